Source: an optimization exercise on an open RTL-to-GDS flow (aim: small area, a short achievable clock period and few clock cycles per item). Production flows keep margins and buffers that such runs may drop.
Function was checked by simulation only, so behaviour that the tests miss may differ from the original.
Runs are listed by start time; runs that overlapped did not see each other's results, and the first one shown may already differ from the original design.
Not every run is shown, and edits may drop behaviour that the tests do not exercise.
Power is estimated from default activity; no workload was simulated.

$ cat design.v
module mant_mul8 (input wire [7:0] x, input wire [7:0] y, output wire [15:0] r0, output wire [15:0] r1);
    wire pp0_0 = x[0] & y[0];
    wire pp0_1 = x[0] & y[1];
    wire pp0_2 = x[0] & y[2];
    wire pp0_3 = x[0] & y[3];
    wire pp0_4 = x[0] & y[4];
    wire pp0_5 = x[0] & y[5];
    wire pp0_6 = x[0] & y[6];
    wire pp0_7 = x[0] & y[7];
    wire pp1_0 = x[1] & y[0];
    wire pp1_1 = x[1] & y[1];
    wire pp1_2 = x[1] & y[2];
    wire pp1_3 = x[1] & y[3];
    wire pp1_4 = x[1] & y[4];
    wire pp1_5 = x[1] & y[5];
    wire pp1_6 = x[1] & y[6];
    wire pp1_7 = x[1] & y[7];
    wire pp2_0 = x[2] & y[0];
    wire pp2_1 = x[2] & y[1];
    wire pp2_2 = x[2] & y[2];
    wire pp2_3 = x[2] & y[3];
    wire pp2_4 = x[2] & y[4];
    wire pp2_5 = x[2] & y[5];
    wire pp2_6 = x[2] & y[6];
    wire pp2_7 = x[2] & y[7];
    wire pp3_0 = x[3] & y[0];
    wire pp3_1 = x[3] & y[1];
    wire pp3_2 = x[3] & y[2];
    wire pp3_3 = x[3] & y[3];
    wire pp3_4 = x[3] & y[4];
    wire pp3_5 = x[3] & y[5];
    wire pp3_6 = x[3] & y[6];
    wire pp3_7 = x[3] & y[7];
    wire pp4_0 = x[4] & y[0];
    wire pp4_1 = x[4] & y[1];
    wire pp4_2 = x[4] & y[2];
    wire pp4_3 = x[4] & y[3];
    wire pp4_4 = x[4] & y[4];
    wire pp4_5 = x[4] & y[5];
    wire pp4_6 = x[4] & y[6];
    wire pp4_7 = x[4] & y[7];
    wire pp5_0 = x[5] & y[0];
    wire pp5_1 = x[5] & y[1];
    wire pp5_2 = x[5] & y[2];
    wire pp5_3 = x[5] & y[3];
    wire pp5_4 = x[5] & y[4];
    wire pp5_5 = x[5] & y[5];
    wire pp5_6 = x[5] & y[6];
    wire pp5_7 = x[5] & y[7];
    wire pp6_0 = x[6] & y[0];
    wire pp6_1 = x[6] & y[1];
    wire pp6_2 = x[6] & y[2];
    wire pp6_3 = x[6] & y[3];
    wire pp6_4 = x[6] & y[4];
    wire pp6_5 = x[6] & y[5];
    wire pp6_6 = x[6] & y[6];
    wire pp6_7 = x[6] & y[7];
    wire pp7_0 = x[7] & y[0];
    wire pp7_1 = x[7] & y[1];
    wire pp7_2 = x[7] & y[2];
    wire pp7_3 = x[7] & y[3];
    wire pp7_4 = x[7] & y[4];
    wire pp7_5 = x[7] & y[5];
    wire pp7_6 = x[7] & y[6];
    wire pp7_7 = x[7] & y[7];
    wire hs0 = pp0_6 ^ pp1_5;
    wire hc0 = pp0_6 & pp1_5;
    wire fs1 = pp0_7 ^ pp1_6 ^ pp2_5;
    wire fc1 = (pp0_7 & pp1_6) | (pp2_5 & (pp0_7 ^ pp1_6));
    wire hs2 = pp3_4 ^ pp4_3;
    wire hc2 = pp3_4 & pp4_3;
    wire fs3 = pp1_7 ^ pp2_6 ^ pp3_5;
    wire fc3 = (pp1_7 & pp2_6) | (pp3_5 & (pp1_7 ^ pp2_6));
    wire hs4 = pp4_4 ^ pp5_3;
    wire hc4 = pp4_4 & pp5_3;
    wire fs5 = pp2_7 ^ pp3_6 ^ pp4_5;
    wire fc5 = (pp2_7 & pp3_6) | (pp4_5 & (pp2_7 ^ pp3_6));
    wire hs6 = pp0_4 ^ pp1_3;
    wire hc6 = pp0_4 & pp1_3;
    wire fs7 = pp0_5 ^ pp1_4 ^ pp2_3;
    wire fc7 = (pp0_5 & pp1_4) | (pp2_3 & (pp0_5 ^ pp1_4));
    wire hs8 = pp3_2 ^ pp4_1;
    wire hc8 = pp3_2 & pp4_1;
    wire fs9 = pp2_4 ^ pp3_3 ^ pp4_2;
    wire fc9 = (pp2_4 & pp3_3) | (pp4_2 & (pp2_4 ^ pp3_3));
    wire fs10 = pp5_1 ^ pp6_0 ^ hs0;
    wire fc10 = (pp5_1 & pp6_0) | (hs0 & (pp5_1 ^ pp6_0));
    wire fs11 = pp5_2 ^ pp6_1 ^ pp7_0;
    wire fc11 = (pp5_2 & pp6_1) | (pp7_0 & (pp5_2 ^ pp6_1));
    wire fs12 = hc0 ^ fs1 ^ hs2;
    wire fc12 = (hc0 & fs1) | (hs2 & (hc0 ^ fs1));
    wire fs13 = pp6_2 ^ pp7_1 ^ fc1;
    wire fc13 = (pp6_2 & pp7_1) | (fc1 & (pp6_2 ^ pp7_1));
    wire fs14 = hc2 ^ fs3 ^ hs4;
    wire fc14 = (hc2 & fs3) | (hs4 & (hc2 ^ fs3));
    wire fs15 = pp5_4 ^ pp6_3 ^ pp7_2;
    wire fc15 = (pp5_4 & pp6_3) | (pp7_2 & (pp5_4 ^ pp6_3));
    wire fs16 = fc3 ^ hc4 ^ fs5;
    wire fc16 = (fc3 & hc4) | (fs5 & (fc3 ^ hc4));
    wire fs17 = pp3_7 ^ pp4_6 ^ pp5_5;
    wire fc17 = (pp3_7 & pp4_6) | (pp5_5 & (pp3_7 ^ pp4_6));
    wire fs18 = pp6_4 ^ pp7_3 ^ fc5;
    wire fc18 = (pp6_4 & pp7_3) | (fc5 & (pp6_4 ^ pp7_3));
    wire fs19 = pp4_7 ^ pp5_6 ^ pp6_5;
    wire fc19 = (pp4_7 & pp5_6) | (pp6_5 & (pp4_7 ^ pp5_6));
    wire hs20 = pp0_3 ^ pp1_2;
    wire hc20 = pp0_3 & pp1_2;
    wire fs21 = pp2_2 ^ pp3_1 ^ pp4_0;
    wire fc21 = (pp2_2 & pp3_1) | (pp4_0 & (pp2_2 ^ pp3_1));
    wire fs22 = pp5_0 ^ hc6 ^ fs7;
    wire fc22 = (pp5_0 & hc6) | (fs7 & (pp5_0 ^ hc6));
    wire fs23 = fc7 ^ hc8 ^ fs9;
    wire fc23 = (fc7 & hc8) | (fs9 & (fc7 ^ hc8));
    wire fs24 = fc9 ^ fc10 ^ fs11;
    wire fc24 = (fc9 & fc10) | (fs11 & (fc9 ^ fc10));
    wire fs25 = fc11 ^ fc12 ^ fs13;
    wire fc25 = (fc11 & fc12) | (fs13 & (fc11 ^ fc12));
    wire fs26 = fc13 ^ fc14 ^ fs15;
    wire fc26 = (fc13 & fc14) | (fs15 & (fc13 ^ fc14));
    wire fs27 = fc15 ^ fc16 ^ fs17;
    wire fc27 = (fc15 & fc16) | (fs17 & (fc15 ^ fc16));
    wire fs28 = pp7_4 ^ fc17 ^ fc18;
    wire fc28 = (pp7_4 & fc17) | (fc18 & (pp7_4 ^ fc17));
    wire fs29 = pp5_7 ^ pp6_6 ^ pp7_5;
    wire fc29 = (pp5_7 & pp6_6) | (pp7_5 & (pp5_7 ^ pp6_6));
    wire hs30 = pp0_2 ^ pp1_1;
    wire hc30 = pp0_2 & pp1_1;
    wire fs31 = pp2_1 ^ pp3_0 ^ hs20;
    wire fc31 = (pp2_1 & pp3_0) | (hs20 & (pp2_1 ^ pp3_0));
    wire fs32 = hs6 ^ hc20 ^ fs21;
    wire fc32 = (hs6 & hc20) | (fs21 & (hs6 ^ hc20));
    wire fs33 = hs8 ^ fc21 ^ fs22;
    wire fc33 = (hs8 & fc21) | (fs22 & (hs8 ^ fc21));
    wire fs34 = fs10 ^ fc22 ^ fs23;
    wire fc34 = (fs10 & fc22) | (fs23 & (fs10 ^ fc22));
    wire fs35 = fs12 ^ fc23 ^ fs24;
    wire fc35 = (fs12 & fc23) | (fs24 & (fs12 ^ fc23));
    wire fs36 = fs14 ^ fc24 ^ fs25;
    wire fc36 = (fs14 & fc24) | (fs25 & (fs14 ^ fc24));
    wire fs37 = fs16 ^ fc25 ^ fs26;
    wire fc37 = (fs16 & fc25) | (fs26 & (fs16 ^ fc25));
    wire fs38 = fs18 ^ fc26 ^ fs27;
    wire fc38 = (fs18 & fc26) | (fs27 & (fs18 ^ fc26));
    wire fs39 = fs19 ^ fc27 ^ fs28;
    wire fc39 = (fs19 & fc27) | (fs28 & (fs19 ^ fc27));
    wire fs40 = fc19 ^ fc28 ^ fs29;
    wire fc40 = (fc19 & fc28) | (fs29 & (fc19 ^ fc28));
    wire fs41 = pp6_7 ^ pp7_6 ^ fc29;
    wire fc41 = (pp6_7 & pp7_6) | (fc29 & (pp6_7 ^ pp7_6));
    assign r0[0] = pp0_0;
    assign r1[0] = 1'b0;
    assign r0[1] = pp0_1;
    assign r1[1] = pp1_0;
    assign r0[2] = pp2_0;
    assign r1[2] = hs30;
    assign r0[3] = hc30;
    assign r1[3] = fs31;
    assign r0[4] = fc31;
    assign r1[4] = fs32;
    assign r0[5] = fc32;
    assign r1[5] = fs33;
    assign r0[6] = fc33;
    assign r1[6] = fs34;
    assign r0[7] = fc34;
    assign r1[7] = fs35;
    assign r0[8] = fc35;
    assign r1[8] = fs36;
    assign r0[9] = fc36;
    assign r1[9] = fs37;
    assign r0[10] = fc37;
    assign r1[10] = fs38;
    assign r0[11] = fc38;
    assign r1[11] = fs39;
    assign r0[12] = fc39;
    assign r1[12] = fs40;
    assign r0[13] = fc40;
    assign r1[13] = fs41;
    assign r0[14] = pp7_7;
    assign r1[14] = fc41;
    assign r0[15] = 1'b0;
    assign r1[15] = 1'b0;
endmodule
module bf16mul_s1 (
    input  wire [15:0] operand_a,
    input  wire [15:0] operand_b,
    output wire [24:0] mid
);
    function [15:0] ks16(input [15:0] p0, input [15:0] q0);
        reg [15:0] g, p, gg, pp, g2, p2;
        integer i, d;
        begin
            g = p0 & q0; p = p0 ^ q0;
            gg = g; pp = p;
            for (d = 1; d < 16; d = d * 2) begin
                g2 = gg; p2 = pp;
                for (i = d; i < 16; i = i + 1) begin
                    g2[i] = gg[i] | (pp[i] & gg[i-d]);
                    p2[i] = pp[i] & pp[i-d];
                end
                gg = g2; pp = p2;
            end
            ks16[0] = p[0];
            for (i = 1; i < 16; i = i + 1) ks16[i] = p[i] ^ gg[i-1];
        end
    endfunction
    wire sign_a = operand_a[15];
    wire sign_b = operand_b[15];
    wire [7:0] exp_a = operand_a[14:7];
    wire [7:0] exp_b = operand_b[14:7];
    wire [6:0] frac_a = operand_a[6:0];
    wire [6:0] frac_b = operand_b[6:0];
    wire sign_r = sign_a ^ sign_b;
    wire ez_a = ~|exp_a;
    wire ez_b = ~|exp_b;
    wire ef_a = &exp_a;
    wire ef_b = &exp_b;
    wire fz_a = ~|frac_a;
    wire fz_b = ~|frac_b;
    wire nan = (ef_a & ~fz_a) | (ef_b & ~fz_b) | (ef_a & ez_b) | (ef_b & ez_a);
    wire inf = ef_a | ef_b;
    wire zero = ez_a | ez_b;
    wire [1:0] spec = nan ? 2'd3 : inf ? 2'd2 : zero ? 2'd1 : 2'd0;
    wire [15:0] r0, r1;
    mant_mul8 u_mm (.x({1'b1, frac_a}), .y({1'b1, frac_b}), .r0(r0), .r1(r1));
    wire [15:0] mp = ks16(r0, r1);
    wire [9:0] exp_sum = {2'b0, exp_a} + {2'b0, exp_b} - 10'd127;
    assign mid = {spec, sign_r, exp_sum, mp[15:5], |mp[4:0]};
endmodule
module bf16mul_s2 (
    input  wire [24:0] mid,
    output reg  [15:0] result
);
    function [7:0] inc7(input [6:0] v);
        reg [6:0] pa, p2; integer i, d;
        begin
            pa = v;
            for (d = 1; d < 7; d = d * 2) begin
                p2 = pa;
                for (i = d; i < 7; i = i + 1) p2[i] = pa[i] & pa[i-d];
                pa = p2;
            end
            inc7[0] = ~v[0];
            for (i = 1; i < 7; i = i + 1) inc7[i] = v[i] ^ pa[i-1];
            inc7[7] = pa[6];
        end
    endfunction
    wire [1:0] spec = mid[24:23];
    wire sign_r = mid[22];
    wire [9:0] es0 = mid[21:12];
    wire [15:5] mp = mid[11:1];
    wire st5 = mid[0];
    wire [9:0] es1 = es0 + 10'd1;
    wire [9:0] es2 = es0 + 10'd2;
    wire ns = mp[15];
    wire [6:0] fw1 = mp[14:8];
    wire [6:0] fw0 = mp[13:7];
    wire ru1 = mp[7] & (mp[6] | mp[5] | st5 | fw1[0]);
    wire ru0 = mp[6] & (mp[5] | st5 | fw0[0]);
    wire [7:0] fi1 = inc7(fw1);
    wire [7:0] fi0 = inc7(fw0);
    wire ovf1 = ru1 & fi1[7];
    wire ovf0 = ru0 & fi0[7];
    wire [6:0] ff1 = ovf1 ? 7'h40 : ru1 ? fi1[6:0] : fw1;
    wire [6:0] ff0 = ovf0 ? 7'h40 : ru0 ? fi0[6:0] : fw0;
    wire inf0 = es0[9] | es0[8] | (&es0[7:0]);
    wire inf1 = es1[9] | es1[8] | (&es1[7:0]);
    wire inf2 = es2[9] | es2[8] | (&es2[7:0]);
    wire zer0 = (es0 == 10'd0);
    wire zer1 = (es1 == 10'd0);
    wire zer2 = (es2 == 10'd0);
    wire [15:0] n1 = ovf1 ? (inf2 ? {sign_r, 15'h7F80} : zer2 ? {sign_r, 15'b0} : {sign_r, es2[7:0], ff1})
                          : (inf1 ? {sign_r, 15'h7F80} : zer1 ? {sign_r, 15'b0} : {sign_r, es1[7:0], ff1});
    wire [15:0] n0 = ovf0 ? (inf1 ? {sign_r, 15'h7F80} : zer1 ? {sign_r, 15'b0} : {sign_r, es1[7:0], ff0})
                          : (inf0 ? {sign_r, 15'h7F80} : zer0 ? {sign_r, 15'b0} : {sign_r, es0[7:0], ff0});
    always @(*) begin
        case (spec)
            2'd3:    result = 16'h7FC0;
            2'd2:    result = {sign_r, 8'hFF, 7'h00};
            2'd1:    result = {sign_r, 15'b0};
            default: result = ns ? n1 : n0;
        endcase
    end
endmodule
module bf16add_s1 (
    input  wire [15:0] operand_a,
    input  wire [15:0] operand_b,
    output wire [38:0] mid
);
    function [9:0] ks9(input [8:0] x, input [8:0] y, input ci);
        reg [8:0] g, p, gg, pp, g2, p2;
        integer i, d;
        begin
            g = x & y; p = x ^ y;
            gg = g; pp = p;
            gg[0] = g[0] | (p[0] & ci);
            for (d = 1; d < 9; d = d * 2) begin
                g2 = gg; p2 = pp;
                for (i = d; i < 9; i = i + 1) begin
                    g2[i] = gg[i] | (pp[i] & gg[i-d]);
                    p2[i] = pp[i] & pp[i-d];
                end
                gg = g2; pp = p2;
            end
            ks9[0] = p[0] ^ ci;
            for (i = 1; i < 9; i = i + 1) ks9[i] = p[i] ^ gg[i-1];
            ks9[9] = gg[8];
        end
    endfunction
    wire sa = operand_a[15];
    wire sb = operand_b[15];
    wire [7:0] ea = operand_a[14:7];
    wire [7:0] eb = operand_b[14:7];
    wire [6:0] fa = operand_a[6:0];
    wire [6:0] fb = operand_b[6:0];
    wire ha = |ea;
    wire hb = |eb;
    wire [7:0] ma = {ha, fa};
    wire [7:0] mb = {hb, fb};
    wire fza = ~|fa;
    wire fzb = ~|fb;
    wire efa = &ea;
    wire efb = &eb;
    wire za = ~ha & fza;
    wire zb = ~hb & fzb;
    wire eff_sub = sa ^ sb;
    reg special;
    reg [15:0] special_result;
    always @(*) begin
        special = 1'b1;
        if ((efa & ~fza) | (efb & ~fzb))
            special_result = 16'h7FC0;
        else if (efa & efb)
            special_result = eff_sub ? 16'h7FC0 : {sa, 8'hFF, 7'h00};
        else if (efa)
            special_result = {sa, 8'hFF, 7'h00};
        else if (efb)
            special_result = {sb, 8'hFF, 7'h00};
        else if (za & zb)
            special_result = {sa & sb, 15'b0};
        else if (za)
            special_result = operand_b;
        else if (zb)
            special_result = operand_a;
        else begin
            special = 1'b0;
            special_result = 16'h0000;
        end
    end
    wire e_lt = ea < eb;
    wire e_eq = ea == eb;
    wire m_lt = ma < mb;
    wire a_lt_b = e_lt | (e_eq & m_lt);
    wire [7:0] dab = ea - eb;
    wire [7:0] dba = eb - ea;
    wire [7:0] elg = e_lt ? eb : ea;
    wire slg = a_lt_b ? sb : sa;
    wire [7:0] mlg = a_lt_b ? mb : ma;
    wire big_ab = |dab[7:4];
    wire big_ba = |dba[7:4];
    wire [17:0] sx_b = {mb, 10'b0} >> (big_ab ? 4'd15 : dab[3:0]);
    wire [17:0] sx_a = {ma, 10'b0} >> (big_ba ? 4'd15 : dba[3:0]);
    wire [17:0] smx = a_lt_b ? sx_a : sx_b;
    wire big = a_lt_b ? big_ba : big_ab;
    wire [7:0] msa = smx[17:10];
    wire gd = smx[9];
    wire rd = smx[8];
    wire st = (|smx[7:0]) | big;
    wire [9:0] s_w = ks9({1'b0, mlg}, {1'b0, msa} ^ {9{eff_sub}}, eff_sub);
    wire [8:0] sum = s_w[8:0];
    assign mid = {special, special_result, slg, elg, 1'b0, sum, gd, rd, st};
endmodule
module bf16add_s2 (
    input  wire [38:0] mid,
    output reg  [15:0] result
);
    function [8:0] inc8(input [7:0] v);
        reg [7:0] pa, p2; integer i, d;
        begin
            pa = v;
            for (d = 1; d < 8; d = d * 2) begin
                p2 = pa;
                for (i = d; i < 8; i = i + 1) p2[i] = pa[i] & pa[i-d];
                pa = p2;
            end
            inc8[0] = ~v[0];
            for (i = 1; i < 8; i = i + 1) inc8[i] = v[i] ^ pa[i-1];
            inc8[8] = pa[7];
        end
    endfunction
    wire special = mid[38];
    wire [15:0] special_result = mid[37:22];
    wire sgn = mid[21];
    wire [7:0] elg = mid[20:13];
    wire [8:0] sum = mid[11:3];    
    wire g = mid[2];
    wire r = mid[1];
    wire s = mid[0];
    wire elg_zero = ~|elg;
    wire elg_254 = (elg == 8'd254);
    wire elg_253 = (elg == 8'd253);
    wire [8:0] elg_i = inc8(elg);
    wire [7:0] elg_p1 = elg_i[7:0];
    wire [8:0] elg_i2 = inc8(elg_p1);
    wire [7:0] elg_p2 = elg_i2[7:0];
    wire [7:0] m_r = sum[8:1];
    wire ru_r = sum[0] & (g | r | s | sum[1]);
    wire [8:0] i_r = inc8(m_r);
    wire ov_r = ru_r & i_r[8];
    wire [6:0] f_r = ru_r ? i_r[6:0] : m_r[6:0];
    wire inf_r = elg_254 | (elg_253 & ov_r);
    wire [7:0] e_r = ov_r ? elg_p2 : elg_p1;
    wire [7:0] m_n = sum[7:0];
    wire ru_n = g & (r | s | sum[0]);
    wire [8:0] i_n = inc8(m_n);
    wire ov_n = ru_n & i_n[8];
    wire [6:0] f_n = ru_n ? i_n[6:0] : m_n[6:0];
    wire inf_n = elg_254 & ov_n;
    wire zero_n = elg_zero & ~ov_n;
    wire [7:0] e_n = ov_n ? elg_p1 : elg;
    wire [7:0] lim = (elg > 8'd1) ? elg - 8'd1 : 8'd0;
    wire [7:0] mask = (lim >= 8'd7) ? 8'd0 : (8'h80 >> lim);
    wire [7:0] nz = sum[7:0] | mask;
    reg [2:0] lz;
    always @(*) begin
        casez (nz)
            8'b1???????: lz = 3'd0;
            8'b01??????: lz = 3'd1;
            8'b001?????: lz = 3'd2;
            8'b0001????: lz = 3'd3;
            8'b00001???: lz = 3'd4;
            8'b000001??: lz = 3'd5;
            8'b0000001?: lz = 3'd6;
            default:     lz = 3'd7;
        endcase
    end
    wire [7:0] m_l = sum[7:0] << lz;
    wire [6:0] f_l = {m_l[6:1], g & (r | s)};
    wire [7:0] e_l = elg - {5'b0, lz};
    wire l_none = (lz == 3'd0);    
    wire c_r = sum[8];
    wire c_n = ~sum[8] & (sum[7] | l_none);
    wire sum_zero = ~|sum;
    always @(*) begin
        if (special)
            result = special_result;
        else if (sum_zero)
            result = 16'h0000;
        else if (c_r)
            result = inf_r ? {sgn, 8'hFF, 7'h00} : {sgn, e_r, f_r};
        else if (c_n)
            result = inf_n ? {sgn, 8'hFF, 7'h00} : zero_n ? {sgn, 15'b0} : {sgn, e_n, f_n};
        else
            result = {sgn, e_l, f_l};
    end
endmodule
module bf16pe (
    input  wire        clk,
    input  wire        load,       
    input  wire        zero_prod,  
    input  wire [15:0] a_in,
    input  wire [15:0] b_in,
    input  wire [15:0] cx_in,
    input  wire [15:0] cy_in,
    output reg  [15:0] dx,         
    output reg  [15:0] acc
);
    wire [24:0] mm_w;
    reg  [24:0] mm;
    wire [15:0] prod_w;
    reg  [15:0] prod;
    wire [38:0] mid_w;
    reg  [38:0] mid;
    wire [15:0] sum_w;
    bf16mul_s1 u_m1 (.operand_a(a_in), .operand_b(b_in), .mid(mm_w));
    bf16mul_s2 u_m2 (.mid(mm), .result(prod_w));
    bf16add_s1 u_a1 (.operand_a(acc), .operand_b(prod), .mid(mid_w));
    bf16add_s2 u_a2 (.mid(mid), .result(sum_w));
    always @(posedge clk) begin
        mm   <= mm_w;
        prod <= zero_prod ? 16'h8000 : prod_w;
        mid  <= load ? {1'b1, cy_in, 22'd0} : mid_w;
        acc  <= load ? cx_in : sum_w;
        dx   <= acc;
    end
endmodule
module bf16sa (
    input  wire          clk,
    input  wire          load,
    input  wire          zero_prod,
    input  wire [4*16-1:0] a_row,    
    input  wire [2*16-1:0] b_col,    
    input  wire [255:0]  c_in,
    output wire [255:0]  d_out
);
    genvar i, m;
    generate
        for (i = 0; i < 4; i = i + 1) begin : ROW
            for (m = 0; m < 2; m = m + 1) begin : COL
                bf16pe u_pe (
                    .clk(clk),
                    .load(load),
                    .zero_prod(zero_prod),
                    .a_in(a_row[i*16 +: 16]),
                    .b_in(b_col[m*16 +: 16]),
                    .cx_in(c_in[(i*4+2*m)*16 +: 16]),
                    .cy_in(c_in[(i*4+2*m+1)*16 +: 16]),
                    .dx(d_out[(i*4+2*m)*16 +: 16]),
                    .acc(d_out[(i*4+2*m+1)*16 +: 16])
                );
            end
        end
    endgenerate
endmodule
module tensor_core (
    input  wire clk,
    input  wire rst_n,
    input  wire [4*4*16-1:0] matrix_a,
    input  wire [4*4*16-1:0] matrix_b,
    input  wire [4*4*16-1:0] matrix_c,
    input  wire valid_in,
    output wire [4*4*16-1:0] matrix_d,
    output reg  valid_out
);
    reg [63:0] a_s0, a_s1, a_s2, a_s3;
    reg [31:0] b_s0, b_s1, b_s2, b_s3, b_s4, b_s5, b_s6, b_s7;
    reg [10:0] busy;      
    reg        run;       
    wire [63:0] a_k [0:3];
    wire [31:0] b_q [0:7];
    genvar n, k;
    generate
        for (k = 0; k < 4; k = k + 1) begin : KS
            for (n = 0; n < 4; n = n + 1) begin : RS
                assign a_k[k][n*16 +: 16] = matrix_a[(n*4+k)*16 +: 16];
            end
            for (n = 0; n < 2; n = n + 1) begin : CS
                assign b_q[2*k][n*16 +: 16]   = matrix_b[(k*4+2*n)*16 +: 16];
                assign b_q[2*k+1][n*16 +: 16] = matrix_b[(k*4+2*n+1)*16 +: 16];
            end
        end
    endgenerate
    wire a_shift = busy[1] | busy[3] | busy[5];
    always @(posedge clk) begin
        if (!run) begin
            a_s0 <= a_k[0]; a_s1 <= a_k[1]; a_s2 <= a_k[2];
        end else if (a_shift) begin
            a_s0 <= a_s1; a_s1 <= a_s2; a_s2 <= a_s3;
        end
        if (!run || a_shift)
            a_s3 <= a_k[3];
        b_s0 <= run ? b_s1 : b_q[0];
        b_s1 <= run ? b_s2 : b_q[1];
        b_s2 <= run ? b_s3 : b_q[2];
        b_s3 <= run ? b_s4 : b_q[3];
        b_s4 <= run ? b_s5 : b_q[4];
        b_s5 <= run ? b_s6 : b_q[5];
        b_s6 <= run ? b_s7 : b_q[6];
        b_s7 <= b_q[7];
    end
    always @(posedge clk or negedge rst_n) begin
        if (!rst_n) begin
            busy <= 11'd0;
            run <= 1'b0;
            valid_out <= 1'b0;
        end else begin
            busy <= {busy[9:0], valid_in};
            run <= valid_in | (|busy[9:0]);
            valid_out <= busy[10];
        end
    end
    bf16sa u_sa (
        .clk(clk),
        .load(~run),
        .zero_prod(~run | busy[0]),
        .a_row(a_s0),
        .b_col(b_s0),
        .c_in(matrix_c),
        .d_out(matrix_d)
    );
endmodule
$ cat run.sh
#!/bin/bash
# synth_recipe.tcl (not shown) runs the flow's synth.tcl, then flattens the netlist and writes it again
# the make line also repeats each setting of config.mk as NAME=value (left out here)
make -C /OpenROAD-flow-scripts/flow DESIGN_CONFIG=/design/flow/config.mk WORK_HOME=/design/flow/orfs CLKGATE_MAP_FILE= SYNTH_SCRIPT=/design/flow/synth_recipe.tcl finish
$ cat config.mk
export PLATFORM = sky130hd
export DESIGN_NAME = tensor_core
export DESIGN_NICKNAME = tensor_core
export VERILOG_FILES = /design/flow/design.v
export SDC_FILE = /design/flow/constraint.sdc
export NUM_CORES = 4
export LEC_CHECK = 0
export CAP_MARGIN = 20
export CORE_MARGIN = 2
export CORE_UTILIZATION = 40
export SLEW_MARGIN = 20
$ cat constraint.sdc
create_clock -name core_clock -period 7.0 [get_ports {clk}]
set_input_delay 1.4000 -clock core_clock [delete_from_list [all_inputs] [get_ports {clk}]]
set_output_delay 1.4000 -clock core_clock [all_outputs]
set_load 0.01 [all_outputs]
==> run summary, run 1 <==
- Setup ws final: slightly below 1 ns
- Buffers and inverters on the worst path: 1
- CTS H-tree depth: 4
- WHS Path Cells: 0
- Crit share post-route: 0.8590
- Critical Path Start Type: flop
- Final WL: approximately 370,000 um
- Register area share after synthesis: 0.2990
- Stages on worst setup path: 25
- Row cnt: ~190
- #FFs+latches synth: 1,413
- Global-route wire length before repair: around 570,000 um
- Synth unique cells: between 100 and 150
- Pwr Density: 494.4 nW/um^2
- Initial Util: 0.4024
- VDD IR max: between 0.3 and 0.4 mV
- Post-Syn Nets: 13.84k
- CP dominant cell by count: a21oi_1
- Clock Tree Buf Depth: 3
- Top cells by count, synth: nor2_1, dfxtp_1, nand2_1
- Max Clk Rate: between 0.15 and 0.2 GHz
- Max-slew headroom: 0.2564
- Hold bufs inserted after CTS: 0
- Final min period: 6.013 ns
- Post-CTS Resized: 0
- Critical Path AT: 6.67 ns
- IO Count: 1,028
- Maxcap violations: 0
- Initial antenna violation count: 56
- DRT Pass-1 Iters: 8
- GRT overflow: 0
- Initial drt markers: 8,189
- Final setup violation count: 0
- Area Growth Syn to Fin: 18.29%
- CTS tree: yes
- Top Family by Delay on Critical Path: compound AO/OA/AOI/OAI gates
- Final hold slack: between 0.3 and 0.4 ns
- Worst hold-check path type: flop to flop
- PortBufs: 1,027
- Clock Latency Late Sink: 0.88 ns
- Setup Fix Bufs, Post-CTS: 0
- Reg2Reg Capture Point: u_sa.ROW[3].COL[1].u_pe.mid[11]
- Synthesized area: 103,400 sq um
- Clock sink count: approximately 1.4k
- Hold Fails Final Rpt: 0
- Tightest Pin Transition: 1.101 ns
- Full die area: between 200,000 and 300,000 sq um
- Pin count of the biggest net entering global routing: approximately 150
- Global Route Usage Sum: 0.2744
- RSZ-0062 raised after global routing: no
- Root Driver: clkbuf_16
- Antenna-violating nets left: 0
- YS warnings: 6
- Area of the core: approximately 260,000 sq um
- Cell count of the worst reg-to-reg path: 25
- Final nets: approximately 14k
- Crit-path slowest cell: or4b_1
- DRC Markers: 0
- Crit path max fanout: 10
- Per-cell routed wire length: 22.98 um
- Synth top area cells: dfxtp_1, ha_1, edfxtp_1
- Number of synthesized flops with an enable pin: 256
- Last element of the critical path: u_sa.ROW[3].COL[1].u_pe.mid[11]
- Yosys top cell area share: 0.2215
- DP HPWL: between 200,000 and 300,000 um
- Routability Congestion: approximately 0.94
- DR vias: ~93k
- Post-Place Setup Slack: about 1.1 ns
- Crit-path max cell delay: around 0.77 ns
- Count of pins over their slew limit: 0
- Vias in the first global route: slightly above 90k
- Clock-pin slew on the worst setup and hold paths: ~0.06 ns
- Syn avg cell area: approximately 8.5 sq um
- CTS buffer count: about 170
- Ys flop type: dfxtp_1
- P_leak: around 50 nW
- CP endpoint kind: flop
- Worst r2r src: u_sa.ROW[3].COL[1].u_pe.acc[7]
- Crit path from: u_sa.ROW[3].COL[1].u_pe.acc[7]
- Share of cells above drive strength 1: 0.07895
- Mapped Cells: between 10k and 15k
- Clock Skew: around 0.083 ns
- Die H: between 500 and 600 um
- Setup Crit Path Kind: flop to flop
- CP required: ~7.7 ns
- Status: finished clean
- R2R Setup Slk: 0.99 ns
- Dominant cell type by area after synthesis: dfxtp_1
- Count leader, synth: nor2_1
- DIE WIDTH: between 500 and 600 um
- Sum Neg Setup Slack: 0 ns
- Async S/R FF share, synth: 0.009200
- Vias per cell: roughly 5.7
-- power breakdown --
group,switching (mW),internal (mW)
sequential,4.71,10.8
combinational,20.8,14.9
clock,3.88,5.37
-- cell families after synthesis --
family / synth area share
DFF: 0.2990
and+or+nand+nor: 0.1770
muxes: 0.08264
adders and majority gates: 0.1412
buffers and inverters: 0.05552
AOI/OAI and AO/OA: 0.1817
xor gates and xnor gates: 0.06295
-- metal layers --
layer  up-vias  GRT usage  routed length, um
met5         -          0                 84
met4        14    0.08557              12350
met3       531    0.04732              26590
met2      3544     0.4334             166800
met1     44998     0.3796             168400
li1      44171          -                  -
-- registers in the layout (all words and copies together) (netlist names), 64 cells and up --
signal                  count
u_sa.ROW.COL.u_pe.mid     304
u_sa.ROW.COL.u_pe.mm      200
u_sa.ROW.COL.u_pe.acc     128
u_sa.ROW.COL.u_pe.dx      128
u_sa.ROW.COL.u_pe.prod    128
a_s0                       64
a_s1                       64
a_s2                       64
a_s3                       64
-- worst min-delay path by stage --
stage	startpoint	endpoint	slack, ns
detailed placement	busy[10]	valid_out	0.35
finish	busy[10]	valid_out	0.35
CTS	busy[10]	valid_out	0.37
global route	busy[10]	valid_out	0.37
global placement	busy[10]	valid_out	0.35
floorplan	busy[10]	valid_out	0.33
-- metrics by stage --
step           instance area, sq um  cells  power [mW]    util
2_1_floorplan                103400  12097       38.85       -
3_3_place_gp                 116300  15958       50.28  0.4526
3_5_place_dp                 116300  15958       50.51  0.4526
4_1_cts                      122200  16265       60.06  0.4757
5_1_grt                      122300  16272       64.92  0.4759
6_report                     122300  16280       60.46  0.4760
-- cells in the final DEF, fill, tap and decap left out, types with 341 or more instances in the layout --
master,n
inv_1,839
o21ai_0,490
nor2_1,1183
ha_1,642
a21oi_1,885
dfxtp_1,1143
mux2_2,488
clkdlybuf4s50_1,1027
and2_1,341
xnor2_1,473
nand2_1,901
-- layout make-up --
type	count	area (sq um)
timing repair buffer	1140	11150
clock inverter	77	1210
inverter	847	3187
multi-input combinational	9174	66830
fill	24564	134600
clock buffer	230	4718
antenna	15	37.54
tap	3384	4234
sequential	1413	30920
Testbench counts, summed over its fixed seeds: cycles 4,616, items 384.
==> run 2: changes to the inputs <==
--- a/design.v
+++ b/design.v
@@ -285,5 +285,5 @@
     input  wire [15:0] operand_a,
     input  wire [15:0] operand_b,
-    output wire [38:0] mid
+    output wire [53:0] mid
 );
     function [9:0] ks9(input [8:0] x, input [8:0] y, input ci);
@@ -358,20 +358,40 @@
     wire big_ab = |dab[7:4];
     wire big_ba = |dba[7:4];
-    wire [17:0] sx_b = {mb, 10'b0} >> (big_ab ? 4'd15 : dab[3:0]);
-    wire [17:0] sx_a = {ma, 10'b0} >> (big_ba ? 4'd15 : dba[3:0]);
+    wire [17:0] sx_b = {mb, 10'b0} >> dab[3:0];
+    wire [17:0] sx_a = {ma, 10'b0} >> dba[3:0];
     wire [17:0] smx = a_lt_b ? sx_a : sx_b;
     wire big = a_lt_b ? big_ba : big_ab;
-    wire [7:0] msa = smx[17:10];
-    wire gd = smx[9];
-    wire rd = smx[8];
+    wire [7:0] msa = big ? 8'd0 : smx[17:10];
+    wire gd = ~big & smx[9];
+    wire rd = ~big & smx[8];
     wire st = (|smx[7:0]) | big;
-    wire [9:0] s_w = ks9({1'b0, mlg}, {1'b0, msa} ^ {9{eff_sub}}, eff_sub);
-    wire [8:0] sum = s_w[8:0];
-    assign mid = {special, special_result, slg, elg, 1'b0, sum, gd, rd, st};
+    wire [7:0] lim = (elg > 8'd1) ? elg - 8'd1 : 8'd0;
+    wire [7:0] mask = (lim >= 8'd7) ? 8'd0 : (8'h80 >> lim);
+    assign mid = {mask, special, special_result, slg, elg, eff_sub, mlg, msa, gd, rd, st};
 endmodule
 module bf16add_s2 (
-    input  wire [38:0] mid,
+    input  wire [53:0] mid,
     output reg  [15:0] result
 );
+    function [9:0] ks9(input [8:0] x, input [8:0] y, input ci);
+        reg [8:0] g, p, gg, pp, g2, p2;
+        integer i, d;
+        begin
+            g = x & y; p = x ^ y;
+            gg = g; pp = p;
+            gg[0] = g[0] | (p[0] & ci);
+            for (d = 1; d < 9; d = d * 2) begin
+                g2 = gg; p2 = pp;
+                for (i = d; i < 9; i = i + 1) begin
+                    g2[i] = gg[i] | (pp[i] & gg[i-d]);
+                    p2[i] = pp[i] & pp[i-d];
+                end
+                gg = g2; pp = p2;
+            end
+            ks9[0] = p[0] ^ ci;
+            for (i = 1; i < 9; i = i + 1) ks9[i] = p[i] ^ gg[i-1];
+            ks9[9] = gg[8];
+        end
+    endfunction
     function [8:0] inc8(input [7:0] v);
         reg [7:0] pa, p2; integer i, d;
@@ -388,12 +408,16 @@
         end
     endfunction
-    wire special = mid[38];
-    wire [15:0] special_result = mid[37:22];
-    wire sgn = mid[21];
-    wire [7:0] elg = mid[20:13];
-    wire [8:0] sum = mid[11:3];    
+    wire special = mid[45];
+    wire [15:0] special_result = mid[44:29];
+    wire sgn = mid[28];
+    wire [7:0] elg = mid[27:20];
+    wire eff_sub = mid[19];
+    wire [7:0] mlg = mid[18:11];
+    wire [7:0] msa = mid[10:3];
     wire g = mid[2];
     wire r = mid[1];
     wire s = mid[0];
+    wire [9:0] s_w = ks9({1'b0, mlg}, {1'b0, msa} ^ {9{eff_sub}}, eff_sub);
+    wire [8:0] sum = s_w[8:0];
     wire elg_zero = ~|elg;
     wire elg_254 = (elg == 8'd254);
@@ -418,6 +442,5 @@
     wire zero_n = elg_zero & ~ov_n;
     wire [7:0] e_n = ov_n ? elg_p1 : elg;
-    wire [7:0] lim = (elg > 8'd1) ? elg - 8'd1 : 8'd0;
-    wire [7:0] mask = (lim >= 8'd7) ? 8'd0 : (8'h80 >> lim);
+    wire [7:0] mask = mid[53:46];
     wire [7:0] nz = sum[7:0] | mask;
     reg [2:0] lz;
@@ -469,6 +492,6 @@
     wire [15:0] prod_w;
     reg  [15:0] prod;
-    wire [38:0] mid_w;
-    reg  [38:0] mid;
+    wire [53:0] mid_w;
+    reg  [53:0] mid;
     wire [15:0] sum_w;
     bf16mul_s1 u_m1 (.operand_a(a_in), .operand_b(b_in), .mid(mm_w));
@@ -479,5 +502,5 @@
         mm   <= mm_w;
         prod <= zero_prod ? 16'h8000 : prod_w;
-        mid  <= load ? {1'b1, cy_in, 22'd0} : mid_w;
+        mid  <= load ? {8'd0, 1'b1, cy_in, 29'd0} : mid_w;
         acc  <= load ? cx_in : sum_w;
         dx   <= acc;
==> run summary, run 2 <==
- Status: finished clean
- Per-cell routed wire length: 23.68 um
- Sum Neg Setup Slack: 0 ns
- Global Route Usage Sum: 0.2781
- Crit path max fanout: 13
- CP endpoint kind: flop
- Synth unique cells: 120
- Row cnt: about 190
- Register area share after synthesis: 0.3135
- Clock Skew: around 0.12 ns
- Critical Path AT: slightly above 6 ns
- Yosys top cell area share: 0.2381
- Async S/R FF share, synth: 0.008480
- Synthesized area: 106,300 sq um
- Dominant cell type by area after synthesis: dfxtp_1
- Vias in the first global route: 93.42k
- DRT Pass-1 Iters: 6
- IO Count: 1,028
- Critical Path Start Type: flop
- GRT overflow: 0
- Max FFs per register: approximately 420
- Final setup violation count: 0
- CP required: approximately 7.7 ns
- Largest regs: u_sa.ROW.COL.u_pe.mid (424), u_sa.ROW.COL.u_pe.mm (200)
- #FFs+latches synth: ~1.5k
- DR vias: 95.65k
- Mapped Cells: ~12k
- DP HPWL: about 310,000 um
- Root Driver: clkbuf_16
- Final nets: 14.59k
- Setup Fix Bufs, Post-CTS: 0
- YS warnings: 6
- Initial drt markers: 8,874
- Area Growth Syn to Fin: 18.47%
- Clock-pin slew on the worst setup and hold paths: 0.06 ns
- Post-Syn Nets: around 14k
- Tightest Pin Transition: 1.092 ns
- Full die area: 269,800 sq um
- Most flops, register: u_sa.ROW.COL.u_pe.mid
- Setup Crit Path Kind: flop to flop
- Ys flop type: dfxtp_1
- Most frequent cells in the layout: dfxtp_1, nor2_1, clkdlybuf4s50_1
- Number of synthesized flops with an enable pin: about 260
- PortBufs: 1,027
- DRC Markers: 0
- Fillers: 24.99k
- Syn avg cell area: approximately 9 sq um
- CTS H-tree depth: 4
- Crit share post-route: 0.7713
- Final min period: 5.399 ns
- Most common cell after layout, fill and taps aside: dfxtp_1
- Share of cells above drive strength 1: 0.08297
- Clock Tree Buf Depth: 4
- Die H: a little over 500 um
- Initial antenna violation count: 49
- Max Clk Rate: ~0.19 GHz
- Met1 Track Usage GR: 0.3792
- Final WL: 391,100 um
- M2 GR Usage: 0.4347
- GR Util met3: 0.05458
- Post-CTS Resized: 0
- GR peak layer: met2
- Vias per cell: roughly 5.8
- Antenna-violating nets left: 0
- Initial Util: 0.4016
- Count leader, synth: dfxtp_1
- Synth top area cells: dfxtp_1, ha_1, edfxtp_1
- Clock Latency Late Sink: around 0.9 ns
- Hold Fails Final Rpt: 0
- Worst hold-check path type: flop to flop
- Area of the core: about 260,000 sq um
- Routability Congestion: between 0.9 and 1
- Top cells by count, synth: dfxtp_1, nor2_1, nand2_1
- DIE WIDTH: around 520 um
- Count of pins over their slew limit: 0
- Max-slew headroom: 0.2670
- CTS buffer count: approximately 180
- Global-route wire length before repair: 587,500 um
- Hold bufs inserted after CTS: 0
- Pin count of the biggest net entering global routing: about 180
- Maxcap violations: 0
- Clock sink count: 1,533
- RSZ-0062 raised after global routing: no
- CTS tree: yes
run 2: changes by cell type in the layout (fill, tap and decap cells not counted), moves of 45 or more:
cell / previous run / this run
dfxtp_1: 1143 / 1264
nor3_1: 202 / 297
o21ai_0: 490 / 435
xor2_1: 270 / 317
xnor2_1: 473 / 428
a21oi_1: 885 / 793
nand2_1: 901 / 845
a21o_1: 98 / 154
inv_1: 839 / 793
nor2_1: 1183 / 1063
run 2: final timing paths:
kind | startpoint | to | slack, ns | depth (start not counted)
max in group asynchronous | rst_n | run | 5.49 | 1
hold reg to reg | busy[10] | valid_out | 0.35 | 0
hold / removal | busy[10] | valid_out | 0.35 | 0
min in group asynchronous | rst_n | busy[9] | 1.00 | 1
setup reg to reg | u_sa.ROW[3].COL[0].u_pe.mid[19] | u_sa.ROW[3].COL[0].u_pe.acc[12] | 1.60 | 17
setup / recovery | u_sa.ROW[3].COL[0].u_pe.mid[19] | u_sa.ROW[3].COL[0].u_pe.acc[12] | 1.60 | 17
run 2: worst max-delay path: stages (launching register included):
cell and delay, ns:
dfxtp_1 0.65, xor2_1 0.15, ha_1 0.40, a21oi_1 0.21, o22ai_1 0.13, o31a_1 0.38
xor2_1 0.24, nor2_1 0.72, nand2_1 0.28, inv_1 0.26, ha_1 0.19, nor2b_1 0.04
o21ai_0 0.15, nor4b_1 0.79, nand2_1 0.15, a32o_1 0.29, o21ai_0 0.16, o21ai_0 0.09
run 2: through the flow:
| stage | utilization | cell area [sq um] | setup slack (ns) | std cells | hold WS, ns |
|---|---|---|---|---|---|
| global route | 0.4757 | 125900 | 0.9620 | 16508 | 0.3677 |
| detailed placement | 0.4522 | 119700 | 1.514 | 16181 | 0.3402 |
| floorplan | - | 106300 | 1.810 | 12097 | 0.3312 |
| finish | 0.4757 | 125900 | 1.601 | 16517 | 0.3500 |
| global placement | 0.4521 | 119600 | 1.571 | 16180 | 0.3413 |
| CTS | 0.4755 | 125800 | 1.536 | 16501 | 0.3536 |
run 2: layout make-up:
type                       instances  area, sq um  area share
timing repair buffer            1146        11230     0.08918
tap                             3533         4420     0.03511
inverter                         809         3044     0.02418
clock inverter                    80         1086    0.008627
sequential                      1533        33320      0.2647
antenna                           15        37.54   0.0002982
multi-input combinational       9161        67680      0.5376
clock buffer                     240         5077     0.04033
run 2: layer usage:
layer / wire length, um / vias to the layer above
li1: - / 44779
met1: 172400 / 46156
met2: 171900 / 3987
met3: 31050 / 702
met4: 15550 / 22
met5: 163 / -
run 2: cells by family after synthesis:
kind of cell               synth area share
xor gates and xnor gates            0.06219
buffers and inverters               0.05049
DFF                                  0.3135
AOI/OAI and AO/OA                    0.1816
muxes                               0.07520
adders and majority gates            0.1390
and+or+nand+nor                      0.1780
Testbench counts for the RTL of run 2, summed over its fixed seeds: cycles 4,616, items 384.
Power of run 2 is not shown: the default activity estimate is doubtful for this run.
==> run 3: changes to the inputs <==
--- a/design.v
+++ b/design.v
@@ -184,24 +184,6 @@
     input  wire [15:0] operand_a,
     input  wire [15:0] operand_b,
-    output wire [24:0] mid
+    output wire [34:0] mid
 );
-    function [15:0] ks16(input [15:0] p0, input [15:0] q0);
-        reg [15:0] g, p, gg, pp, g2, p2;
-        integer i, d;
-        begin
-            g = p0 & q0; p = p0 ^ q0;
-            gg = g; pp = p;
-            for (d = 1; d < 16; d = d * 2) begin
-                g2 = gg; p2 = pp;
-                for (i = d; i < 16; i = i + 1) begin
-                    g2[i] = gg[i] | (pp[i] & gg[i-d]);
-                    p2[i] = pp[i] & pp[i-d];
-                end
-                gg = g2; pp = p2;
-            end
-            ks16[0] = p[0];
-            for (i = 1; i < 16; i = i + 1) ks16[i] = p[i] ^ gg[i-1];
-        end
-    endfunction
     wire sign_a = operand_a[15];
     wire sign_b = operand_b[15];
@@ -223,12 +205,31 @@
     wire [15:0] r0, r1;
     mant_mul8 u_mm (.x({1'b1, frac_a}), .y({1'b1, frac_b}), .r0(r0), .r1(r1));
-    wire [15:0] mp = ks16(r0, r1);
+    wire [5:0] lo = {1'b0, r0[4:0]} + {1'b0, r1[4:0]};
     wire [9:0] exp_sum = {2'b0, exp_a} + {2'b0, exp_b} - 10'd127;
-    assign mid = {spec, sign_r, exp_sum, mp[15:5], |mp[4:0]};
+    assign mid = {spec, sign_r, exp_sum, r0[14:5], r1[14:5], lo[5], |lo[4:0]};
 endmodule
 module bf16mul_s2 (
-    input  wire [24:0] mid,
+    input  wire [34:0] mid,
     output reg  [15:0] result
 );
+    function [10:0] ks11(input [10:0] x, input [10:0] y, input ci);
+        reg [10:0] g, p, gg, pp, g2, p2;
+        integer i, d;
+        begin
+            g = x & y; p = x ^ y;
+            gg = g; pp = p;
+            gg[0] = g[0] | (p[0] & ci);
+            for (d = 1; d < 11; d = d * 2) begin
+                g2 = gg; p2 = pp;
+                for (i = d; i < 11; i = i + 1) begin
+                    g2[i] = gg[i] | (pp[i] & gg[i-d]);
+                    p2[i] = pp[i] & pp[i-d];
+                end
+                gg = g2; pp = p2;
+            end
+            ks11[0] = p[0] ^ ci;
+            for (i = 1; i < 11; i = i + 1) ks11[i] = p[i] ^ gg[i-1];
+        end
+    endfunction
     function [7:0] inc7(input [6:0] v);
         reg [6:0] pa, p2; integer i, d;
@@ -245,8 +246,9 @@
         end
     endfunction
-    wire [1:0] spec = mid[24:23];
-    wire sign_r = mid[22];
-    wire [9:0] es0 = mid[21:12];
-    wire [15:5] mp = mid[11:1];
+    wire [1:0] spec = mid[34:33];
+    wire sign_r = mid[32];
+    wire [9:0] es0 = mid[31:22];
+    wire [10:0] hi = ks11({1'b0, mid[21:12]}, {1'b0, mid[11:2]}, mid[1]);
+    wire [15:5] mp = hi;
     wire st5 = mid[0];
     wire [9:0] es1 = es0 + 10'd1;
@@ -285,5 +287,5 @@
     input  wire [15:0] operand_a,
     input  wire [15:0] operand_b,
-    output wire [53:0] mid
+    output wire [38:0] mid
 );
     function [9:0] ks9(input [8:0] x, input [8:0] y, input ci);
@@ -324,27 +326,8 @@
     wire zb = ~hb & fzb;
     wire eff_sub = sa ^ sb;
-    reg special;
-    reg [15:0] special_result;
-    always @(*) begin
-        special = 1'b1;
-        if ((efa & ~fza) | (efb & ~fzb))
-            special_result = 16'h7FC0;
-        else if (efa & efb)
-            special_result = eff_sub ? 16'h7FC0 : {sa, 8'hFF, 7'h00};
-        else if (efa)
-            special_result = {sa, 8'hFF, 7'h00};
-        else if (efb)
-            special_result = {sb, 8'hFF, 7'h00};
-        else if (za & zb)
-            special_result = {sa & sb, 15'b0};
-        else if (za)
-            special_result = operand_b;
-        else if (zb)
-            special_result = operand_a;
-        else begin
-            special = 1'b0;
-            special_result = 16'h0000;
-        end
-    end
+    wire nan = (efa & ~fza) | (efb & ~fzb) | (efa & efb & eff_sub);
+    wire inf = efa | efb;
+    wire pass = za | zb;
+    wire [1:0] kind = nan ? 2'd3 : inf ? 2'd2 : pass ? 2'd1 : 2'd0;
     wire e_lt = ea < eb;
     wire e_eq = ea == eb;
@@ -354,5 +337,5 @@
     wire [7:0] dba = eb - ea;
     wire [7:0] elg = e_lt ? eb : ea;
-    wire slg = a_lt_b ? sb : sa;
+    wire slg = (za & zb) ? (sa & sb) : a_lt_b ? sb : sa;
     wire [7:0] mlg = a_lt_b ? mb : ma;
     wire big_ab = |dab[7:4];
@@ -368,8 +351,8 @@
     wire [7:0] lim = (elg > 8'd1) ? elg - 8'd1 : 8'd0;
     wire [7:0] mask = (lim >= 8'd7) ? 8'd0 : (8'h80 >> lim);
-    assign mid = {mask, special, special_result, slg, elg, eff_sub, mlg, msa, gd, rd, st};
+    assign mid = {mask, kind, slg, elg, eff_sub, mlg, msa ^ {8{eff_sub}}, gd, rd, st};
 endmodule
 module bf16add_s2 (
-    input  wire [53:0] mid,
+    input  wire [38:0] mid,
     output reg  [15:0] result
 );
@@ -408,15 +391,14 @@
         end
     endfunction
-    wire special = mid[45];
-    wire [15:0] special_result = mid[44:29];
+    wire [1:0] kind = mid[30:29];
     wire sgn = mid[28];
     wire [7:0] elg = mid[27:20];
     wire eff_sub = mid[19];
     wire [7:0] mlg = mid[18:11];
-    wire [7:0] msa = mid[10:3];
+    wire [7:0] msa = mid[10:3];        
     wire g = mid[2];
     wire r = mid[1];
     wire s = mid[0];
-    wire [9:0] s_w = ks9({1'b0, mlg}, {1'b0, msa} ^ {9{eff_sub}}, eff_sub);
+    wire [9:0] s_w = ks9({1'b0, mlg}, {eff_sub, msa}, eff_sub);
     wire [8:0] sum = s_w[8:0];
     wire elg_zero = ~|elg;
@@ -442,5 +424,5 @@
     wire zero_n = elg_zero & ~ov_n;
     wire [7:0] e_n = ov_n ? elg_p1 : elg;
-    wire [7:0] mask = mid[53:46];
+    wire [7:0] mask = mid[38:31];
     wire [7:0] nz = sum[7:0] | mask;
     reg [2:0] lz;
@@ -459,5 +441,7 @@
     wire [7:0] m_l = sum[7:0] << lz;
     wire [6:0] f_l = {m_l[6:1], g & (r | s)};
-    wire [7:0] e_l = elg - {5'b0, lz};
+    wire [3:0] e_lo = {1'b0, elg[2:0]} - {1'b0, lz};
+    wire [4:0] e_hi_m1 = elg[7:3] - 5'd1;
+    wire [7:0] e_l = {e_lo[3] ? e_hi_m1 : elg[7:3], e_lo[2:0]};
     wire l_none = (lz == 3'd0);    
     wire c_r = sum[8];
@@ -465,6 +449,10 @@
     wire sum_zero = ~|sum;
     always @(*) begin
-        if (special)
-            result = special_result;
+        if (kind == 2'd3)
+            result = 16'h7FC0;
+        else if (kind == 2'd2)
+            result = {sgn, 8'hFF, 7'h00};
+        else if (kind == 2'd1)
+            result = {sgn, elg, mlg[6:0]};
         else if (sum_zero)
             result = 16'h0000;
@@ -488,10 +476,10 @@
     output reg  [15:0] acc
 );
-    wire [24:0] mm_w;
-    reg  [24:0] mm;
+    wire [34:0] mm_w;
+    reg  [34:0] mm;
     wire [15:0] prod_w;
     reg  [15:0] prod;
-    wire [53:0] mid_w;
-    reg  [53:0] mid;
+    wire [38:0] mid_w;
+    reg  [38:0] mid;
     wire [15:0] sum_w;
     bf16mul_s1 u_m1 (.operand_a(a_in), .operand_b(b_in), .mid(mm_w));
@@ -502,6 +490,6 @@
         mm   <= mm_w;
         prod <= zero_prod ? 16'h8000 : prod_w;
-        mid  <= load ? {8'd0, 1'b1, cy_in, 29'd0} : mid_w;
-        acc  <= load ? cx_in : sum_w;
+        mid  <= load ? {8'd0, 2'd1, cx_in[15:7], 2'b0, cx_in[6:0], 11'd0} : mid_w;
+        acc  <= load ? cy_in : sum_w;
         dx   <= acc;
     end
@@ -546,6 +534,6 @@
 );
     reg [63:0] a_s0, a_s1, a_s2, a_s3;
-    reg [31:0] b_s0, b_s1, b_s2, b_s3, b_s4, b_s5, b_s6, b_s7;
-    reg [10:0] busy;      
+    reg [31:0] b_s0, b_s1, b_s2, b_s3, b_s4, b_s5, b_s6;
+    reg [9:0]  busy;      
     reg        run;       
     wire [63:0] a_k [0:3];
@@ -563,5 +551,5 @@
         end
     endgenerate
-    wire a_shift = busy[1] | busy[3] | busy[5];
+    wire a_shift = busy[0] | busy[2] | busy[4];
     always @(posedge clk) begin
         if (!run) begin
@@ -572,22 +560,21 @@
         if (!run || a_shift)
             a_s3 <= a_k[3];
-        b_s0 <= run ? b_s1 : b_q[0];
-        b_s1 <= run ? b_s2 : b_q[1];
-        b_s2 <= run ? b_s3 : b_q[2];
-        b_s3 <= run ? b_s4 : b_q[3];
-        b_s4 <= run ? b_s5 : b_q[4];
-        b_s5 <= run ? b_s6 : b_q[5];
-        b_s6 <= run ? b_s7 : b_q[6];
-        b_s7 <= b_q[7];
+        b_s0 <= run ? b_s1 : b_q[1];
+        b_s1 <= run ? b_s2 : b_q[2];
+        b_s2 <= run ? b_s3 : b_q[3];
+        b_s3 <= run ? b_s4 : b_q[4];
+        b_s4 <= run ? b_s5 : b_q[5];
+        b_s5 <= run ? b_s6 : b_q[6];
+        b_s6 <= b_q[7];
     end
     always @(posedge clk or negedge rst_n) begin
         if (!rst_n) begin
-            busy <= 11'd0;
+            busy <= 10'd0;
             run <= 1'b0;
             valid_out <= 1'b0;
         end else begin
-            busy <= {busy[9:0], valid_in};
-            run <= valid_in | (|busy[9:0]);
-            valid_out <= busy[10];
+            busy <= {busy[8:0], valid_in};
+            run <= valid_in | (|busy[8:0]);
+            valid_out <= busy[9];
         end
     end
@@ -595,7 +582,7 @@
         .clk(clk),
         .load(~run),
-        .zero_prod(~run | busy[0]),
-        .a_row(a_s0),
-        .b_col(b_s0),
+        .zero_prod(~run),
+        .a_row(run ? a_s0 : a_k[0]),
+        .b_col(run ? b_s0 : b_q[0]),
         .c_in(matrix_c),
         .d_out(matrix_d)
--- a/config.mk
+++ b/config.mk
@@ -6,4 +6,5 @@
 export NUM_CORES = 4
 export LEC_CHECK = 0
+export ABC_AREA = 1
 export CAP_MARGIN = 20
 export CORE_MARGIN = 2
==> run summary, run 3 <==
- Most frequent cells in the layout: nand2_1, inv_1, dfxtp_1
- Pin count of the biggest net entering global routing: ~180
- Final nets: ~18k
- Initial Util: 0.4013
- Worst r2r src: u_sa.ROW[3].COL[0].u_pe.mm[1]
- CP endpoint kind: flop
- Setup Fix Bufs, Post-CTS: 0
- Mapped Cells: around 16k
- Vias per cell: ~5
- Crit share post-route: 0.6759
- Worst hold-check path type: flop to flop
- Full die area: 272,500 sq um
- Most flops, register: u_sa.ROW.COL.u_pe.mid
- Final min period: approximately 4.7 ns
- Clock Skew: ~0.1 ns
- DRC Markers: 0
- Syn avg cell area: approximately 6.9 sq um
- Max Used Layer: met5
- Worst Hold Launch: busy[9]
- DRT Pass-1 Iters: 7
- Status: finished clean
- Final instance area: 127,200 sq um
- Area of the core: 267,400 sq um
- Post-CTS Resized: 0
- Met2 wire len: 167,900 um
- Clock Latency Late Sink: between 0.9 and 1 ns
- Area Growth Syn to Fin: 18.50%
- Antenna-violating nets left: 0
- CTS H-tree depth: 4
- Routability Congestion: 0.9727
- Fillers: 27.34k
- Sum Neg Setup Slack: 0 ns
- Setup ws final: 2.269 ns
- Max FFs per register: between 300 and 400
- Clock sink count: about 1.5k
- IO Count: 1,028
- Initial antenna violation count: 56
- Yosys top cell area share: 0.2209
- Synth top area cells: dfxtp_1, nand2_1, ha_1
- Largest regs: u_sa.ROW.COL.u_pe.mid (304), u_sa.ROW.COL.u_pe.mm (272)
- GRT overflow: 0
- Final Non-Filler Cells: 20.21k
- WL met1: ~170,000 um
- Final setup violation count: 0
- Async S/R FF share, synth: 0.008264
- Initial drt markers: 8,601
- YS warnings: 4
- Placed insts: a little under 20k
- Clock-pin slew on the worst setup and hold paths: 0.06 ns
- Die H: 522.0 um
- #FFs+latches synth: 1,452
- Critical Path AT: 5.36 ns
- Critical Path Start Type: flop
- CTS tree: yes
- Placed Area: 120,900 sq um
- Per-cell routed wire length: roughly 19 um
- DR vias: 103.0k
- Synth unique cells: 85
- Top cells by count, synth: nand2_1, inv_1, dfxtp_1
- Maxcap violations: 0
- Max Clk Rate: between 0.2 and 0.25 GHz
- Share of cells above drive strength 1: 0.04676
- Setup Crit Path Kind: flop to flop
- Row cnt: 190
- Crit path from: u_sa.ROW[3].COL[0].u_pe.mm[1]
- Count of pins over their slew limit: 0
- Most common cell after layout, fill and taps aside: nand2_1
- PortBufs: just over 1k
- Crit path max fanout: 10
- Vias in the first global route: about 96k
- CP required: 7.63 ns
- Post-Syn Nets: between 15k and 20k
- Ys flop type: dfxtp_1
- DP HPWL: just over 300,000 um
- Final WL: 382,200 um
- Dominant cell type by area after synthesis: dfxtp_1
- CTS buffer count: around 180
- Global-route wire length before repair: 577,400 um
- Tightest Pin Transition: between 1 and 1.5 ns
- Post-Place Setup Slack: about 1.9 ns
- Register area share after synthesis: 0.2953
- Met3 Routed Length: slightly below 30,000 um
- Global Route Usage Sum: 0.2712
- Root Driver: clkbuf_16
- RSZ-0062 raised after global routing: no
- Synthesized area: about 110,000 sq um
- Count leader, synth: nand2_1
- Max-slew headroom: 0.1798
- Hold Fails Final Rpt: 0
- Number of synthesized flops with an enable pin: 256
- DIE WIDTH: ~520 um
- Hold bufs inserted after CTS: 0
- Clock Tree Buf Depth: 4
==> run 3: cell count changes after synthesis, moves of 346 or more <==
cell / change
o21ai_0: +706
xnor2_1: -353
and2_1: -346
nand3_1: +541
nand2_1: +3788
mux2_2: -480
inv_1: +1401
==> run 3: per-stage QoR <==
step	utilization	hold slack, ns
2_1_floorplan	-	0.3312
3_3_place_gp	0.4522	0.3464
3_5_place_dp	0.4522	0.3457
4_1_cts	0.4751	0.3525
5_1_grt	0.4754	0.3728
6_report	0.4755	0.3521
==> run 3: logic make-up (layout without fill, tap and decap cells) <==
group | count (synthesis) | count (layout) | share of synthesized area
compound gates | 2410 | 2410 | 0.1244
xor+xnor | 481 | 481 | 0.04076
fa+ha+maj | 1040 | 1040 | 0.1453
buf+inv | 2776 | 3748 | 0.09911
flops | 1452 | 1452 | 0.2953
mux | 30 | 30 | 0.002798
other cells | 0 | 42 | 0
simple gates | 7454 | 7454 | 0.2923
==> run 3: area by class of cell <==
cell class | instances | area (sq um) | area share
Multi-Input combinational cell | 11415 | 65040 | 0.5114
Sequential cell | 1452 | 31690 | 0.2492
Timing Repair Buffer | 1131 | 11140 | 0.08757
Inverter | 2294 | 8623 | 0.06781
Clock buffer | 225 | 4930 | 0.03877
Tap cell | 3552 | 4444 | 0.03495
Clock inverter | 98 | 1201 | 0.009445
Antenna cell | 42 | 105.1 | 0.0008265
==> run 3: final timing paths <==
kind                       slack, ns                               to  depth (start not counted)
max reg2reg                     2.27  u_sa.ROW[3].COL[0].u_pe.prod[6]                         17
max                             2.27  u_sa.ROW[3].COL[0].u_pe.prod[6]                         17
min in group asynchronous       0.88                          busy[6]                          1
min reg2reg                     0.35                        valid_out                          0
min                             0.35                        valid_out                          0
max in group asynchronous       5.63                              run                          1
==> run 3: routing by layer <==
layer | vias up | GRT usage
li1 | 51811 | -
met1 | 47047 | 0.3741
met2 | 3548 | 0.4296
met3 | 519 | 0.04853
met4 | 54 | 0.08222
met5 | - | 0
==> run 3: worst max-delay path, cell delays in order, from the launching register on <==
cell,delay [ns]
dfxtp_1,0.32
inv_1,0.05
fa_1,0.41
inv_1,0.16
fa_1,0.28
nand3_1,0.10
nand2_1,0.13
xor2_1,0.42
ha_1,0.26
inv_1,0.04
nor2_1,0.17
nand3_1,0.13
or2_1,0.25
nor2_2,0.33
inv_2,0.17
o21ai_0,0.18
o21ai_0,0.09
o21ai_0,0.95
Testbench counts for the RTL of run 3, summed over its fixed seeds: cycles 4,232, items 384.
Power of run 3 is not shown: the default activity estimate is doubtful for this run.
==> run 4: changes to the inputs <==
--- a/config.mk
+++ b/config.mk
@@ -6,7 +6,7 @@
 export NUM_CORES = 4
 export LEC_CHECK = 0
-export ABC_AREA = 1
 export CAP_MARGIN = 20
 export CORE_MARGIN = 2
 export CORE_UTILIZATION = 40
+export SETUP_SLACK_MARGIN = 2.5
 export SLEW_MARGIN = 20
==> run summary, run 4 <==
- Mapped Cells: approximately 12k
- GRT overflow: 0
- Crit path from: u_sa.ROW[2].COL[0].u_pe.mm[1]
- Setup Crit Path Kind: flop to flop
- Number of synthesized flops with an enable pin: 256
- Worst Hold Launch: busy[9]
- DR vias: roughly 96k
- Initial drt markers: 9,149
- Worst r2r src: u_sa.ROW[2].COL[0].u_pe.mm[1]
- CTS buffer count: approximately 180
- Register area share after synthesis: 0.2986
- Max-slew headroom: 0.2104
- DRT Pass-1 Iters: 7
- CTS tree: yes
- Initial Util: 0.4011
- DRC Markers: 0
- PortBufs: between 1k and 1.5k
- Row cnt: between 150 and 200
- DIE WIDTH: approximately 520 um
- Final WL: around 380,000 um
- IO Count: approximately 1.0k
- R2R Setup Slk: roughly 2.6 ns
- Per-cell routed wire length: 22.25 um
- Global-route wire length before repair: roughly 570,000 um
- Synthesized area: between 100,000 and 150,000 sq um
- Sum Neg Setup Slack: 0 ns
- Core Util, Final: 0.4789
- Root Driver: clkbuf_16
- Hold Fails Final Rpt: 0
- Antenna-violating nets left: 0
- CP Cell Sequence: inv_1 -> fa_1 -> inv_1 -> fa_1 -> a211oi_2 -> nor2_1 -> o31ai_2 -> xor2_1 -> or4_1 -> o21ba_2 -> a21oi_1 -> a311oi_1 -> o31ai_1
- Maxcap violations: 0
- Dominant cell type by area after synthesis: dfxtp_1
- DP HPWL: between 200,000 and 300,000 um
- Final nets: about 15k
- Clock Tree Buf Depth: 4
- Pin count of the biggest net entering global routing: approximately 160
- Post-Syn Nets: 14.26k
- Share of cells above drive strength 1: 0.08939
- Status: finished clean
- Clock Skew: 0.1260 ns
- Ys flop type: dfxtp_1
- Area Growth Syn to Fin: 19.41%
- Top cells by count, synth: nor2_1, dfxtp_1, inv_1
- Crit-path max cell delay: a little under 0.7 ns
- Tightest Pin Transition: around 1.2 ns
- Crit-path slowest cell: or4_1
- Max Clk Rate: between 0.2 and 0.25 GHz
- Max FFs per register: a little over 300
- Count of pins over their slew limit: 0
- Worst hold-check path type: flop to flop
- Routability Congestion: 0.9717
- Global Route Usage Sum: 0.2686
- Vias in the first global route: around 91k
- Full die area: between 200,000 and 300,000 sq um
- Crit path max fanout: 6
- Critical Path Start Type: flop
- YS warnings: 4
- #FFs+latches synth: 1,452
- Fillers: between 20k and 30k
- CP endpoint kind: flop
- Final setup violation count: 0
- Clock-pin slew on the worst setup and hold paths: 0.06 ns
- Initial antenna violation count: between 60 and 70
- Async S/R FF share, synth: 0.008264
- Top Family by Delay on Critical Path: compound AO/OA/AOI/OAI gates
- Area of the core: about 260,000 sq um
- Final min period: 4.435 ns
- Largest regs: u_sa.ROW.COL.u_pe.mid (304), u_sa.ROW.COL.u_pe.mm (272)
- Clock Latency Late Sink: 0.92 ns
- Buffers and inverters on the worst path: 2
- Die H: ~520 um
- Most common cell after layout, fill and taps aside: nor2_1
- Most frequent cells in the layout: nor2_1, dfxtp_1, clkdlybuf4s50_1
- Syn avg cell area: about 8.5 sq um
- RSZ-0062 raised after global routing: yes
- Most flops, register: u_sa.ROW.COL.u_pe.mid
- CTS H-tree depth: 4
- Clock sink count: around 1.5k
- Crit share post-route: 0.6335
- Critical Path AT: ~5 ns
- Synth unique cells: 125
- CP required: about 7.7 ns
- Count leader, synth: nor2_1
- Synth top area cells: dfxtp_1, ha_1, edfxtp_1
- Yosys top cell area share: 0.2233
- Vias per cell: 5.648
run 4: kinds of logic after synthesis:
logic type,count (synthesis),share of synthesized area
adders and majority gates,1042,0.1471
muxes,855,0.08619
DFF,1452,0.2986
xor gates and xnor gates,604,0.04984
buffers and inverters,1586,0.05689
AOI/OAI and AO/OA,2881,0.1794
and+or+nand+nor,4027,0.1820
run 4: worst register-to-register path: cells and delay by family, from the launching register on:
family          cells  cell delay, ns
fa+ha+maj           2            0.70
compound gates      6            1.99
simple gates        2            0.80
xor+xnor            1            0.26
flops               1            0.30
buf+inv             2            0.16
run 4: final timing paths:
path | to | cells after the start
worst min-delay path | valid_out | 0
min in group asynchronous | busy[4] | 1
worst min register to register | valid_out | 0
worst max-delay path | u_sa.ROW[2].COL[0].u_pe.prod[7] | 13
max in group asynchronous | run | 1
worst max register to register | u_sa.ROW[2].COL[0].u_pe.prod[7] | 13
run 4: routing by layer:
metal | up-vias | wire length [um] | GRT usage
li1 | 45848 | - | -
met1 | 45488 | 169400 | 0.3746
met2 | 3662 | 167100 | 0.4210
met3 | 567 | 28780 | 0.04876
met4 | 50 | 11060 | 0.07914
met5 | - | 326 | 0
run 4: layout make-up:
| type | count | area, sq um | area share |
|---|---|---|---|
| Inverter | 994 | 3740 | 0.02951 |
| Sequential cell | 1452 | 31700 | 0.2501 |
| Multi-Input combinational cell | 9412 | 69290 | 0.5467 |
| Antenna cell | 18 | 45.04 | 0.0003554 |
| Clock inverter | 93 | 974.7 | 0.007691 |
| Tap cell | 3533 | 4420 | 0.03488 |
| Clock buffer | 231 | 4906 | 0.03871 |
| Timing Repair Buffer | 1197 | 11660 | 0.09200 |
run 4: what timing repair did:
| item | in CTS | in global routing |
|---|---|---|
| gates resized for setup | 28 | 96 |
| setup buffers | 10 | 29 |
| pin swaps | 1 | 13 |
| cloned | 3 | 0 |
| hold buffers | 0 | 0 |
| endpoints found under the setup margin | 143 | 121 |
run 4: per-stage QoR:
stage	std cells	hold WS [ns]	cell area (sq um)	worst slack, ns
2_1_floorplan	12447	0.3312	106200	2.518
3_3_place_gp	16545	0.3360	119900	1.881
3_5_place_dp	16546	0.3396	119900	1.870
4_1_cts	16883	0.3514	126000	2.508
5_1_grt	16923	0.3621	126700	2.432
6_report	16930	0.3467	126700	2.565
Power of run 4 is not shown: the default activity estimate is doubtful for this run.
==> run 5: changes to the inputs <==
--- a/config.mk
+++ b/config.mk
@@ -9,4 +9,4 @@
 export CORE_MARGIN = 2
 export CORE_UTILIZATION = 40
-export SETUP_SLACK_MARGIN = 2.5
+export SETUP_SLACK_MARGIN = 3.2
 export SLEW_MARGIN = 20
==> run summary, run 5 <==
- Max FFs per register: a little over 300
- Most flops, register: u_sa.ROW.COL.u_pe.mid
- DP HPWL: slightly below 300,000 um
- Crit-path slowest cell: fa_2
- Global-route wire length before repair: roughly 570,000 um
- Most common cell after layout, fill and taps aside: nor2_1
- Critical Path Start Type: flop
- DRC Markers: 0
- Clock Skew: approximately 0.11 ns
- Initial drt markers: 8,813
- Vias in the first global route: about 93k
- Number of synthesized flops with an enable pin: 256
- Full die area: roughly 270,000 sq um
- Buffers and inverters on the worst path: 16
- Largest regs: u_sa.ROW.COL.u_pe.mid (304), u_sa.ROW.COL.u_pe.mm (272)
- CTS H-tree depth: 4
- Setup ws final: ~2.9 ns
- Top cells by count, synth: nor2_1, dfxtp_1, inv_1
- Dominant cell type by area after synthesis: dfxtp_1
- Final min period: 4.051 ns
- Top Family by Delay on Critical Path: buffers and inverters
- Root Driver: clkbuf_16
- Post-Place Setup Slack: 1.821 ns
- Area Growth Syn to Fin: 26.22%
- Clock Latency Late Sink: around 0.91 ns
- CP required: approximately 7.7 ns
- Critical Path AT: approximately 4.8 ns
- Max Clk Rate: roughly 0.25 GHz
- Clock Tree Buf Depth: 4
- Crit share post-route: 0.5787
- GRT overflow: 0
- Die H: between 500 and 600 um
- CTS tree: yes
- Vias per cell: between 5 and 6
- Per-cell routed wire length: ~22 um
- Maxcap violations: 0
- DRT Pass-1 Iters: 8
- DR vias: 97.25k
- CTS buffer count: about 170
- Synth unique cells: roughly 130
- Clock sink count: around 1.5k
- Hold bufs inserted after CTS: 0
- Most frequent cells in the layout: nor2_1, dfxtp_1, clkdlybuf4s50_1
- Core Util, Final: 0.5062
- Worst hold-check path type: flop to flop
- Pin count of the biggest net entering global routing: between 150 and 200
- Synthesized area: roughly 110,000 sq um
- CP endpoint kind: flop
- Fillers: 24.99k
- Crit-path max cell delay: around 0.43 ns
- Syn avg cell area: around 8.5 sq um
- #FFs+latches synth: ~1.5k
- Routability Congestion: between 0.9 and 1
- Area of the core: ~260,000 sq um
- Final nets: 15.39k
- Ys flop type: dfxtp_1
- Max-slew headroom: 0.3094
- Final setup violation count: 0
- Placed insts: 16.55k
- Register area share after synthesis: 0.2986
- Yosys top cell area share: 0.2233
- Synth top area cells: dfxtp_1, ha_1, edfxtp_1
- Tightest Pin Transition: slightly above 1 ns
- Global Route Usage Sum: 0.2703
- Hold Fails Final Rpt: 0
- Initial Util: 0.4011
- Mapped Cells: between 10k and 15k
- Sum Neg Setup Slack: 0 ns
- IO Count: between 1k and 1.5k
- Post-Syn Nets: roughly 14k
- Antenna-violating nets left: 0
- Async S/R FF share, synth: 0.008264
- CP dominant cell by count: buf_6
- Crit path max fanout: 4
- Clock-pin slew on the worst setup and hold paths: roughly 0.06 ns
- Setup Crit Path Kind: flop to flop
- RSZ-0062 raised after global routing: yes
- Row cnt: around 190
- DIE WIDTH: 519.1 um
- Count leader, synth: nor2_1
- Initial antenna violation count: between 70 and 80
- Count of pins over their slew limit: 0
- Share of cells above drive strength 1: 0.1596
- Status: finished clean
- PortBufs: roughly 1k
- Final Non-Filler Cells: approximately 17k
- Final WL: 384,100 um
- YS warnings: 4
[run 5: changes by cell type in the layout (fill, tap and decap cells not counted), moves of 48 or more]
cell | before | now
dfxtp_2 | 3 | 62
mux2i_1 | 365 | 315
buf_4 | 161 | 426
nor2_1 | 1432 | 1384
buf_6 | 1 | 50
dfxtp_1 | 1181 | 1114
[run 5: path summary, 6_finish.rpt]
kind,start,to,slack [ns],cells past startpoint
hold reg to reg,busy[9],valid_out,0.35,0
setup / recovery,u_sa.ROW[3].COL[0].u_pe.mid[3],u_sa.ROW[3].COL[0].u_pe.acc[2],2.95,26
max in group asynchronous,rst_n,run,5.74,1
min in group asynchronous,rst_n,busy[2],0.86,1
hold / removal,busy[9],valid_out,0.35,0
setup reg to reg,u_sa.ROW[3].COL[0].u_pe.mid[3],u_sa.ROW[3].COL[0].u_pe.acc[2],2.95,26
[run 5: area by class of cell]
cell class / instances / area (sq um) / share of cell area
antenna: 24 / 60.06 / 0.0004483
clock buffer: 227 / 4807 / 0.03588
clock inverter: 87 / 952.2 / 0.007108
inverter: 994 / 3794 / 0.02832
multi-input combinational: 9415 / 73310 / 0.5472
sequential: 1452 / 31800 / 0.2374
tap: 3533 / 4420 / 0.03300
timing repair buffer: 1540 / 14820 / 0.1106
[run 5: cell families (layout without fill, tap and decap cells)]
family | after synthesis | after routing | synth area share
compound gates | 2881 | 2884 | 0.1794
fa+ha+maj | 1042 | 1042 | 0.1471
other cells | 0 | 24 | 0
xor+xnor | 604 | 604 | 0.04984
buf+inv | 1586 | 2848 | 0.05689
mux | 855 | 857 | 0.08619
flops | 1452 | 1452 | 0.2986
simple gates | 4027 | 4028 | 0.1820
[run 5: per-layer routing]
| metal | vias to the layer above | share of wire | track usage |
|---|---|---|---|
| li1 | 46525 | - | - |
| met1 | 46301 | 0.45 | 0.3785 |
| met2 | 3764 | 0.45 | 0.4281 |
| met3 | 618 | 0.076 | 0.04619 |
| met4 | 44 | 0.029 | 0.07108 |
| met5 | - | 0.00075 | 0 |
[run 5: per-stage QoR]
stage,hold WS (ns),area [sq um]
after global placement,0.3345,120400
after detailed placement,0.3389,120400
after global routing,0.3567,133900
final,0.3496,134000
after floorplan,0.3312,107000
after CTS,0.3521,130300
[run 5: what timing repair did]
item | in CTS | in global routing
gates cloned | 5 | 5
pin swaps | 129 | 195
setup buffers | 231 | 148
endpoints found under the setup margin | 536 | 406
resized for setup | 458 | 539
Power of run 5 is not shown: the default activity estimate is doubtful for this run.
==> run 6: changes to the inputs <==
--- a/config.mk
+++ b/config.mk
@@ -6,7 +6,8 @@
 export NUM_CORES = 4
 export LEC_CHECK = 0
+export ABC_AREA = 1
 export CAP_MARGIN = 20
 export CORE_MARGIN = 2
 export CORE_UTILIZATION = 40
-export SETUP_SLACK_MARGIN = 3.2
+export SETUP_SLACK_MARGIN = 3.0
 export SLEW_MARGIN = 20
==> run summary, run 6 <==
- Status: finished clean
- Global-route wire length before repair: about 570,000 um
- Most flops, register: u_sa.ROW.COL.u_pe.mid
- Synth unique cells: 85
- Setup ws final: around 3.0 ns
- PortBufs: around 1k
- Max FFs per register: just over 300
- Fillers: roughly 27k
- Row cnt: 190
- DP HPWL: 300,300 um
- CTS H-tree depth: 4
- Clock sink count: 1,452
- CP endpoint kind: flop
- Die H: ~520 um
- Share of cells above drive strength 1: 0.06017
- Crit share post-route: 0.5685
- Maxcap violations: 0
- DR vias: ~100k
- Storage element area: between 30,000 and 40,000 sq um
- Vias in the first global route: 95.87k
- Routability Congestion: between 0.9 and 1
- RSZ-0062 raised after global routing: yes
- Per-cell routed wire length: around 19 um
- Dominant cell type by area after synthesis: dfxtp_1
- IO Count: between 1k and 1.5k
- Synthesized area: ~110,000 sq um
- Async S/R FF share, synth: 0.008264
- Clock Latency Late Sink: between 0.9 and 1 ns
- Clock Skew: around 0.11 ns
- #FFs+latches synth: between 1k and 1.5k
- Setup Crit Path Kind: flop to flop
- Tightest Pin Transition: about 1.0 ns
- Crit path from: u_sa.ROW[3].COL[0].u_pe.mm[2]
- Post-Place Setup Slack: about 1.9 ns
- Global Route Usage Sum: 0.2681
- Crit path max fanout: 10
- Vias per cell: 5.108
- Most common cell after layout, fill and taps aside: nand2_1
- Final setup violation count: 0
- Synth top area cells: dfxtp_1, nand2_1, ha_1
- Pin count of the biggest net entering global routing: between 100 and 150
- Final nets: around 18k
- DRT Pass-1 Iters: 9
- Core Util, Final: 0.4812
- Full die area: approximately 270,000 sq um
- Worst Hold Launch: busy[9]
- Largest regs: u_sa.ROW.COL.u_pe.mid (304), u_sa.ROW.COL.u_pe.mm (272)
- Critical Path Start Type: flop
- Count of pins over their slew limit: 0
- Initial drt markers: roughly 8.7k
- Critical Path AT: 4.62 ns
- Number of synthesized flops with an enable pin: roughly 260
- Max-slew headroom: 0.3219
- Ys flop type: dfxtp_1
- Sum Neg Setup Slack: 0 ns
- GRT overflow: 0
- Root Driver: clkbuf_16
- Area of the core: 267,400 sq um
- Max Clk Rate: between 0.2 and 0.3 GHz
- Initial Util: 0.4013
- Area of the multi-input gates: 65,840 sq um
- Clock Tree Buf Depth: 4
- CTS tree: yes
- Syn avg cell area: 6.860 sq um
- Antenna-violating nets left: 0
- Yosys top cell area share: 0.2209
- Top cells by count, synth: nand2_1, inv_1, dfxtp_1
- Register area share after synthesis: 0.2953
- Mapped Cells: between 15k and 20k
- Area Growth Syn to Fin: 19.91%
- Post-Syn Nets: 17.45k
- Clock-pin slew on the worst setup and hold paths: around 0.060 ns
- YS warnings: 4
- DIE WIDTH: ~520 um
- CP required: 7.64 ns
- Worst hold-check path type: flop to flop
- Final min period: 3.980 ns
- Hold Fails Final Rpt: 0
- Count leader, synth: nand2_1
- CTS buffer count: approximately 180
- Initial antenna violation count: 66
- Most frequent cells in the layout: nand2_1, inv_1, dfxtp_1
- Final WL: 380,500 um
- Worst r2r src: u_sa.ROW[3].COL[0].u_pe.mm[2]
- DRC Markers: 0
-- run 6: cell types whose count changed in the layout (fill, tap and decap cells not counted), sizes merged, moves of 178 or more --
cell / change
xnor2: -301
nand2: +3904
mux2: -461
nand3: +548
o21ai: +664
mux2i: -365
nor2: -250
buf: -355
xor2: +178
inv: +1282
-- run 6: logic make-up (layout without fill, tap and decap cells) --
group           Yosys count  in the layout  synth area share
fa+ha+maj              1040           1040            0.1453
flops                  1452           1452            0.2953
xor+xnor                481            481           0.04076
buf+inv                2776           3803           0.09911
compound gates         2410           2410            0.1244
other cells               0             21                 0
mux                      30             30          0.002798
simple gates           7454           7454            0.2923
-- run 6: cell type report --
class,count,area share
repair buffers,1187,0.09222
flip-flops and latches,1452,0.2463
diodes,21,0.0004084
clock buffers,237,0.03966
multi-input cells,11415,0.5116
clock inverters,84,0.007564
well taps,3552,0.03454
repair inverters,1,0.00008751
inverters,2294,0.06757
-- run 6: worst paths after layout --
| kind | end | cells past startpoint | slack [ns] |
|---|---|---|---|
| max | u_sa.ROW[3].COL[0].u_pe.prod[1] | 17 | 3.02 |
| min | valid_out | 0 | 0.35 |
| max reg2reg | u_sa.ROW[3].COL[0].u_pe.prod[1] | 17 | 3.02 |
| min reg2reg | valid_out | 0 | 0.35 |
| max in group asynchronous | run | 1 | 5.73 |
| min in group asynchronous | valid_out | 1 | 0.87 |
-- run 6: metrics by stage --
stage          instance area [sq um]  hold WS [ns]  std cells
2_1_floorplan                 107500        0.3312      15643
3_3_place_gp                  120900        0.3335      19833
3_5_place_dp                  120900        0.3402      19833
4_1_cts                       127500        0.3543      20173
5_1_grt                       128700        0.3635      20230
6_report                      128700        0.3504      20243
-- run 6: routing by layer --
layer | routed length [um] | vias to the layer above | track usage
li1 | - | 51912 | -
met1 | 171600 | 47406 | 0.3708
met2 | 168100 | 3472 | 0.4256
met3 | 28670 | 553 | 0.04782
met4 | 11710 | 60 | 0.07620
met5 | 409 | - | 0
-- run 6: critical path, cell delays in order (launching register included) --
cell and delay, ns:
dfxtp_1 0.30, inv_1 0.06, fa_1 0.27, inv_1 0.10
fa_1 0.43, nand3_1 0.11, nand2_1 0.10, a21oi_1 0.31
xor2_2 0.39, inv_1 0.11, nand3_1 0.14, or2_1 0.18
nor2_4 0.09, inv_2 0.18, nand2_1 0.13, inv_1 0.14
o2111ai_1 0.13, a21oi_1 0.55
-- run 6: timing repair --
| action | in CTS | in global routing |
|---|---|---|
| cloned | 2 | 6 |
| hold buffers | 0 | 0 |
| gates resized for setup | 78 | 170 |
| setup endpoints to repair | 342 | 269 |
| pin swaps | 2 | 9 |
| buffers inserted | 17 | 43 |
Power of run 6 is not shown: the default activity estimate is doubtful for this run.
==> run 7: changes to the inputs <==
--- a/config.mk
+++ b/config.mk
@@ -10,4 +10,4 @@
 export CORE_MARGIN = 2
 export CORE_UTILIZATION = 40
-export SETUP_SLACK_MARGIN = 3.0
+export SETUP_SLACK_MARGIN = 3.6
 export SLEW_MARGIN = 20
==> run summary, run 7 <==
- Status: finished clean
- Per-cell routed wire length: around 20 um
- DR vias: around 110k
- YS warnings: 4
- RSZ-0062 raised after global routing: yes
- CP Cell Sequence: buf_12 -> inv_16 -> or2_4 -> o21ai_4 -> buf_12 -> clkinv_16 -> nand2_1 -> inv_2 -> fa_1 -> inv_1 -> fa_2 -> fa_1 -> inv_1 -> fa_2
- Synth top area cells: dfxtp_1, nand2_1, ha_1
- Final setup violation count: 0
- Global Route Usage Sum: 0.2811
- Crit-path slowest cell: fa_1
- Final WL: ~410,000 um
- Full die area: 272,500 sq um
- Register area share after synthesis: 0.2953
- Top cells by count, synth: nand2_1, inv_1, dfxtp_1
- Vias in the first global route: 98.52k
- DP HPWL: 300,900 um
- PortBufs: 1,027
- GRT overflow: 0
- Clock Skew: between 0.1 and 0.15 ns
- IO Count: 1,028
- Most flops, register: u_sa.ROW.COL.u_pe.mid
- Routability Congestion: between 0.9 and 1
- Clock-pin slew on the worst setup and hold paths: around 0.06 ns
- Crit-path max cell delay: roughly 0.55 ns
- Initial Util: 0.4013
- Yosys top cell area share: 0.2209
- Crit share post-route: 0.5241
- Critical Path AT: 4.49 ns
- Row cnt: 190
- Worst r2r src: run
- Synthesized area: around 110,000 sq um
- Vias per cell: 5.157
- Max-slew headroom: 0.2531
- CTS tree: yes
- Syn avg cell area: just under 7 sq um
- Count of pins over their slew limit: 0
- Ys flop type: dfxtp_1
- Crit path max fanout: 8
- CTS buffer count: roughly 180
- Setup Crit Path Kind: flop to flop
- CP endpoint kind: flop
- Async S/R FF share, synth: 0.008264
- Fillers: ~26k
- Cell count of the worst reg-to-reg path: 14
- Worst Hold Launch: busy[9]
- Mapped Cells: about 16k
- Clock sink count: ~1.5k
- Largest regs: u_sa.ROW.COL.u_pe.mid (304), u_sa.ROW.COL.u_pe.mm (272)
- Clock Tree Buf Depth: 4
- Pin count of the biggest net entering global routing: 105
- Synth unique cells: 85
- Hold Fails Final Rpt: 0
- Area Growth Syn to Fin: 29.47%
- WHS Path Cells: 0
- DIE WIDTH: 522.0 um
- Clock Latency Late Sink: 0.93 ns
- Max FFs per register: between 300 and 400
- DRT Pass-1 Iters: 7
- Area of the core: 267,400 sq um
- Critical Path Start Type: flop
- Dominant cell type by area after synthesis: dfxtp_1
- Most common cell after layout, fill and taps aside: nand2_1
- Die H: approximately 520 um
- Most frequent cells in the layout: nand2_1, inv_1, nor2_1
- Initial antenna violation count: 70
- Worst Hold End: valid_out
- Share of cells above drive strength 1: 0.1496
- Number of synthesized flops with an enable pin: 256
- Count leader, synth: nand2_1
- R2R Setup Slk: between 3 and 4 ns
- Max Clk Rate: 0.2726 GHz
- DRC Markers: 0
- Global-route wire length before repair: between 500,000 and 600,000 um
- CTS H-tree depth: 4
- Antenna-violating nets left: 0
- Worst hold-check path type: flop to flop
- CP required: approximately 8 ns
- Maxcap violations: 0
- Final nets: roughly 19k
- Post-Syn Nets: approximately 17k
- Reg2Reg Capture Point: u_sa.ROW[2].COL[0].u_pe.mm[6]
- Root Driver: clkbuf_16
- Initial drt markers: just over 9k
- Sum Neg Setup Slack: 0 ns
- #FFs+latches synth: 1,452
- Tightest Pin Transition: about 1.1 ns
- Final min period: about 3.7 ns
run 7: worst max-delay path by stage:
stage	startpoint	endpoint	slack [ns]	cells past startpoint
after floorplan	matrix_b[38]	u_sa.ROW[0].COL[1].u_pe.mm[7]	2.98	11
after global placement	matrix_b[32]	u_sa.ROW[3].COL[1].u_pe.mm[0]	1.92	12
after detailed placement	matrix_b[34]	u_sa.ROW[3].COL[1].u_pe.mm[0]	1.87	12
after CTS	run	u_sa.ROW[2].COL[0].u_pe.mm[7]	3.31	13
after global routing	run	u_sa.ROW[2].COL[0].u_pe.mm[6]	3.25	14
final	run	u_sa.ROW[2].COL[0].u_pe.mm[6]	3.33	14
run 7: worst max-delay path: cells and delay by family, from the launching register on:
family	cells	cell delay (ns)
and+or+nand+nor	2	0.35
DFF	1	0.52
adders and majority gates	4	1.88
buffers and inverters	7	0.71
AOI/OAI and AO/OA	1	0.07
run 7: final cells by class:
class | count | area [sq um] | area share
multi-input combinational | 11428 | 70890 | 0.5102
sequential | 1452 | 31910 | 0.2297
timing repair buffer | 1633 | 16460 | 0.1184
inverter | 2294 | 8911 | 0.06414
clock buffer | 238 | 5045 | 0.03631
tap | 3552 | 4444 | 0.03199
clock inverter | 80 | 1015 | 0.007303
timing repair inverter | 16 | 188.9 | 0.001360
antenna | 29 | 72.57 | 0.0005223
run 7: cell families after synthesis:
| kind of cell | Yosys count | synth area share |
|---|---|---|
| AND/OR/NAND/NOR | 7454 | 0.2923 |
| XOR/XNOR | 481 | 0.04076 |
| flip-flops | 1452 | 0.2953 |
| adder cells (fa/ha/maj) | 1040 | 0.1453 |
| AO/OA/AOI/OAI | 2410 | 0.1244 |
| multiplexers | 30 | 0.002798 |
| buffers and inverters | 2776 | 0.09911 |
run 7: through the flow:
step	hold slack (ns)	utilization	worst slack (ns)	instances	area (sq um)
finish	0.3482	0.5195	3.332	20722	138900
CTS	0.3522	0.4981	3.311	20390	133200
detailed placement	0.3395	0.4539	1.872	19827	121400
global placement	0.3348	0.4539	1.916	19827	121400
floorplan	0.3312	-	2.979	15643	108400
global route	0.3533	0.5194	3.248	20709	138900
run 7: what timing repair did:
action,in CTS,in global routing
endpoints found under the setup margin,972,519
hold endpoints to repair,0,0
buffers inserted,202,289
pin swaps,133,321
hold buffers,0,0
cloned,43,14
resized for setup,890,867
run 7: per-layer routing:
metal	wire length (um)	up-vias	GRT usage
met2	180300	3735	0.4467
met4	15910	48	0.09582
met3	29210	727	0.04719
met5	332	-	0
met1	179400	49467	0.3844
li1	-	52888	-
Power of run 7 is not shown: the default activity estimate is doubtful for this run.
==> run 8: changes to the inputs <==
--- a/config.mk
+++ b/config.mk
@@ -10,4 +10,4 @@
 export CORE_MARGIN = 2
 export CORE_UTILIZATION = 40
-export SETUP_SLACK_MARGIN = 3.6
+export SETUP_SLACK_MARGIN = 4.0
 export SLEW_MARGIN = 20
==> run summary, run 8 <==
- Status: finished clean
- Clock Skew: about 0.12 ns
- Final setup violation count: 0
- Top cells by count, synth: nand2_1, inv_1, dfxtp_1
- DRC Markers: 0
- Worst Hold Launch: busy[9]
- Max Clk Rate: approximately 0.28 GHz
- Share of cells above drive strength 1: 0.2581
- Final nets: 19.48k
- CTS tree: yes
- Storage element area: 32,170 sq um
- Most flops, register: u_sa.ROW.COL.u_pe.mid
- Setup Crit Path Kind: flop to flop
- CP dominant cell by count: a21oi_2
- Initial drt markers: slightly above 10k
- #FFs+latches synth: between 1k and 1.5k
- Register area share after synthesis: 0.2953
- Critical Path Start Type: flop
- Most common cell after layout, fill and taps aside: nand2_1
- Worst r2r src: run
- Ys flop type: dfxtp_1
- Final WL: around 430,000 um
- Area of the core: 267,400 sq um
- CTS buffer count: 176
- Vias in the first global route: just over 100k
- Synth unique cells: between 80 and 90
- Count of pins over their slew limit: 0
- Full die area: 272,500 sq um
- IO Count: slightly above 1k
- Clock Tree Buf Depth: 4
- Syn avg cell area: approximately 7 sq um
- Sum Neg Setup Slack: 0 ns
- GR Util met3: 0.04763
- Area Growth Syn to Fin: 42.53%
- Met1 Track Usage GR: 0.4013
- Async S/R FF share, synth: 0.008264
- GRT overflow: 0
- Worst Hold End: valid_out
- Reg2Reg Capture Point: u_sa.ROW[3].COL[0].u_pe.mm[30]
- DIE WIDTH: around 520 um
- Initial Util: 0.4013
- M2 GR Usage: 0.4653
- Cell count of the worst reg-to-reg path: 19
- Crit path max fanout: 8
- R2R Setup Slk: about 3.4 ns
- Clock Latency Late Sink: between 0.9 and 1 ns
- Tightest Pin Transition: between 1 and 1.5 ns
- Max FFs per register: just over 300
- Buffers and inverters on the worst path: 8
- Row cnt: 190
- Per-cell routed wire length: between 20 and 25 um
- Max-slew headroom: 0.2896
- Global Route Usage Sum: 0.2925
- PortBufs: 1,027
- Clock-pin slew on the worst setup and hold paths: approximately 0.06 ns
- DRT Pass-1 Iters: 7
- Critical Path AT: around 4.4 ns
- GR peak layer: met2
- Final min period: between 3 and 4 ns
- Initial antenna violation count: 64
- Most frequent cells in the layout: nand2_1, inv_1, dfxtp_1
- Largest regs: u_sa.ROW.COL.u_pe.mid (304), u_sa.ROW.COL.u_pe.mm (272)
- DP HPWL: 300,600 um
- CP required: around 7.8 ns
- Area of the multi-input gates: 78,140 sq um
- Die H: around 520 um
- DR vias: approximately 110k
- CP endpoint kind: flop
- Synth top area cells: dfxtp_1, nand2_1, ha_1
- Number of synthesized flops with an enable pin: ~260
- Global-route wire length before repair: about 620,000 um
- Worst hold-check path type: flop to flop
- Core Util, Final: 0.5719
- Clock sink count: 1,452
- RSZ-0062 raised after global routing: yes
- WHS Path Cells: 0
- Maxcap violations: 0
- Final hold slack: between 0.3 and 0.4 ns
- Antenna-violating nets left: 0
- Fillers: 24.42k
- Hold Fails Final Rpt: 0
- YS warnings: 4
- Routability Congestion: approximately 0.96
- Dominant cell type by area after synthesis: dfxtp_1
- CTS H-tree depth: 4
- Yosys top cell area share: 0.2209
- Top Family by Delay on Critical Path: buffers and inverters
- Mapped Cells: approximately 16k
- Crit-path slowest cell: dfrtp_4
- Crit share post-route: 0.5156
- Synthesized area: about 110,000 sq um
- CP Cell Sequence: buf_12 -> buf_16 -> buf_6 -> buf_16 -> mux2i_4 -> clkinvlp_4 -> buf_6 -> ha_4 -> ha_4 -> a21oi_2 -> nand2_1 -> a21oi_1 -> inv_1 -> a21oi_2 -> inv_1 -> a21oi_2 -> nor2_1 -> nor2_1 -> xor2_1
- Post-Syn Nets: 17.45k
- Crit-path max cell delay: around 0.5 ns
- Root Driver: clkbuf_16
- Crit path from: run
- Pin count of the biggest net entering global routing: approximately 80
- Count leader, synth: nand2_1
- Vias per cell: approximately 5.3
-- run 8: cell types whose count changed in the layout (fill, tap and decap cells not counted), sizes merged, moves of 5 or more --
cell,previous run,this run
clkdlybuf4s50,1007,763
clkinvlp,41,52
dlygate4sd2,17,198
inv,2256,2251
buf,586,1252
clkinv,74,80
clkdlybuf4s15,1,52
diode,29,21
-- run 8: how the worst max path moves through the flow --
| stage | end | slack, ns | depth (start not counted) |
|---|---|---|---|
| 6_report | u_sa.ROW[3].COL[0].u_pe.mm[30] | 3.39 | 19 |
| 5_1_grt | u_sa.ROW[3].COL[0].u_pe.mm[30] | 3.28 | 19 |
| 4_1_cts | u_sa.ROW[1].COL[1].u_pe.mm[6] | 3.45 | 14 |
| 3_5_place_dp | u_sa.ROW[3].COL[1].u_pe.mm[7] | 2.01 | 11 |
| 3_3_place_gp | u_sa.ROW[3].COL[1].u_pe.mm[7] | 2.03 | 11 |
| 2_1_floorplan | u_sa.ROW[0].COL[1].u_pe.mm[7] | 2.98 | 11 |
-- run 8: stage by stage --
step | cell area, sq um | cells | setup WS [ns]
after floorplan | 108500 | 15643 | 2.979
after global placement | 121500 | 19828 | 2.034
after detailed placement | 121500 | 19828 | 2.010
after CTS | 142000 | 20870 | 3.447
after global routing | 152900 | 21382 | 3.280
final | 153000 | 21387 | 3.391
-- run 8: logic make-up after synthesis --
family | Yosys count | share of synthesized area
multiplexers | 30 | 0.002798
XOR/XNOR | 481 | 0.04076
buffers and inverters | 2776 | 0.09911
adder cells (fa/ha/maj) | 1040 | 0.1453
AND/OR/NAND/NOR | 7454 | 0.2923
AO/OA/AOI/OAI | 2410 | 0.1244
flip-flops | 1452 | 0.2953
-- run 8: cell type report --
type | count | area share
diodes | 21 | 0.0003436
inverters | 2294 | 0.06039
clock buffers | 236 | 0.03281
multi-input cells | 11433 | 0.5108
clock inverters | 86 | 0.006650
repair inverters | 22 | 0.001595
well taps | 3552 | 0.02906
repair buffers | 2291 | 0.1480
flip-flops and latches | 1452 | 0.2103
-- run 8: timing repair --
action | in CTS | in global routing
hold buffers | 0 | 0
buffers inserted | 662 | 473
gates cloned | 58 | 23
gates resized for setup | 2630 | 1828
endpoints found under the setup margin | 1170 | 704
pin swaps | 661 | 1059
-- run 8: worst reg2reg max path, stage by stage, from the launching register on --
cell        delay (ns)
dfrtp_4           0.50
buf_12            0.19
buf_16            0.19
buf_6             0.13
buf_16            0.12
mux2i_4           0.27
clkinvlp_4        0.34
buf_6             0.23
ha_4              0.24
ha_4              0.24
a21oi_2           0.13
nand2_1           0.10
a21oi_1           0.16
inv_1             0.07
a21oi_2           0.17
inv_1             0.07
a21oi_2           0.12
nor2_1            0.05
nor2_1            0.12
xor2_1            0.14
-- run 8: per-layer routing --
metal / wire, um / vias up
met1: 184400 / 52521
met5: 239 / -
met3: 34880 / 889
met4: 17700 / 38
met2: 194000 / 4612
li1: - / 54299
Power of run 8 is left out: the tool's default activity adds up to more than one toggle a clock period on the data nets, which glitch-free logic cannot reach.
==> run 9: changes to the inputs <==
--- a/config.mk
+++ b/config.mk
@@ -10,4 +10,4 @@
 export CORE_MARGIN = 2
 export CORE_UTILIZATION = 40
-export SETUP_SLACK_MARGIN = 4.0
+export SETUP_SLACK_MARGIN = 3.3
 export SLEW_MARGIN = 20
==> run summary, run 9 <==
- Pin count of the biggest net entering global routing: between 100 and 150
- Yosys top cell area share: 0.2209
- Mux cell area share after synthesis: 0.002798
- DP HPWL: approximately 300,000 um
- Status: finished clean
- RSZ-0062 raised after global routing: yes
- Tightest Pin Transition: roughly 1.0 ns
- Clock Latency Late Sink: just under 0.9 ns
- Most frequent cells in the layout: nand2_1, inv_1, dfxtp_1
- Register area share after synthesis: 0.2953
- Area of the core: approximately 270,000 sq um
- Last element of the critical path: u_sa.ROW[1].COL[0].u_pe.mm[7]
- Crit share post-route: 0.5277
- Clock Tree Buf Depth: 4
- Clock-pin slew on the worst setup and hold paths: about 0.06 ns
- Final setup violation count: 0
- Clock sink count: 1,452
- #FFs+latches synth: about 1.5k
- Antenna-violating nets left: 0
- CP endpoint kind: flop
- Cell count of the worst reg-to-reg path: 15
- Syn avg cell area: 6.860 sq um
- Final instance area: 131,900 sq um
- Area Growth Syn to Fin: 22.95%
- Synthesized area: about 110,000 sq um
- Worst r2r src: run
- DRC Markers: 0
- Fillers: 26.97k
- Final WL: around 390,000 um
- Synth Area in Adders: 0.1453
- Global-route wire length before repair: ~580,000 um
- DRT Pass-1 Iters: 8
- Critical Path AT: about 4.5 ns
- Crit path from: run
- Synth Area in Simple Gates: 0.2923
- Hold bufs inserted after CTS: 0
- Final nets: approximately 18k
- CP required: 7.81 ns
- DIE WIDTH: ~520 um
- Mapped Cells: approximately 16k
- Max Clk Rate: roughly 0.27 GHz
- PortBufs: around 1k
- CTS buffer count: roughly 180
- Post-Syn Nets: ~17k
- Final min period: 3.694 ns
- Initial antenna violation count: 82
- Maxcap violations: 0
- Worst hold-check path type: flop to flop
- Xor and xnor area share after synthesis: 0.04076
- R2R Setup Slk: between 3 and 4 ns
- Setup Crit Path Kind: flop to flop
- Critical Path Start Type: flop
- CTS tree: yes
- Initial Util: 0.4013
- Vias in the first global route: 96.68k
- Clock Skew: about 0.06 ns
- Number of synthesized flops with an enable pin: ~260
- Initial drt markers: roughly 8.1k
- IO Count: 1,028
- Max FFs per register: 304
- Placed Area: between 100,000 and 150,000 sq um
- CTS H-tree depth: 4
- Dominant cell type by area after synthesis: dfxtp_1
- Share of cells above drive strength 1: 0.08803
- Vias per cell: 5.105
- Async S/R FF share, synth: 0.008264
- Max-slew headroom: 0.3065
- Per-cell routed wire length: ~19 um
- Full die area: ~270,000 sq um
- Most common cell after layout, fill and taps aside: nand2_1
- Synth Area in Compound Gates: 0.1244
- Reg2Reg Capture Point: u_sa.ROW[1].COL[0].u_pe.mm[7]
- Hold Fails Final Rpt: 0
- GRT overflow: 0
- Count of pins over their slew limit: 0
- Die H: between 500 and 600 um
- Root Driver: clkbuf_16
- Worst Hold Launch: busy[9]
- Count leader, synth: nand2_1
- Largest regs: u_sa.ROW.COL.u_pe.mid (304), u_sa.ROW.COL.u_pe.mm (272)
- Largest family of logic cells by synthesized area: simple AND/OR/NAND/NOR gates
- Synth top area cells: dfxtp_1, nand2_1, ha_1
- Most flops, register: u_sa.ROW.COL.u_pe.mid
- YS warnings: 4
- Sum Neg Setup Slack: 0 ns
- Synth unique cells: 85
- Top cells by count, synth: nand2_1, inv_1, dfxtp_1
- Crit path max fanout: 8
- Routability Congestion: a little under 1
- Row cnt: 190
- DR vias: between 100k and 150k
- Ys flop type: dfxtp_1
- Global Route Usage Sum: 0.2697
[run 9: cell counts after synthesis]
No cell type changed its count.
[run 9: worst max-delay path, cell delays in order, from the launching register on]
cell and delay [ns]:
dfrtp_4 0.47, buf_6 0.13, buf_16 0.15, mux2i_4 0.27, buf_12 0.14, clkinvlp_4 0.09, buf_12 0.16, buf_8 0.13
nand2_2 0.05, inv_2 0.04, fa_2 0.56, inv_2 0.04, fa_2 0.33, fa_2 0.53, inv_2 0.04, fa_2 0.50
[run 9: how the worst min path moves through the flow]
stage	to	slack [ns]	depth (start not counted)
after floorplan	valid_out	0.33	0
after detailed placement	valid_out	0.35	0
after CTS	valid_out	0.35	0
final	valid_out	0.36	0
after global placement	valid_out	0.33	0
after global routing	valid_out	0.37	0
[run 9: layer usage]
metal | vias up | wire, um | GRT usage
li1 | 52195 | - | -
met5 | - | 394 | 0
met1 | 48053 | 172000 | 0.3667
met4 | 62 | 12360 | 0.08065
met3 | 527 | 28070 | 0.04957
met2 | 3305 | 172400 | 0.4330
[run 9: cell families after synthesis]
logic type                 Yosys count
DFF                               1452
xor gates and xnor gates           481
and+or+nand+nor                   7454
AOI/OAI and AO/OA                 2410
muxes                               30
buffers and inverters             2776
adders and majority gates         1040
[run 9: metrics by stage]
step / setup WS, ns / hold WS [ns] / util / instances
floorplan: 2.914 / 0.3312 / - / 15643
global placement: 1.498 / 0.3342 / 0.4534 / 19830
detailed placement: 1.481 / 0.3477 / 0.4534 / 19830
CTS: 3.222 / 0.3540 / 0.4811 / 20194
global route: 3.200 / 0.3660 / 0.4932 / 20386
finish: 3.306 / 0.3572 / 0.4934 / 20400
[run 9: repair_timing]
action	4_1_cts	5_1_grt
hold endpoints to repair	0	0
resized for setup	185	460
cloned	10	15
setup endpoints to repair	544	385
pin swaps	8	105
setup buffers	32	156
[run 9: layout make-up]
class	count	area, sq um	share of cell area
clock inverter	94	1235	0.009359
multi-input combinational	11417	67330	0.5103
antenna	35	87.58	0.0006638
sequential	1452	31740	0.2405
tap	3552	4444	0.03368
clock buffer	228	4922	0.03730
timing repair buffer	1319	13320	0.1010
timing repair inverter	9	88.84	0.0006733
inverter	2294	8775	0.06650
Power of run 9 is not shown: the default activity estimate is doubtful for this run.
==> run 10: changes to the inputs <==
--- a/config.mk
+++ b/config.mk
@@ -10,4 +10,5 @@
 export CORE_MARGIN = 2
 export CORE_UTILIZATION = 40
-export SETUP_SLACK_MARGIN = 3.3
+export PLACE_DENSITY = 0.7
+export SETUP_SLACK_MARGIN = 3.6
 export SLEW_MARGIN = 20
==> run summary, run 10 <==
- DRT Pass-1 Iters: 8
- Critical Path AT: about 4.5 ns
- Initial Util: 0.4013
- Largest regs: u_sa.ROW.COL.u_pe.mid (304), u_sa.ROW.COL.u_pe.mm (272)
- Vias per cell: roughly 5.2
- Antenna-violating nets left: 0
- Dominant cell type by area after synthesis: dfxtp_1
- Crit-path max cell delay: 0.53 ns
- Synth unique cells: 85
- Final WL: around 400,000 um
- Async S/R FF share, synth: 0.008264
- Area of the core: between 200,000 and 300,000 sq um
- Clock Latency Late Sink: about 0.92 ns
- Count of pins over their slew limit: 0
- PortBufs: approximately 1.0k
- Setup Crit Path Kind: flop to flop
- Root Driver: clkbuf_16
- CTS tree: yes
- Post-Syn Nets: between 15k and 20k
- Synthesized area: roughly 110,000 sq um
- Routability Congestion: 0.9768
- Clock-pin slew on the worst setup and hold paths: about 0.060 ns
- DRC Markers: 0
- Mapped Cells: 15.64k
- CTS buffer count: around 180
- Vias in the first global route: between 90k and 100k
- Die H: between 500 and 600 um
- Count leader, synth: nand2_1
- YS warnings: 4
- Row cnt: 190
- Most frequent cells in the layout: nand2_1, inv_1, nor2_1
- Fillers: 25.30k
- IO Count: roughly 1.0k
- Number of synthesized flops with an enable pin: between 200 and 300
- Core Util, Final: 0.5190
- CP endpoint kind: flop
- Hold bufs inserted after CTS: 0
- Per-cell routed wire length: just under 20 um
- Register area share after synthesis: 0.2953
- CTS H-tree depth: 4
- Clock sink count: ~1.5k
- Critical Path Start Type: flop
- Synth top area cells: dfxtp_1, nand2_1, ha_1
- Top cells by count, synth: nand2_1, inv_1, dfxtp_1
- Initial antenna violation count: 48
- Global Route Usage Sum: 0.2740
- CP required: about 7.9 ns
- Top Family by Delay on Critical Path: adder cells
- Most flops, register: u_sa.ROW.COL.u_pe.mid
- Max-slew headroom: 0.2992
- Final nets: 18.76k
- Tightest Pin Transition: roughly 1.1 ns
- Share of cells above drive strength 1: 0.1474
- Max Clk Rate: roughly 0.27 GHz
- Most common cell after layout, fill and taps aside: nand2_1
- Pin count of the biggest net entering global routing: 150
- GRT overflow: 0
- Sum Neg Setup Slack: 0 ns
- Hold Fails Final Rpt: 0
- Initial drt markers: 9,701
- Yosys top cell area share: 0.2209
- Final setup violation count: 0
- DIE WIDTH: 522.0 um
- Max FFs per register: 304
- Worst hold-check path type: flop to flop
- Crit share post-route: 0.5256
- Clock Tree Buf Depth: 4
- Syn avg cell area: roughly 6.9 sq um
- Clock Skew: between 0.09 and 0.1 ns
- RSZ-0062 raised after global routing: yes
- Crit path max fanout: 6
- Final min period: ~3.7 ns
- #FFs+latches synth: 1,452
- Buffers and inverters on the worst path: 9
- Full die area: 272,500 sq um
- Global-route wire length before repair: approximately 600,000 um
- Status: finished clean
- Area Growth Syn to Fin: 29.33%
- Ys flop type: dfxtp_1
- DR vias: ~110k
- Maxcap violations: 0
- DP HPWL: between 200,000 and 300,000 um
- Crit-path slowest cell: fa_1
- CP Cell Sequence: buf_16 -> buf_16 -> buf_8 -> o21ai_4 -> buf_12 -> buf_12 -> inv_12 -> nand2_4 -> inv_2 -> fa_2 -> inv_2 -> fa_2 -> fa_1 -> inv_2 -> fa_2
==> run 10: layer usage <==
metal  track usage  wire length, um  vias up  share of wire
met5             0              147        -        0.00037
met4        0.1241            21920       24          0.055
met3       0.05467            35650      891          0.089
met2        0.4358           177600     4629           0.44
met1        0.3573           164200    49887           0.41
li1              -                -    52822              -
==> run 10: logic make-up after synthesis <==
| family | count (synthesis) | synth area share |
|---|---|---|
| xor+xnor | 481 | 0.04076 |
| mux | 30 | 0.002798 |
| flops | 1452 | 0.2953 |
| simple gates | 7454 | 0.2923 |
| buf+inv | 2776 | 0.09911 |
| fa+ha+maj | 1040 | 0.1453 |
| compound gates | 2410 | 0.1244 |
==> run 10: what timing repair did <==
item	in CTS	in global routing
endpoints found under the setup margin	848	502
pin swaps	80	380
resized for setup	721	1008
buffers inserted	171	279
gates cloned	44	17
==> run 10: final cells by class <==
cell class / count / area, sq um / area share
tap: 3552 / 4444 / 0.03202
timing repair buffer: 1586 / 16100 / 0.1160
clock inverter: 100 / 1321 / 0.009519
multi-input combinational: 11427 / 70980 / 0.5114
antenna: 23 / 57.56 / 0.0004147
sequential: 1452 / 31900 / 0.2299
clock buffer: 224 / 4856 / 0.03499
timing repair inverter: 15 / 181.4 / 0.001307
inverter: 2294 / 8952 / 0.06450
==> run 10: path summary, 6_finish.rpt <==
path | slack [ns] | to | cells past startpoint | start
setup / recovery | 3.32 | u_sa.ROW[3].COL[1].u_pe.mm[5] | 15 | run
hold / removal | 0.35 | valid_out | 0 | busy[9]
setup reg to reg | 3.32 | u_sa.ROW[3].COL[1].u_pe.mm[5] | 15 | run
hold reg to reg | 0.35 | valid_out | 0 | busy[9]
max in group asynchronous | 5.74 | run | 1 | rst_n
min in group asynchronous | 0.89 | valid_out | 1 | rst_n
==> run 10: stage by stage <==
step                      worst slack, ns  hold WS [ns]  cells  cell area [sq um]
after floorplan                     2.979        0.3312  15643             108400
after global placement              1.876        0.3326  19815             121300
after detailed placement            1.845        0.3373  19815             121300
after CTS                           3.340        0.3507  20354             132400
after global routing                3.243        0.3513  20661             138800
final                               3.321        0.3484  20673             138800
Power of run 10 is not shown: the default activity estimate is doubtful for this run.

-- static timing again, ports no longer ideal --
In the flow no input, the clock included, has a driving cell. The finished layouts below were timed again as built, in two steps. Step 1 assumes that a clkbuf_16 drives the clock port and a buf_2 every other input. Step 2 also shifts input and output timing later by t, the mid clock arrival at the registers, as if the neighbouring blocks saw the same clock. Slacks: no drivers / after step 1 / after step 2; pairs: no drivers / after step 1.
run	shift t [ns]	setup WS [ns]	cell pins on the clock port's net
run 1	0.945	0.987 / 0.987 / 0.987	1
run 2	0.950	1.601 / 1.601 / 1.601	1
run 3	0.974	2.269 / 2.269 / 1.936	1
run 4	0.965	2.565 / 2.565 / 1.805	1
run 5	0.961	2.949 / 2.949 / 2.352	1
run 6	0.967	3.020 / 3.020 / 2.270	1
run 7	0.985	3.332 / 3.332 / 2.470	1
run 8	0.968	3.391 / 3.391 / 2.501	1
run 9	0.954	3.306 / 3.233 / 2.455	1
run 10	0.972	3.321 / 3.321 / 2.433	1
After both steps every run listed still meets setup and hold. For run 8, which loses most, drivers alone change the setup slack by 0.000 ns; drivers and shift together by -0.890 ns.
